Context: an optimization exercise on an open-source flow, tuned for small area, a short achievable clock period and few clock cycles per item. The choices shown serve that exercise and are no tape-out recipe. Where RTL was checked, it was by simulation tests only, not by an equivalence proof against the original. Runs are listed by start time; runs that overlapped did not see each other's results, and the first one shown may already differ from the original design. The series may have gaps, and a smaller design here may also do less where the tests do not look. No functional check of the RTL was part of run 8.

**flow/run.sh**
```bash
#!/bin/bash
# synth_recipe.tcl (not shown) runs the flow's synth.tcl, then flattens the netlist and writes it again
# the make line also repeats each setting of config.mk as NAME=value (left out here)
make -C /OpenROAD-flow-scripts/flow DESIGN_CONFIG=/design/flow/config.mk WORK_HOME=/design/flow/orfs CLKGATE_MAP_FILE= SYNTH_SCRIPT=/design/flow/synth_recipe.tcl finish
```
**flow/config.mk**
```make
export PLATFORM = sky130hd
export DESIGN_NAME = mul
export DESIGN_NICKNAME = mul
export VERILOG_FILES = /design/flow/design.v
export SDC_FILE = /design/flow/constraint.sdc
export NUM_CORES = 4
export LEC_CHECK = 0
export CAP_MARGIN = 20
export CORE_MARGIN = 2
export CORE_UTILIZATION = 40
export SLEW_MARGIN = 20
```
**flow/constraint.sdc**
```tcl
create_clock -name core_clock -period 13.0 [get_ports {clk}]
set_input_delay 2.6000 -clock core_clock [delete_from_list [all_inputs] [get_ports {clk}]]
set_output_delay 2.6000 -clock core_clock [all_outputs]
set_load 0.01 [all_outputs]
```
**flow/design.v**
```verilog
module mul(
    input                                    clk,
    input                                    rst,
	input                                    clear_pipeline,	
	input                                    mul_initial,
	input  [(3)-1:0]                             mul_para,
	input  [(32)-1:0]                         mul_rs0,
	input  [(32)-1:0]                         mul_rs1,
	output                                   mul_ready,
	output                                   mul_finished,
	output [(32)-1:0]                         mul_data,	
	input                                    mul_ack
);
    function [($clog2(32+1))-1:0] highest_pos(input [(32)-1:0] d);
	integer i;
	begin
	    highest_pos = 0;
	    for (i=0;i<32;i=i+1)
		    if ( d[i] )
	            highest_pos = i;
	end
	endfunction
	function [($clog2(32+1))-1:0] sumbits(input [(32)-1:0] d);
	integer i;
	begin
	    sumbits = 0;
		for (i=0;i<32;i=i+1)
		    sumbits = sumbits + d[i];
	end
	endfunction
	reg                           calc_flag;
	reg  [(3)-1:0]                    calc_para;
	reg                           calc_sign_xor,calc_sign_rs0;
	reg  [(32)-1:0]                calc_a,calc_b,calc_x,calc_y;
	reg  [($clog2(32+1))-1:0]      calc_a_pos,calc_b_pos;
	wire                          calc_over;
	wire [(32)-1:0]                calc_a_in,calc_b_in,calc_x_in,calc_y_in;	
	reg                           write_flag;
	reg  [(32)-1:0]                write_data;
    wire                          write_over;
	wire [(32)-1:0]              rs0_word = mul_rs0;
	wire [(32)-1:0]              rs1_word = mul_rs1;
	wire                        rs0_sign = mul_para[2] ? (~mul_para[0] & rs0_word[31]) : ( (mul_para[1:0]!=2'b11) & rs0_word[31] );
	wire                        rs1_sign = mul_para[2] ? (~mul_para[0] & rs1_word[31]) : ( ~mul_para[1] & rs1_word[31] );	
	wire [(32)-1:0]              rs0_data = rs0_sign ? ( ~rs0_word + 1'b1 ) : rs0_word;
	wire [(32)-1:0]              rs1_data = rs1_sign ? ( ~rs1_word + 1'b1 ) : rs1_word;	
    wire                      mul_direct = mul_para[2] ? ((rs1_word==0)|(rs0_data<rs1_data)) : ((rs0_word==0)|(rs1_word==0));	
    wire                     mul_is_busy = calc_flag|(write_flag & ~write_over);
	assign                     mul_ready = ~mul_is_busy;
	wire                      calc_start = mul_initial & ~mul_direct & ~mul_is_busy & ~clear_pipeline;	
	wire                     write_start = mul_initial &  mul_direct & ~mul_is_busy & ~clear_pipeline;
	always @ ( posedge clk or posedge  rst ) if (   rst   )  calc_flag <= 0;  else
	if ( calc_start )
	    calc_flag <= 1'b1;
	else if ( calc_over|clear_pipeline )
	    calc_flag <= 1'b0;
	else;
	always @ ( posedge clk or posedge  rst ) if (   rst   )  calc_para <= 0;  else
	if ( calc_start|write_start )
	    calc_para <= mul_para[2:0];
	else;
	always @ ( posedge clk or posedge  rst ) if (   rst   )  calc_sign_xor <= 0;  else
	if ( calc_start|write_start )
	    calc_sign_xor <= (mul_para[2]&(rs1_word==0)) ? 0 : (rs0_sign^rs1_sign);
	else;
	always @ ( posedge clk or posedge  rst ) if (   rst   )  calc_sign_rs0 <= 0;  else
	if ( calc_start|write_start )
	    calc_sign_rs0 <= rs0_sign;
    else;
	wire                num_less_compare = sumbits(rs0_data)<sumbits(rs1_data);
	always @ ( posedge clk or posedge  rst ) if (   rst   )  calc_a <= 0;  else
	if ( calc_start|write_start )
	    if ( mul_para[2] )
		    calc_a <= rs0_data;
		else
		    calc_a <= num_less_compare ? rs1_data : rs0_data;
	else if ( calc_flag )
	    calc_a <= calc_a_in;
	else;
	always @ ( posedge clk or posedge  rst ) if (   rst   )  calc_b <= 0;  else
	if ( calc_start|write_start )
	    if ( mul_para[2] )
		    calc_b <= rs1_data;
		else
		    calc_b <= num_less_compare ? rs0_data : rs1_data;
	else if ( calc_flag )
	    calc_b <= calc_b_in;
	else;
	always @ ( posedge clk or posedge  rst ) if (   rst   )  calc_x <= 0;  else
	if ( calc_start|write_start )
	    if ( mul_para[2] )
		    calc_x <= ( rs1_word==0 ) ? 32'hffffffff : 0;
		else
		    calc_x <= 0;
	else if ( calc_flag )
	    calc_x <= calc_x_in;
	else;
	always @ ( posedge clk or posedge  rst ) if (   rst   )  calc_y <= 0;  else
	if ( calc_start|write_start )
	    calc_y <= 0;
	else if ( calc_flag )
	    calc_y <= calc_y_in;
	else;
    wire [(32)-1:0]              pos_a_in = calc_flag ? calc_a_in : rs0_data;
    wire [(5)-1:0]                 pos_a_out = highest_pos(pos_a_in);
    wire [(32)-1:0]              pos_b_in = calc_flag ? calc_b_in : rs1_data;
    wire [(5)-1:0]                 pos_b_out = highest_pos(pos_b_in);
    always @ ( posedge clk or posedge  rst ) if (   rst   )  calc_a_pos <= 0;  else
	if ( calc_start|write_start )
        if ( mul_para[2] )
            calc_a_pos <= pos_a_out;
        else 
            calc_a_pos <= num_less_compare ? pos_b_out : pos_a_out;
	else if ( calc_flag )
	    calc_a_pos <= pos_a_out;
    else;
    always @ ( posedge clk or posedge  rst ) if (   rst   )  calc_b_pos <= 0;  else
	if ( calc_start|write_start )
        if ( mul_para[2] )
            calc_b_pos <= pos_b_out;
        else 
            calc_b_pos <= num_less_compare ? pos_a_out : pos_b_out;
	else if ( calc_flag )
	    calc_b_pos <= pos_b_out;
    else;
	wire [($clog2(32+1))-1:0] calc_ab_gap = calc_a_pos - calc_b_pos;
	wire [($clog2(32))-1:0]  calc_ab_diff = calc_ab_gap;
	wire [(2*32)-1:0]           mul_shift = calc_a<<calc_b_pos;
	wire                        sub_sign = calc_para[2] ? 1'b1 : calc_sign_xor;
	wire [(32)-1:0]           low_add_in0 = calc_para[2] ? calc_a : calc_x;
	wire [(32)-1:0]           low_add_in1 = calc_para[2] ? ( calc_b<<calc_ab_diff ) : mul_shift;
    wire [(32+1)-1:0]         low_add_out = sub_sign ? (low_add_in0 - low_add_in1) : (low_add_in0 + low_add_in1);
	wire                       carry_bit = low_add_out[32];
	wire                    high_add_bit = calc_para[2] ? 1'b0 : carry_bit;
    wire [(32)-1:0]          high_add_in0 = calc_para[2] ? calc_a : calc_y;
    wire [(32)-1:0]          high_add_in1 = calc_para[2] ? ( ( calc_b<<calc_ab_diff )>>1 ) : (mul_shift>>32);
    wire [(32)-1:0]          high_add_out = sub_sign ? (high_add_in0 - high_add_in1 - high_add_bit) : (high_add_in0 + high_add_in1 + high_add_bit);
	assign                     calc_a_in = calc_para[2] ?  ( carry_bit ? high_add_out : low_add_out ) : calc_a;
	assign                     calc_b_in = calc_para[2] ? calc_b : ( calc_b ^ (1'b1<<calc_b_pos) );
	assign                     calc_x_in = calc_para[2] ? ( calc_x|( (1'b1<<calc_ab_diff)>>carry_bit ) ) : low_add_out;
	assign                     calc_y_in = calc_para[2] ? calc_y : high_add_out;
	assign                     calc_over = calc_flag & ( calc_para[2] ? ( calc_a_in<calc_b ) : (calc_b_in==0) );
	always @ ( posedge clk or posedge  rst ) if (   rst   )  write_flag <= 0;  else
	if( write_start|(calc_over & ~clear_pipeline) )
	    write_flag <= 1'b1;
	else if ( write_over|clear_pipeline )
	    write_flag <= 1'b0;
	else;
	always @*
	if ( write_flag )
	    case(calc_para)
	    3'h0          :  write_data = calc_x;
	    3'h1,3'h2,3'h3:  write_data = calc_y;
        3'h4,3'h5     :  write_data = calc_sign_xor ? (~calc_x+1'b1) : calc_x;
        3'h6,3'h7     :  write_data = calc_sign_rs0 ? (~calc_a+1'b1) : calc_a;
        endcase
	else
	    write_data = 0;
	reg  [(1*32)-1:0] mulbuf_data;
	reg  [($clog2(1+1))-1:0]       mulbuf_length;
	wire [(1*32)-1:0] primary_data   = mulbuf_data|(write_data<<(mulbuf_length*32));
	wire [($clog2(1+1))-1:0]       primary_length = (mulbuf_length==1) ? 1 : (mulbuf_length + write_flag);
    assign write_over = write_flag & (mulbuf_length<1);
    assign mul_finished   = primary_length!=0;
    assign mul_data       = primary_data;
    always @ ( posedge clk or posedge  rst ) if (   rst   )  mulbuf_data <= 0;  else
    if ( clear_pipeline )	
	    mulbuf_data <= 0;
	else
	    mulbuf_data <= primary_data>>(mul_ack*32);
	always @ ( posedge clk or posedge  rst ) if (   rst   )  mulbuf_length <= 0;  else
	if ( clear_pipeline )
	    mulbuf_length <= 0;
	else
	    mulbuf_length <= primary_length - mul_ack;
endmodule
```
==> flow_metrics.env, run 1 <==
export IMPL_layout_commonest_cell="nand2_1"
export IMPL_async_flop_share=1.00
export IMPL_ys_top_cells_by_area="dfrtp_1 15%, ha_1 8.6%, mux4_2 5.6%"
export IMPL_ys_types=103
export IMPL_fin_setup_tns_ns=0
export IMPL_pin_count=106
export IMPL_rsz0062_at_grt="no"
export IMPL_num_vias=34016
export IMPL_worst_ep_required_time_ns=13.41
export IMPL_crit_path_top_delay_cell="xnor2_1"
export IMPL_core_area_um2=75900
export IMPL_routedWlPerCell_um=29.9
export IMPL_netlist_instances=4065
export IMPL_final_cell_mix="436 x nand2_1, 307 x o21ai_0, 294 x nor2_1"
export IMPL_grt_pass1_wl_mm=220
export IMPL_cts_sinks=178
export IMPL_synth_edf_count=0
export IMPL_place_port_buffers=105
export IMPL_drt_iter0_markers=4957
export IMPL_ys_ff_latch=178
export IMPL_synth_compound_area_frac=0.279
export IMPL_tritoncts="done"
export IMPL_synth_fa_ha_area_frac=0.121
export IMPL_relSlewSlack=0.259
export IMPL_synth_top_area_frac=0.145
export IMPL_fin_crit_sh=0.951
export IMPL_initial_utilization=0.404
export IMPL_numCtsBuffers=17
export IMPL_synth_cell_area_um2=30600
export IMPL_grt_total_usage=0.382
export IMPL_cts_root_buf="clkbuf_16"
export IMPL_synthMuxAreaShare=0.107
export IMPL_drtPass1Iterations=9
export IMPL_syn_area_per_cell_um2=7.54
export IMPL_cts_buffer_depth=2
export IMPL_worst_setup_path_type="reg2reg"
export IMPL_antenna_found_initial=6
export IMPL_cp_end_kind="register"
export IMPL_synth_main_ff_cell="dfrtp_1"
export IMPL_cp_max_fo=8
export IMPL_wl_mm=153
export IMPL_yosysTopAreaCell="dfrtp_1"
export IMPL_hold_path_class="reg2reg"
export IMPL_ant_nets=0
export IMPL_drive_above_1_share=0.101
export IMPL_multiInputGateArea_um2=24200
export IMPL_vias_per_cell=6.66
export IMPL_arrival_ns=12.77
export IMPL_cts_hold_buf=0
export IMPL_clk_pin_slew_ns=0.08
export IMPL_finalHoldViolations=0
export IMPL_fin_skew_ns=0.0145
export IMPL_grt_start_max_net_pins=141
export IMPL_gp_congestion=1.10
export IMPL_n_fill_cell=7785
export IMPL_cp_slowest_stage_delay_ns=0.68
export IMPL_dpl_hpwl_mm=119
export IMPL_critPathLaunch="calc_a_pos[3]$_DFFE_PP0P_"
export IMPL_worstReg2RegStart="calc_a_pos[3]$_DFFE_PP0P_"
export IMPL_ys_warn_count=1
export IMPL_synth_xor_xnor_area_share=0.0778
export IMPL_die_area_um2=78900
export IMPL_hold_path_startpoint="calc_y[27]$_DFFE_PP0P_"
export IMPL_period_minus_slack_ns=12.36
export IMPL_dpl_worst_slack_ns=0.593
export IMPL_outcome="complete, no violations"
export IMPL_synth_top_family_by_area="compound AO/OA/AOI/OAI gates"
export IMPL_clk_latency_ns=0.54
export IMPL_layout_setup_ws_ns=0.636
export IMPL_finalMaxSlewViolations=0
export IMPL_remaining_drc_errors=0
export IMPL_area_delta_synth_final_pct=10.1
export IMPL_ff_latch_area_um2=4470
export IMPL_htree_levels=4
export IMPL_layout_nets=4396
export IMPL_cpMostUsedCell="o21ai_0"
export IMPL_synth_nets=4402
export IMPL_fp_dieH_um=281
export IMPL_worstMarginPinSlew_ns=1.10
export IMPL_crit_path_start_kind="register"
export IMPL_synthSimpleGateAreaFrac=0.202
export IMPL_die_x_um=281
export IMPL_overflow=0
export IMPL_seq_area_frac_synth=0.145
export IMPL_grt_pass1_vias=31799
export IMPL_drv_cap=0
export IMPL_setup_viol=0
export IMPL_fmax_mhz=80.9
export IMPL_row_count=101
[cells by family (layout without fill, tap and decap cells)]
logic type / Yosys count / count (layout)
simple gates: 1306 / 1306
compound gates: 1302 / 1302
buf+inv: 524 / 531
xor+xnor: 267 / 267
fa+ha+maj: 265 / 265
mux: 223 / 223
flops: 178 / 178
other cells: 0 / 3
[metrics by stage]
| step | hold slack (ns) | area, µm² | instances | utilization |
|---|---|---|---|---|
| detailed placement | 0.464 | 33100 | 5068 | 0.436 |
| global route | 0.508 | 33700 | 5102 | 0.444 |
| finish | 0.481 | 33800 | 5105 | 0.444 |
| floorplan | 0.442 | 30600 | 4065 | - |
| global placement | 0.453 | 33100 | 5068 | 0.435 |
| CTS | 0.481 | 33700 | 5100 | 0.444 |
[Yosys cell counts, drive strengths merged, types with 23 or more instances]
library cell / n
a211oi: 49
a21o: 85
a21oi: 288
a221oi: 29
a31oi: 59
and2: 26
and3: 32
buf: 80
clkbuf: 197
dfrtp: 178
fa: 54
ha: 211
inv: 246
mux2: 69
mux2i: 78
mux4: 76
nand2: 437
nand2b: 59
nand3: 105
nand4: 39
nor2: 299
nor2b: 78
nor3: 104
nor4: 23
o211ai: 78
o21a: 42
o21ai: 327
o22ai: 36
o31ai: 67
o41ai: 23
or3: 36
xnor2: 171
xor2: 96
[per-layer routing]
| metal | GRT usage | part of all wire |
|---|---|---|
| met4 | 0.287 | 0.091 |
| met1 | 0.471 | 0.37 |
| met5 | 0 | 0.000085 |
| met3 | 0.0996 | 0.12 |
| met2 | 0.570 | 0.42 |
[repair_timing]
action	4_1_cts	5_1_grt
resized for setup	0	8
buffers inserted	0	2
setup endpoints to repair	0	2
[final timing paths]
kind                            depth (start not counted)                      end  slack, ns
worst max-delay path                                   48   write_flag$_DFFE_PP0P_       0.64
worst min-delay path                                    2   calc_y[27]$_DFFE_PP0P_       0.48
worst max register to register                         48   write_flag$_DFFE_PP0P_       0.64
worst min register to register                          2   calc_y[27]$_DFFE_PP0P_       0.48
max in group asynchronous                               3    calc_y[3]$_DFFE_PP0P_       8.91
min in group asynchronous                               2  mulbuf_length$_DFF_PP0_       2.64
[worst max-delay path, delay by kind of cell (launching register included)]
family	cells	cell delay (ns)
AO/OA/AOI/OAI	23	5.10
XOR/XNOR	2	0.78
flip-flops	1	0.51
adder cells (fa/ha/maj)	6	2.18
buffers and inverters	1	0.16
AND/OR/NAND/NOR	15	3.16
multiplexers	1	0.30
[flip-flops by register name, summed over array words and instances, names as in the netlist]
name and count:
calc_a 32, calc_b 32, calc_x 32, calc_y 32, mulbuf_data 32, calc_a_pos 5, calc_b_pos 5, calc_para 3
calc_flag 1, calc_sign_rs0 1, calc_sign_xor 1, mulbuf_length 1, write_flag 1
[final cells by class]
class / count / share of cell area
Tap cell: 1030 / 0.0382
Multi-Input combinational cell: 3363 / 0.718
Sequential cell: 178 / 0.132
Clock inverter: 15 / 0.00552
Inverter: 247 / 0.0277
Antenna cell: 3 / 0.000222
Timing Repair Buffer: 252 / 0.0653
Clock buffer: 17 / 0.0126
Power of run 1 is left out: the tool's default activity adds up to more than one toggle a clock period on the data nets, which glitch-free logic cannot reach.
==> run 2: changes to the inputs <==
==> flow/design.v (replaced) <==
module mul(
    input             clk,
    input             rst,
    input             clear_pipeline,
    input             mul_initial,
    input      [2:0]  mul_para,
    input      [31:0] mul_rs0,
    input      [31:0] mul_rs1,
    output            mul_ready,
    output            mul_finished,
    output     [31:0] mul_data,
    input             mul_ack
);
    function [5:0] lzc(input [31:0] d);
        integer i;
        begin
            lzc = 6'd32;
            for (i = 0; i < 32; i = i + 1)
                if (d[i])
                    lzc = 6'd31 - i;
        end
    endfunction
    localparam S_IDLE = 2'd0, S_PREP = 2'd1, S_ITER = 2'd2, S_WB = 2'd3;
    reg  [1:0]  state;
    reg         fin;
    reg  [2:0]  op;
    reg  [31:0] A, X, Y;
    reg  [4:0]  cnt;
    reg         neg;
    assign mul_ready    = (state == S_IDLE) | (state == S_WB);
    assign mul_finished = fin;
    assign mul_data     = Y;
    wire accept = mul_initial & mul_ready & ~clear_pipeline;
    wire y_free = ~fin | mul_ack;
    wire is_div = op[2];
    wire sA = is_div ? (~op[0] & A[31]) : ((op[1:0] != 2'b11) & A[31]);
    wire sB = is_div ? (~op[0] & X[31]) : (~op[1] & X[31]);
    wire [31:0] mA = sA ? (~A + 32'd1) : A;
    wire [31:0] mB = sB ? (~X + 32'd1) : X;
    wire [5:0]  lzA = lzc(mA);
    wire [5:0]  lzB = lzc(mB);
    wire        swap   = lzA > lzB;
    wire [31:0] mcand  = swap ? mB : mA;
    wire [31:0] mplr   = swap ? mA : mB;
    wire [5:0]  lzm    = swap ? lzA : lzB;
    wire        m_zero = lzm[5];
    wire        d_zero = (X == 32'd0);
    wire [6:0]  sdiff  = {1'b0, lzB} - {1'b0, lzA};
    wire        d_less = sdiff[6];
    wire [31:0] sh_in  = is_div ? mB : mplr;
    wire [4:0]  sh_amt = is_div ? sdiff[4:0] : {lzm[4:2], 2'b00};
    wire [31:0] sh_out = sh_in << sh_amt;
    wire        direct = is_div ? (d_zero | d_less) : m_zero;
    wire [31:0] direct_res = ~is_div ? 32'd0 :
                             op[1]   ? A :
                             d_zero  ? 32'hffffffff : 32'd0;
    wire [3:0]  dig = X[31:28];
    wire [35:0] pp  = ({36{dig[0]}} & {4'd0, A})
                    + ({36{dig[1]}} & {3'd0, A, 1'b0})
                    + ({36{dig[2]}} & {2'd0, A, 2'b0})
                    + ({36{dig[3]}} & {1'd0, A, 3'b0});
    wire [36:0] m_lo = {1'b0, Y, 4'b0} + {1'b0, pp};
    wire [27:0] m_hi = X[27:0] + {27'd0, m_lo[36]};
    wire [32:0] d_diff = {1'b0, Y} - {1'b0, A};
    wire        d_ge   = ~d_diff[32];
    wire        sel_x  = is_div ? ~op[1] : (op[1:0] != 2'b00);
    wire [31:0] wb_v   = sel_x ? X : Y;
    wire        wb_cin = neg & ((~is_div & sel_x) ? (Y == 32'd0) : 1'b1);
    wire [31:0] wb_res = (wb_v ^ {32{neg}}) + {31'd0, wb_cin};
    always @(posedge clk or posedge rst)
        if (rst) begin
            state <= S_IDLE;
            fin   <= 1'b0;
        end else if (clear_pipeline) begin
            state <= S_IDLE;
            fin   <= 1'b0;
        end else begin
            case (state)
            S_IDLE: begin
                if (mul_ack) fin <= 1'b0;
                if (accept) state <= S_PREP;
            end
            S_PREP:
                if (y_free) begin
                    fin   <= direct;
                    state <= direct ? S_IDLE : S_ITER;
                end
            S_ITER:
                if (cnt == 5'd0) state <= S_WB;
            S_WB: begin
                fin   <= 1'b1;
                state <= accept ? S_PREP : S_IDLE;
            end
            endcase
        end
    always @(posedge clk) begin
        if (mul_ready) begin
            op <= mul_para;
            A  <= mul_rs0;
            X  <= mul_rs1;
        end
        case (state)
        S_PREP:
            if (y_free) begin
                neg <= is_div ? (op[1] ? sA : (sA ^ sB)) : (sA ^ sB);
                if (direct) begin
                    Y <= direct_res;
                end else if (is_div) begin
                    A   <= sh_out;
                    X   <= 32'd0;
                    Y   <= mA;
                    cnt <= sdiff[4:0];
                end else begin
                    A   <= mcand;
                    X   <= sh_out;
                    Y   <= 32'd0;
                    cnt <= {2'b00, 3'd7 - lzm[4:2]};
                end
            end
        S_ITER: begin
            cnt <= cnt - 5'd1;
            if (is_div) begin
                A <= A >> 1;
                X <= {X[30:0], d_ge};
                if (d_ge) Y <= d_diff[31:0];
            end else begin
                X <= {m_hi, m_lo[35:32]};
                Y <= m_lo[31:0];
            end
        end
        S_WB:
            Y <= wb_res;
        default: ;
        endcase
    end
endmodule
==> flow_metrics.env, run 2 <==
export IMPL_layout_nets=3269
export IMPL_finalHoldViolations=0
export IMPL_drtPass1Iterations=6
export IMPL_wl_met3_mm=11.1
export IMPL_netlist_instances=3040
export IMPL_arrival_ns=10.39
export IMPL_cts_root_buf="clkbuf_16"
export IMPL_cts_sinks=108
export IMPL_synth_fa_ha_area_frac=0.132
export IMPL_num_vias=25301
export IMPL_synthMuxAreaShare=0.0651
export IMPL_finalMaxSlewViolations=0
export IMPL_row_count=84
export IMPL_setup_viol=0
export IMPL_gp_congestion=1.09
export IMPL_worstMarginPinSlew_ns=1.20
export IMPL_cts_buffer_depth=2
export IMPL_cp_max_fo=40
export IMPL_synth_xor_xnor_area_share=0.0885
export IMPL_grt_start_max_net_pins=67
export IMPL_numCtsBuffers=9
export IMPL_hold_path_class="reg2reg"
export IMPL_rsz0062_at_grt="no"
export IMPL_remaining_drc_errors=0
export IMPL_crit_path_top_delay_cell="o31ai_1"
export IMPL_overflow=0
export IMPL_routedWlPerCell_um=30.1
export IMPL_seq_area_frac_synth=0.120
export IMPL_vias_per_cell=6.83
export IMPL_cts_hold_buf=0
export IMPL_top_layer_used="met4"
export IMPL_ys_warn_count=1
export IMPL_cp_end_kind="register"
export IMPL_synth_cell_area_um2=21500
export IMPL_grt_total_usage=0.388
export IMPL_async_flop_share=0.0278
export IMPL_place_port_buffers=105
export IMPL_htree_levels=3
export IMPL_area_delta_synth_final_pct=9.31
export IMPL_cts_resized=0
export IMPL_layout_commonest_cell="nand2_1"
export IMPL_dpl_hpwl_mm=85.2
export IMPL_relSlewSlack=0.195
export IMPL_tritoncts="done"
export IMPL_synth_nets=3300
export IMPL_wl_mm=112
export IMPL_yosysTopAreaCell="ha_1"
export IMPL_met1_length_mm=44.1
export IMPL_top_regs="A x32, X x32, Y x32"
export IMPL_fp_dieH_um=236
export IMPL_die_x_um=236
export IMPL_syn_area_per_cell_um2=7.07
export IMPL_synth_top_family_by_area="compound AO/OA/AOI/OAI gates"
export IMPL_synth_compound_area_frac=0.294
export IMPL_ys_types=99
export IMPL_fmax_mhz=99.0
export IMPL_fin_crit_sh=0.777
export IMPL_initial_utilization=0.406
export IMPL_worst_ep_required_time_ns=13.29
export IMPL_cpMostUsedCell="nand2_1"
export IMPL_post_cts_buffers=0
export IMPL_drive_above_1_share=0.0614
export IMPL_die_area_um2=55600
export IMPL_worst_setup_path_type="reg2reg"
export IMPL_wl_met2_mm=48.6
export IMPL_drt_iter0_markers=3522
export IMPL_clk_latency_ns=0.44
export IMPL_ys_top_cells_by_area="ha_1 7.2%, xnor2_1 6.8%, a21oi_1 6.2%"
export IMPL_yosys_top_cells_count="352 x nand2_1, 298 x nor2_1, 265 x a21oi_1"
export IMPL_drv_cap=0
export IMPL_clk_pin_slew_ns=0.10
export IMPL_grt_pass1_vias=23841
export IMPL_ys_ff_latch=108
export IMPL_final_cell_mix="351 x nand2_1, 292 x nor2_1, 265 x a21oi_1"
export IMPL_antenna_found_initial=3
export IMPL_fin_setup_tns_ns=0
export IMPL_core_area_um2=52900
export IMPL_cp_slowest_stage_delay_ns=0.53
export IMPL_synth_most_common_cell="nand2_1"
export IMPL_synth_top_area_frac=0.0722
export IMPL_ant_nets=0
export IMPL_synth_main_ff_cell="dfxtp_1"
export IMPL_synth_edf_count=41
export IMPL_grt_pass1_wl_mm=161
export IMPL_period_minus_slack_ns=10.10
export IMPL_fin_skew_ns=0.0234
export IMPL_synthSimpleGateAreaFrac=0.231
export IMPL_crit_path_start_kind="register"
export IMPL_ff2ff_setup_slack_ns=2.90
export IMPL_pin_count=106
export IMPL_outcome="complete, no violations"
run 2: kinds of logic after synthesis:
family | count (synthesis)
compound gates | 967
xor+xnor | 217
fa+ha+maj | 188
buf+inv | 371
flops | 108
mux | 137
simple gates | 1052
run 2: path summary, 6_finish.rpt:
kind | startpoint | endpoint | cells past startpoint
worst max-delay path | X[30]$_DFF_P_ | X[30]$_DFF_P_ | 40
worst min-delay path | state[1]$_DFFE_PP0P_ | state[1]$_DFFE_PP0P_ | 2
worst max register to register | X[30]$_DFF_P_ | X[30]$_DFF_P_ | 40
worst min register to register | state[1]$_DFFE_PP0P_ | state[1]$_DFFE_PP0P_ | 2
max in group asynchronous | rst | state[1]$_DFFE_PP0P_ | 2
min in group asynchronous | rst | state[0]$_DFFE_PP0P_ | 2
run 2: area by class of cell:
| class | instances | area, µm² |
|---|---|---|
| Inverter | 143 | 537 |
| Multi-Input combinational cell | 2561 | 17500 |
| Timing Repair Buffer | 186 | 1670 |
| Sequential cell | 108 | 2590 |
| Clock inverter | 7 | 86.3 |
| Tap cell | 688 | 861 |
| Antenna cell | 4 | 10.0 |
| Clock buffer | 9 | 225 |
| Fill cell | 5479 | 29400 |
run 2: worst max-delay path, delay by kind of cell, from the launching register on:
kind / cells / cell delay, ns
AO/OA/AOI/OAI: 16 / 4.07
XOR/XNOR: 2 / 0.27
adder cells (fa/ha/maj): 7 / 2.49
buffers and inverters: 2 / 0.51
flip-flops: 1 / 0.32
AND/OR/NAND/NOR: 13 / 2.23
run 2: routing by layer:
layer  vias up  track usage
met4         0        0.250
met5         -            0
li1      10969            -
met1     12161        0.497
met3       403       0.0695
met2      1768        0.600
run 2: stage by stage:
stage	hold WS, ns	worst slack, ns	instance area [µm²]	instances	util
4_1_cts	0.623	3.21	23500	3702	0.444
3_5_place_dp	0.597	3.26	23200	3686	0.438
2_1_floorplan	0.542	5.06	21500	3040	-
6_report	0.627	2.90	23500	3706	0.444
5_1_grt	0.658	2.25	23500	3702	0.444
3_3_place_gp	0.585	3.30	23100	3686	0.438
Testbench counts for the RTL of run 2, summed over its fixed seeds: cycles 79,704, items 12,000.
Power of run 2 is left out for the same reason.
==> run 3: changes to the inputs <==
--- a/flow/design.v
+++ b/flow/design.v
@@ -29,3 +29,4 @@
     reg         neg;
-    assign mul_ready    = (state == S_IDLE) | (state == S_WB);
+    wire   last         = (cnt == 5'd0);
+    assign mul_ready    = (state == S_IDLE) | (state == S_WB) | ((state == S_ITER) & last & ~neg);
     assign mul_finished = fin;
@@ -62,3 +63,4 @@
     wire [36:0] m_lo = {1'b0, Y, 4'b0} + {1'b0, pp};
-    wire [27:0] m_hi = X[27:0] + {27'd0, m_lo[36]};
+    wire [27:0] x_inc = X[27:0] + 28'd1;
+    wire [27:0] m_hi = m_lo[36] ? x_inc : X[27:0];
     wire [32:0] d_diff = {1'b0, Y} - {1'b0, A};
@@ -88,3 +90,10 @@
             S_ITER:
-                if (cnt == 5'd0) state <= S_WB;
+                if (last) begin
+                    if (neg) begin
+                        state <= S_WB;
+                    end else begin
+                        fin   <= 1'b1;
+                        state <= accept ? S_PREP : S_IDLE;
+                    end
+                end
             S_WB: begin
@@ -96,7 +105,2 @@
     always @(posedge clk) begin
-        if (mul_ready) begin
-            op <= mul_para;
-            A  <= mul_rs0;
-            X  <= mul_rs1;
-        end
         case (state)
@@ -124,6 +128,12 @@
                 X <= {X[30:0], d_ge};
-                if (d_ge) Y <= d_diff[31:0];
+                if (last & ~neg & ~op[1])
+                    Y <= {X[30:0], d_ge};
+                else if (d_ge)
+                    Y <= d_diff[31:0];
             end else begin
                 X <= {m_hi, m_lo[35:32]};
-                Y <= m_lo[31:0];
+                if (last & ~neg & sel_x)
+                    Y <= {m_hi, m_lo[35:32]};
+                else
+                    Y <= m_lo[31:0];
             end
@@ -134,2 +144,7 @@
         endcase
+        if (mul_ready) begin
+            op <= mul_para;
+            A  <= mul_rs0;
+            X  <= mul_rs1;
+        end
     end
==> flow_metrics.env, run 3 <==
export IMPL_outcome="complete, no violations"
export IMPL_overflow=0
export IMPL_synth_top_area_frac=0.142
export IMPL_routedWlPerCell_um=34.2
export IMPL_fp_dieH_um=240
export IMPL_layout_nets=3293
export IMPL_synth_nets=3328
export IMPL_cts_root_buf="clkbuf_16"
export IMPL_ys_types=102
export IMPL_grt_start_max_net_pins=58
export IMPL_die_area_um2=57400
export IMPL_finalHoldViolations=0
export IMPL_cp_slowest_stage_delay_ns=0.74
export IMPL_vias_per_cell=7.03
export IMPL_ys_top_cells_by_area="edfxtp_1 14%, ha_1 6.9%, xnor2_1 6.5%"
export IMPL_final_cell_mix="353 x nand2_1, 299 x nor2_1, 234 x a21oi_1"
export IMPL_async_flop_share=0.0278
export IMPL_place_port_buffers=105
export IMPL_cp_max_fo=30
export IMPL_drtPass1Iterations=7
export IMPL_ant_nets=0
export IMPL_period_minus_slack_ns=9.43
export IMPL_yosys_top_cells_count="355 x nand2_1, 305 x nor2_1, 235 x a21oi_1"
export IMPL_grt_total_usage=0.444
export IMPL_fmax_mhz=106
export IMPL_synth_main_ff_cell="edfxtp_1"
export IMPL_arrival_ns=9.58
export IMPL_layout_commonest_cell="nand2_1"
export IMPL_ys_warn_count=1
export IMPL_synth_most_common_cell="nand2_1"
export IMPL_clk_pin_slew_ns=0.11
export IMPL_drive_above_1_share=0.0612
export IMPL_n_fill_cell=5653
export IMPL_fin_skew_ns=0.0285
export IMPL_yosysTopAreaCell="edfxtp_1"
export IMPL_numCtsBuffers=9
export IMPL_syn_area_per_cell_um2=7.24
export IMPL_cts_buffer_depth=2
export IMPL_fin_setup_tns_ns=0
export IMPL_htree_levels=3
export IMPL_worst_ep_required_time_ns=13.15
export IMPL_wl_mm=130
export IMPL_area_delta_synth_final_pct=9.28
export IMPL_cts_hold_buf=0
export IMPL_rsz0062_at_grt="no"
export IMPL_seq_area_frac_synth=0.145
export IMPL_num_vias=26646
export IMPL_worst_setup_path_type="reg2reg"
export IMPL_top_regs="A x32, X x32, Y x32"
export IMPL_relSlewSlack=0.144
export IMPL_fin_crit_sh=0.725
export IMPL_ys_ff_latch=108
export IMPL_initial_utilization=0.404
export IMPL_netlist_instances=3070
export IMPL_worstMarginPinSlew_ns=1.28
export IMPL_cts_sinks=108
export IMPL_hold_path_class="reg2reg"
export IMPL_core_area_um2=55000
export IMPL_setup_viol=0
export IMPL_die_x_um=240
export IMPL_finish_utilization=0.442
export IMPL_clk_latency_ns=0.43
export IMPL_crit_path_start_kind="register"
export IMPL_pin_count=106
export IMPL_grt_pass1_wl_mm=182
export IMPL_synth_edf_count=105
export IMPL_antenna_found_initial=7
export IMPL_drt_iter0_markers=4800
export IMPL_cts_resized=0
export IMPL_tritoncts="done"
export IMPL_synth_cell_area_um2=22200
export IMPL_finalMaxSlewViolations=0
export IMPL_dpl_hpwl_mm=99.9
export IMPL_remaining_drc_errors=0
export IMPL_grt_pass1_vias=24852
export IMPL_post_cts_buffers=0
export IMPL_cp_end_kind="register"
export IMPL_row_count=86
export IMPL_gp_congestion=1.16
export IMPL_crit_path_top_delay_cell="edfxtp_1"
export IMPL_drv_cap=0
run 3: cell types whose count changed after synthesis, sizes merged, moves of 14 or more:
cell    delta
o21ai     -22
mux2i     -44
edfxtp    +64
nand3     +24
o211ai    +23
a21oi     -30
and3      +17
a21o      +19
a22oi     -17
dfxtp     -64
a211oi    -14
run 3: metrics by stage:
step | setup WS [ns] | std cells | hold WS [ns] | area, µm²
after floorplan | 4.85 | 3070 | 0.575 | 22200
after detailed placement | 3.92 | 3772 | 0.578 | 23900
final | 3.57 | 3793 | 0.607 | 24300
after CTS | 3.86 | 3788 | 0.603 | 24200
after global routing | 3.10 | 3788 | 0.652 | 24300
after global placement | 4.00 | 3772 | 0.583 | 23900
run 3: logic make-up (layout without fill, tap and decap cells):
family,after synthesis,in the layout,synth area share
flops,108,108,0.145
mux,95,95,0.0443
compound gates,954,954,0.286
fa+ha+maj,186,186,0.126
xor+xnor,229,229,0.0903
other cells,0,5,0
simple gates,1121,1121,0.242
buf+inv,377,347,0.0659
run 3: per-layer routing:
layer,global-route usage,up-vias,wire length (µm)
met1,0.540,12599,46700
met5,0.00173,-,68
li1,-,11167,-
met3,0.127,611,16800
met4,0.365,8,13200
met2,0.649,2261,53100
run 3: worst paths after layout:
path	from	depth (start not counted)	to	slack [ns]
max in group asynchronous	rst	2	state[1]$_DFFE_PP0P_	10.53
setup / recovery	X[28]$_DFFE_PP_	29	Y[27]$_DFFE_PP_	3.57
hold reg to reg	fin$_DFFE_PP0P_	2	fin$_DFFE_PP0P_	0.61
hold / removal	fin$_DFFE_PP0P_	2	fin$_DFFE_PP0P_	0.61
min in group asynchronous	rst	2	state[0]$_DFFE_PP0P_	2.33
setup reg to reg	X[28]$_DFFE_PP_	29	Y[27]$_DFFE_PP_	3.57
run 3: cell type report:
type                       instances  area, µm²  share of cell area
antenna                            5       12.5            0.000515
clock buffer                       9        225             0.00928
clock inverter                     7       80.1             0.00330
inverter                         153        577              0.0238
multi-input combinational       2585      17600               0.726
sequential                       108       3230               0.133
tap                              748        936              0.0385
timing repair buffer             178       1600              0.0659
run 3: worst max-delay path, delay by kind of cell (launching register included):
kind	cells	cell delay, ns
AOI/OAI and AO/OA	12	3.58
adders and majority gates	5	2.11
and+or+nand+nor	7	1.55
buffers and inverters	3	0.80
DFF	1	0.74
xor gates and xnor gates	2	0.33
Testbench counts for the RTL of run 3, summed over its fixed seeds: cycles 73,847, items 12,000.
Power of run 3 is left out for the same reason.
==> run 4: changes to the inputs <==
==> flow/design.v (replaced) <==
module mul(
    input             clk,
    input             rst,
    input             clear_pipeline,
    input             mul_initial,
    input      [2:0]  mul_para,
    input      [31:0] mul_rs0,
    input      [31:0] mul_rs1,
    output            mul_ready,
    output            mul_finished,
    output     [31:0] mul_data,
    input             mul_ack
);
    function [5:0] lzc(input [31:0] x);
        reg [15:0] v0; reg [15:0] c0;
        reg [7:0]  v1; reg [15:0] c1;
        reg [3:0]  v2; reg [11:0] c2;
        reg [1:0]  v3; reg [7:0]  c3;
        reg        v4; reg [4:0]  c4;
        integer i;
        begin
            for (i = 0; i < 16; i = i + 1) begin
                v0[i] = x[2*i+1] | x[2*i];
                c0[i] = ~x[2*i+1];
            end
            for (i = 0; i < 8; i = i + 1) begin
                v1[i] = v0[2*i+1] | v0[2*i];
                c1[2*i +: 2] = v0[2*i+1] ? {1'b0, c0[2*i+1]} : {1'b1, c0[2*i]};
            end
            for (i = 0; i < 4; i = i + 1) begin
                v2[i] = v1[2*i+1] | v1[2*i];
                c2[3*i +: 3] = v1[2*i+1] ? {1'b0, c1[2*(2*i+1) +: 2]} : {1'b1, c1[2*(2*i) +: 2]};
            end
            for (i = 0; i < 2; i = i + 1) begin
                v3[i] = v2[2*i+1] | v2[2*i];
                c3[4*i +: 4] = v2[2*i+1] ? {1'b0, c2[3*(2*i+1) +: 3]} : {1'b1, c2[3*(2*i) +: 3]};
            end
            v4 = v3[1] | v3[0];
            c4 = v3[1] ? {1'b0, c3[7:4]} : {1'b1, c3[3:0]};
            lzc = v4 ? {1'b0, c4} : 6'd32;
        end
    endfunction
    localparam S_IDLE = 2'd0, S_ITER = 2'd1, S_WB = 2'd2;
    reg  [1:0]  state;
    reg         fin;
    reg  [2:0]  op;
    reg         neg;
    reg  [32:0] A;
    reg  [31:0] X, Y, OUT;
    reg  [3:0]  cnt;
    reg         first;       
    wire last     = (cnt == 4'd0);
    wire is_div   = op[2];
    wire out_free = ~fin | mul_ack;
    assign mul_ready    = (state == S_IDLE) |
                          (~fin & ((state == S_WB) | ((state == S_ITER) & last & ~neg)));
    assign mul_finished = fin;
    assign mul_data     = OUT;
    wire accept = mul_initial & mul_ready & ~clear_pipeline;
    wire        i_div = mul_para[2];
    wire        sA = i_div ? (~mul_para[0] & mul_rs0[31]) : ((mul_para[1:0] != 2'b11) & mul_rs0[31]);
    wire        sB = i_div ? (~mul_para[0] & mul_rs1[31]) : (~mul_para[1] & mul_rs1[31]);
    wire [32:0] eA = {sA, mul_rs0};
    wire [32:0] eB = {sB, mul_rs1};
    wire [32:0] nA = 33'd0 - eA;
    wire [32:0] nB = 33'd0 - eB;
    wire [31:0] mA = sA ? nA[31:0] : mul_rs0;
    wire [31:0] mB = sB ? nB[31:0] : mul_rs1;
    wire        pA = &(mul_rs0[31:1] | ~mul_rs0[30:0]);
    wire        pB = &(mul_rs1[31:1] | ~mul_rs1[30:0]);
    wire [5:0]  lzA = sA ? lzc(~mul_rs0) - {5'd0, pA} : lzc(mul_rs0);
    wire [5:0]  lzB = sB ? lzc(~mul_rs1) - {5'd0, pB} : lzc(mul_rs1);
    wire        swap   = lzA > lzB;
    wire        m_neg  = sA ^ sB;
    wire [32:0] mcand  = swap ? (sA ? nB : eB) : (sB ? nA : eA);
    wire [31:0] mplr   = swap ? mA : mB;
    wire [5:0]  lzm    = swap ? lzA : lzB;
    wire        m_zero = lzm[5];
    wire        d_zero = (mul_rs1 == 32'd0);
    wire [6:0]  sdiff  = {1'b0, lzB} - {1'b0, lzA};
    wire        d_less = sdiff[6];
    wire [31:0] sh_in  = i_div ? mB : mplr;
    wire [4:0]  sh_amt = i_div ? (sdiff[4:0] | 5'd1) : {lzm[4:3], 3'b000};
    wire        fill   = ~i_div & m_neg;
    wire [32:0] sh_out = ({1'b0, sh_in} << sh_amt) | ({33{fill}} & ~({33{1'b1}} << sh_amt));
    wire        i_direct = i_div ? (d_zero | d_less) : m_zero;
    wire [31:0] direct_res = ~i_div      ? 32'd0 :
                             mul_para[1] ? mul_rs0 :
                             d_zero      ? 32'hffffffff : 32'd0;
    wire        i_neg = i_div & (mul_para[1] ? sA : (sA ^ sB));
    wire [8:0]  bq = {X[31:24], X[23] & ~last};
    localparam [63:0] SEXT = 64'h0 - (64'd85 << 34);
    reg  [63:0] pp_sum;
    integer k;
    always @* begin
        pp_sum = {X[23:0], Y, 8'b0} + SEXT + ({63'd0, first} << 40);
        for (k = 0; k < 4; k = k + 1) begin : booth
            reg one, two, ng;
            reg [34:0] row;
            one = bq[2*k+1] ^ bq[2*k];
            two = (bq[2*k+2] & ~bq[2*k+1] & ~bq[2*k]) | (~bq[2*k+2] & bq[2*k+1] & bq[2*k]);
            ng  = bq[2*k+2];
            row = ({35{one}} & {A[32], A[32], A}) | ({35{two}} & {A[32], A, 1'b0});
            row = row ^ {35{ng}};
            pp_sum = pp_sum + ({28'd0, ~row[34], row[33:0]} << (2*k)) + ({63'd0, ng} << (2*k));
        end
    end
    wire [63:0] m_sum = pp_sum;
    wire [31:0] m_hi  = m_sum[63:32];
    wire [33:0] d_diff1 = {2'b0, Y} - {1'b0, A};
    wire        d_ge1   = ~d_diff1[33];
    wire [31:0] d_y1    = d_ge1 ? d_diff1[31:0] : Y;
    wire [32:0] d_diff2 = {1'b0, d_y1} - {1'b0, A[32:1]};
    wire        d_ge2   = ~d_diff2[32];
    wire [31:0] d_y2    = d_ge2 ? d_diff2[31:0] : d_y1;
    wire [31:0] d_q     = {X[29:0], d_ge1, d_ge2};
    wire        sel_x   = is_div ? ~op[1] : (op[1:0] != 2'b00);
    wire [31:0] it_x    = is_div ? d_q  : m_hi;
    wire [31:0] it_y    = is_div ? d_y2 : m_sum[31:0];
    wire [31:0] it_res  = sel_x ? it_x : it_y;
    wire [31:0] wb_v   = sel_x ? X : Y;
    wire        wb_cin = neg & ((~is_div & sel_x) ? (Y == 32'd0) : 1'b1);
    wire [31:0] wb_res = (wb_v ^ {32{neg}}) + {31'd0, wb_cin};
    wire it_done = (state == S_ITER) & last;
    wire wr_it   = it_done & ~neg & out_free;           
    wire wr_wb   = (state == S_WB) & out_free;          
    wire out_wr  = wr_it | wr_wb;
    wire wr_dir  = accept & i_direct & out_free & ~out_wr;
    always @(posedge clk or posedge rst)
        if (rst) begin
            state <= S_IDLE;
            fin   <= 1'b0;
        end else if (clear_pipeline) begin
            state <= S_IDLE;
            fin   <= 1'b0;
        end else begin
            if (out_wr | wr_dir)
                fin <= 1'b1;
            else if (mul_ack)
                fin <= 1'b0;
            if (accept)
                state <= ~i_direct ? S_ITER : wr_dir ? S_IDLE : S_WB;
            else if (it_done)
                state <= wr_it ? S_IDLE : S_WB;
            else if (wr_wb)
                state <= S_IDLE;
        end
    always @(posedge clk) begin
        if (state == S_ITER) begin
            cnt   <= cnt - 4'd1;
            first <= 1'b0;
            A   <= is_div ? (A >> 2) : A;
            X   <= it_x;
            Y   <= it_y;
        end
        if (out_wr)
            OUT <= wr_it ? it_res : wb_res;
        if (accept) begin
            op  <= mul_para;
            neg <= i_neg & ~i_direct;
            A   <= i_div ? sh_out : mcand;
            X   <= i_direct ? direct_res : i_div ? 32'd0 : sh_out[31:0];
            Y   <= i_direct ? direct_res : i_div ? mA : (lzm[2:0] == 3'd0) ? mcand[31:0] : 32'd0;
            first <= ~i_div & m_neg & (lzm[2:0] != 3'd0);
            cnt <= i_div ? sdiff[4:1] : {2'b00, 2'd3 - lzm[4:3]};
            if (wr_dir)
                OUT <= direct_res;
        end
    end
endmodule
--- a/flow/config.mk
+++ b/flow/config.mk
@@ -7,5 +7,8 @@
 export LEC_CHECK = 0
+export ABC_AREA = 1
 export CAP_MARGIN = 20
 export CORE_MARGIN = 2
-export CORE_UTILIZATION = 40
+export CORE_UTILIZATION = 45
+export SETUP_SLACK_MARGIN = 5
 export SLEW_MARGIN = 20
+export TNS_END_PERCENT = 100
==> flow_metrics.env, run 4 <==
export IMPL_arrival_ns=8.17
export IMPL_crit_path_start_kind="input port"
export IMPL_grt_pass1_vias=35146
export IMPL_rsz0062_at_grt="yes"
export IMPL_synth_cell_area_um2=32000
export IMPL_core_area_um2=70300
export IMPL_cts_buffer_depth=2
export IMPL_worstReg2RegStart="cnt[0]$_DFFE_PP_"
export IMPL_layout_commonest_cell="nand2_1"
export IMPL_whs_path_depth=2
export IMPL_drtPass1Iterations=8
export IMPL_drive_above_1_share=0.0702
export IMPL_setup_viol=0
export IMPL_tritoncts="done"
export IMPL_worstRegToRegCells=37
export IMPL_gp_congestion=1.08
export IMPL_yosysTopAreaCell="nand2_1"
export IMPL_grt_pass1_wl_mm=239
export IMPL_synth_main_ff_cell="edfxtp_1"
export IMPL_top_layer_used="met5"
export IMPL_cp_max_fo=36
export IMPL_pin_count=106
export IMPL_final_cell_mix="1100 x nand2_1, 603 x inv_1, 451 x o21ai_0"
export IMPL_overflow=0
export IMPL_whs_endpoint="OUT[10]$_DFF_P_"
export IMPL_wl_met2_mm=73.0
export IMPL_multiInputGateArea_um2=24500
export IMPL_clk_pin_slew_ns=0.07
export IMPL_synth_nets=5510
export IMPL_relSlewSlack=0.116
export IMPL_wl_mm=167
export IMPL_numCtsBuffers=17
export IMPL_cts_root_buf="clkbuf_16"
export IMPL_layoutNonFillerInstCount=6015
export IMPL_yosys_top_cells_count="1103 x nand2_1, 609 x inv_1, 459 x o21ai_0"
export IMPL_drv_cap=0
export IMPL_seq_area_frac_synth=0.122
export IMPL_r2r_end="OUT[28]$_DFF_P_"
export IMPL_cp_end_kind="register"
export IMPL_cts_sinks=141
export IMPL_worst_ep_required_time_ns=13.20
export IMPL_ys_types=78
export IMPL_worstMarginPinSlew_ns=1.31
export IMPL_netlist_instances=5105
export IMPL_fmax_mhz=125
export IMPL_ant_nets=0
export IMPL_dpl_worst_slack_ns=3.71
export IMPL_grt_start_max_net_pins=73
export IMPL_ys_top_cells_by_area="nand2_1 13%, edfxtp_1 9.9%, ha_1 9.1%"
export IMPL_vias_per_cell=6.20
export IMPL_initial_utilization=0.456
export IMPL_met1_length_mm=62.0
export IMPL_worst_setup_path_type="in2reg"
export IMPL_outcome="complete, no violations"
export IMPL_dp_cells=5952
export IMPL_antenna_found_initial=3
export IMPL_period_minus_slack_ns=7.97
export IMPL_syn_area_per_cell_um2=6.27
export IMPL_largest_reg_flops=33
export IMPL_synth_edf_count=106
export IMPL_ff_latch_area_um2=3900
export IMPL_async_flop_share=0.0213
export IMPL_fin_skew_ns=0.0231
export IMPL_place_port_buffers=105
export IMPL_die_area_um2=73300
export IMPL_grt_total_usage=0.440
export IMPL_area_delta_synth_final_pct=7.47
export IMPL_synth_most_common_cell="nand2_1"
export IMPL_ys_warn_count=1
export IMPL_htree_levels=4
export IMPL_synth_top_area_frac=0.129
export IMPL_drt_iter0_markers=4836
export IMPL_fin_setup_tns_ns=0
export IMPL_hold_path_startpoint="OUT[10]$_DFF_P_"
export IMPL_die_x_um=271
export IMPL_regMostFlops="A"
export IMPL_fin_crit_sh=0.613
export IMPL_cts_hold_buf=0
export IMPL_finalHoldViolations=0
export IMPL_dpl_hpwl_mm=135
export IMPL_clk_latency_ns=0.47
export IMPL_layout_setup_ws_ns=5.03
export IMPL_hold_path_class="reg2reg"
export IMPL_num_vias=37323
export IMPL_remaining_drc_errors=0
export IMPL_n_fill_cell=7522
export IMPL_ys_ff_latch=141
export IMPL_ff2ff_setup_slack_ns=5.12
export IMPL_wl_met3_mm=15.9
export IMPL_finalMaxSlewViolations=0
export IMPL_routedWlPerCell_um=27.7
export IMPL_fp_dieH_um=271
export IMPL_layout_nets=5465
export IMPL_row_count=97
==> run 4: critical path: stages <==
cell             delay [ns]
clkdlybuf4s50_1        0.70
nand2_1                0.15
inv_1                  0.08
nand3_1                0.17
o221ai_1               0.33
a21oi_1                0.15
a21oi_1                0.17
ha_1                   0.23
nand3_2                0.12
o21ai_0                0.42
nand2_1                0.23
ha_1                   0.43
and3_1                 0.26
nand2_4                0.17
nand2_8                0.29
nand3_2                0.18
nand2_2                0.27
nor2_4                 0.07
buf_12                 0.15
buf_4                  0.14
nor2_4                 0.26
nand3_1                0.12
nand2_1                0.15
inv_1                  0.08
nand3_1                0.12
nand3_1                0.09
==> run 4: worst max path at each step <==
stage / from / to / depth (start not counted)
after floorplan: mul_rs1[22] / X[14]$_DFFE_PP_ / 30
after global placement: mul_rs0[3] / X[9]$_DFFE_PP_ / 25
after CTS: mul_rs0[30] / Y[0]$_DFFE_PP_ / 28
after detailed placement: mul_rs0[3] / X[10]$_DFFE_PP_ / 26
after global routing: A[2]$_DFFE_PP_ / OUT[10]$_DFF_P_ / 27
final: mul_rs0[6] / X[31]$_DFFE_PP_ / 26
==> run 4: logic make-up after synthesis <==
kind of cell / after synthesis / share of synthesized area
buf+inv: 930 / 0.119
compound gates: 1243 / 0.223
mux: 1 / 0.000313
fa+ha+maj: 333 / 0.153
simple gates: 2160 / 0.302
flops: 141 / 0.122
xor+xnor: 297 / 0.0812
==> run 4: metrics by stage <==
step	instance area, µm²	hold WS (ns)	util
after floorplan	32000	0.541	-
after global placement	33400	0.523	0.475
after detailed placement	33400	0.528	0.475
after global routing	34400	0.583	0.490
after CTS	34100	0.544	0.485
final	34400	0.545	0.490
==> run 4: layout make-up <==
cell class / count / area share
multi-input combinational: 4039 / 0.712
sequential: 141 / 0.113
inverter: 693 / 0.0767
timing repair buffer: 163 / 0.0454
tap: 940 / 0.0342
clock buffer: 21 / 0.0141
clock inverter: 11 / 0.00269
timing repair inverter: 5 / 0.00102
antenna: 2 / 0.000145
==> run 4: what timing repair did <==
action	4_1_cts	5_1_grt
setup buffers	1	16
pin swaps	3	3
endpoints found under the hold margin	0	0
setup endpoints to repair	115	128
gates resized for setup	18	47
gates cloned	5	5
==> run 4: metal layers <==
layer,global-route usage,up-vias
met5,0,-
met4,0.346,2
met3,0.0756,523
met2,0.698,2233
met1,0.529,17526
li1,-,17039
Testbench counts for the RTL of run 4, summed over its fixed seeds: cycles 36,821, items 12,000.
Power of run 4 is left out for the same reason.
==> run 5: changes to the inputs <==
--- a/flow/design.v
+++ b/flow/design.v
@@ -48,3 +48,4 @@
     reg  [32:0] A;
-    reg  [31:0] X, Y, OUT;
+    reg  [31:0] X, Y, OUT, OUT2;
+    reg         v2;          
     reg  [3:0]  cnt;
@@ -53,5 +54,4 @@
     wire is_div   = op[2];
-    wire out_free = ~fin | mul_ack;
     assign mul_ready    = (state == S_IDLE) |
-                          (~fin & ((state == S_WB) | ((state == S_ITER) & last & ~neg)));
+                          (~v2 & ((state == S_WB) | ((state == S_ITER) & last & ~neg)));
     assign mul_finished = fin;
@@ -121,9 +121,11 @@
     wire [31:0] wb_v   = sel_x ? X : Y;
-    wire        wb_cin = neg & ((~is_div & sel_x) ? (Y == 32'd0) : 1'b1);
-    wire [31:0] wb_res = (wb_v ^ {32{neg}}) + {31'd0, wb_cin};
-    wire it_done = (state == S_ITER) & last;
-    wire wr_it   = it_done & ~neg & out_free;           
-    wire wr_wb   = (state == S_WB) & out_free;          
-    wire out_wr  = wr_it | wr_wb;
-    wire wr_dir  = accept & i_direct & out_free & ~out_wr;
+    wire [31:0] wb_res = (wb_v ^ {32{neg}}) + {31'd0, neg};
+    wire       occ0    = ~fin | (~v2 & mul_ack);
+    wire       occ2    = v2 & ~mul_ack;
+    wire       occ1    = ~occ0 & ~occ2;
+    wire       it_done = (state == S_ITER) & last;
+    wire       res1    = (it_done & ~neg) | (state == S_WB);         
+    wire [31:0] res1_v = (state == S_WB) ? wb_res : it_res;
+    wire       push1   = res1 & ~occ2;
+    wire       push2   = accept & i_direct & ~occ2 & ~(occ1 & push1);  
     always @(posedge clk or posedge rst)
@@ -132,2 +134,3 @@
             fin   <= 1'b0;
+            v2    <= 1'b0;
         end else if (clear_pipeline) begin
@@ -135,14 +138,23 @@
             fin   <= 1'b0;
+            v2    <= 1'b0;
         end else begin
-            if (out_wr | wr_dir)
-                fin <= 1'b1;
-            else if (mul_ack)
-                fin <= 1'b0;
+            fin <= ~occ0 | push1 | push2;
+            v2  <= occ2 | (occ1 & (push1 | push2)) | (push1 & push2);
             if (accept)
-                state <= ~i_direct ? S_ITER : wr_dir ? S_IDLE : S_WB;
+                state <= ~i_direct ? S_ITER : push2 ? S_IDLE : S_WB;
             else if (it_done)
-                state <= wr_it ? S_IDLE : S_WB;
-            else if (wr_wb)
+                state <= push1 ? S_IDLE : S_WB;
+            else if (push1)
                 state <= S_IDLE;
         end
+    always @(posedge clk) begin
+        if (occ0)
+            OUT <= push1 ? res1_v : direct_res;
+        else if (mul_ack)
+            OUT <= OUT2;
+        if (occ1)
+            OUT2 <= push1 ? res1_v : direct_res;
+        else if (occ0)
+            OUT2 <= direct_res;
+    end
     always @(posedge clk) begin
@@ -155,4 +167,2 @@
         end
-        if (out_wr)
-            OUT <= wr_it ? it_res : wb_res;
         if (accept) begin
@@ -165,4 +175,2 @@
             cnt <= i_div ? sdiff[4:1] : {2'b00, 2'd3 - lzm[4:3]};
-            if (wr_dir)
-                OUT <= direct_res;
         end
==> flow_metrics.env, run 5 <==
export IMPL_worstMarginPinSlew_ns=1.28
export IMPL_finalHoldViolations=0
export IMPL_crit_path_start_kind="input port"
export IMPL_crit_path_top_delay_cell="clkinvlp_2"
export IMPL_synth_top_area_frac=0.153
export IMPL_hold_path_startpoint="OUT2[12]$_DFFE_PP_"
export IMPL_drv_cap=0
export IMPL_remaining_drc_errors=0
export IMPL_place_port_buffers=105
export IMPL_period_minus_slack_ns=7.86
export IMPL_yosys_top_cells_count="1167 x nand2_1, 598 x inv_1, 478 x nor2_1"
export IMPL_largest_reg_flops=33
export IMPL_die_area_um2=76400
export IMPL_gp_congestion=1.09
export IMPL_synth_nets=5652
export IMPL_rsz0062_at_grt="no"
export IMPL_relSlewSlack=0.136
export IMPL_row_count=99
export IMPL_finish_utilization=0.490
export IMPL_routedWlPerCell_um=26.9
export IMPL_final_cell_mix="1163 x nand2_1, 593 x inv_1, 471 x nor2_1"
export IMPL_layout_commonest_cell="nand2_1"
export IMPL_worstReg2RegStart="cnt[0]$_DFFE_PP_"
export IMPL_hold_path_class="reg2reg"
export IMPL_clk_pin_slew_ns=0.09
export IMPL_synth_edf_count=170
export IMPL_core_area_um2=73200
export IMPL_clk_latency_ns=0.47
export IMPL_yosysTopAreaCell="edfxtp_1"
export IMPL_fp_dieH_um=276
export IMPL_cts_buffer_depth=2
export IMPL_synth_most_common_cell="nand2_1"
export IMPL_area_delta_synth_final_pct=7.51
export IMPL_fin_crit_sh=0.604
export IMPL_fin_skew_ns=0.0226
export IMPL_whs_endpoint="OUT[12]$_DFFE_PP_"
export IMPL_regMostFlops="A"
export IMPL_cp_end_kind="register"
export IMPL_die_x_um=276
export IMPL_worstRegToRegCells=33
export IMPL_num_vias=37928
export IMPL_fmax_mhz=127
export IMPL_ant_nets=0
export IMPL_finalMaxSlewViolations=0
export IMPL_tritoncts="done"
export IMPL_netlist_instances=5247
export IMPL_ys_ff_latch=174
export IMPL_numCtsBuffers=17
export IMPL_whs_path_depth=2
export IMPL_grt_pass1_vias=35496
export IMPL_ys_top_cells_by_area="edfxtp_1 15%, nand2_1 13%, ha_1 8.8%"
export IMPL_grt_pass1_wl_mm=239
export IMPL_ys_types=75
export IMPL_arrival_ns=8.19
export IMPL_seq_area_frac_synth=0.156
export IMPL_cts_sinks=174
export IMPL_drtPass1Iterations=8
export IMPL_overflow=0
export IMPL_initial_utilization=0.456
export IMPL_dpl_hpwl_mm=135
export IMPL_ff2ff_setup_slack_ns=5.26
export IMPL_synth_main_ff_cell="edfxtp_1"
export IMPL_antenna_found_initial=9
export IMPL_dp_cells=6131
export IMPL_syn_area_per_cell_um2=6.36
export IMPL_cp_slowest_stage_delay_ns=0.69
export IMPL_worst_setup_path_type="in2reg"
export IMPL_cts_root_buf="clkbuf_16"
export IMPL_outcome="complete, no violations"
export IMPL_grt_total_usage=0.422
export IMPL_drt_iter0_markers=4750
export IMPL_holdWs_ns=0.525
export IMPL_ys_warn_count=1
export IMPL_setup_viol=0
export IMPL_r2r_end="OUT2[22]$_DFFE_PP_"
export IMPL_cp_max_fo=25
export IMPL_layoutNonFillerInstCount=6179
export IMPL_async_flop_share=0.0230
export IMPL_drive_above_1_share=0.0690
export IMPL_pin_count=106
export IMPL_synth_cell_area_um2=33400
export IMPL_crit_chain="clkdlybuf4s50_1, inv_1, o21ai_0, a2111oi_1, o2111ai_1, nor2_1, ha_1, ha_1, xnor2_1, a22oi_1, ha_1, nor2_1, nor2_1, nand2_2, clkinvlp_2, nand2_1, nand2_1, nand2_1, nand2_1, nand2_1, nand3_1, a21oi_1"
export IMPL_vias_per_cell=6.14
export IMPL_layout_nets=5610
export IMPL_htree_levels=4
export IMPL_grt_start_max_net_pins=92
export IMPL_fin_setup_tns_ns=0
export IMPL_wl_mm=166
export IMPL_worst_ep_required_time_ns=13.33
export IMPL_cpMostUsedCell="nand2_1"
-- run 5: changes by cell type after synthesis, sizes merged, moves of 49 or more --
cell and delta:
a21oi +57, edfxtp +64, nand2 +61, nand3 +51, nand4 -49, nor2 +56
-- run 5: cell families (layout without fill, tap and decap cells) --
family / after synthesis / after routing / share of synthesized area
AOI/OAI and AO/OA: 1255 / 1255 / 0.214
buffers and inverters: 921 / 889 / 0.111
and+or+nand+nor: 2282 / 2284 / 0.299
DFF: 174 / 174 / 0.156
muxes: 1 / 1 / 0.000300
adders and majority gates: 333 / 333 / 0.147
xor gates and xnor gates: 281 / 281 / 0.0738
other: 0 / 3 / 0
-- run 5: worst max-delay path by stage --
| stage | startpoint | slack, ns | to | cells past startpoint |
|---|---|---|---|---|
| finish | mul_rs0[8] | 5.14 | X[31]$_DFFE_PP_ | 22 |
| global route | cnt[0]$_DFFE_PP_ | 5.02 | OUT2[22]$_DFFE_PP_ | 33 |
| CTS | mul_rs0[10] | 4.90 | Y[22]$_DFFE_PP_ | 27 |
| detailed placement | mul_rs0[10] | 3.96 | Y[22]$_DFFE_PP_ | 27 |
| global placement | mul_rs1[13] | 4.16 | Y[22]$_DFFE_PP_ | 28 |
| floorplan | mul_rs1[6] | 6.46 | A[21]$_DFFE_PP_ | 30 |
-- run 5: routing by layer --
| layer | up-vias | track usage | wire length (µm) |
|---|---|---|---|
| met2 | 2144 | 0.655 | 71300 |
| met3 | 486 | 0.0744 | 15500 |
| met1 | 17804 | 0.525 | 64100 |
| met4 | 12 | 0.316 | 15200 |
| li1 | 17482 | - | - |
| met5 | - | 0 | 65 |
-- run 5: timing repair --
| action | 4_1_cts | 5_1_grt |
|---|---|---|
| hold buffers | 0 | 0 |
| pin swaps | 0 | 4 |
| hold endpoints to repair | 0 | 0 |
| cloned | 1 | 2 |
| setup endpoints to repair | 111 | 132 |
| resized for setup | 10 | 36 |
| buffers inserted | 0 | 10 |
-- run 5: area by class of cell --
class | count | area [µm²]
clock inverters | 14 | 170
repair inverters | 1 | 5.00
inverters | 686 | 2600
multi-input cells | 4154 | 24600
clock buffers | 17 | 425
fillers | 7857 | 37300
repair buffers | 171 | 1620
flip-flops and latches | 174 | 5200
diodes | 3 | 7.51
well taps | 959 | 1200
-- run 5: stage by stage --
| step | cell area, µm² | worst slack, ns |
|---|---|---|
| finish | 35900 | 5.14 |
| global route | 35900 | 5.02 |
| CTS | 35600 | 4.90 |
| detailed placement | 35000 | 3.96 |
| global placement | 35000 | 4.16 |
| floorplan | 33400 | 6.46 |
-- run 5: critical path, delay by kind of cell --
family	cells	cell delay, ns
compound gates	5	1.45
buf+inv	3	1.50
simple gates	10	1.75
xor+xnor	1	0.08
fa+ha+maj	3	0.78
Testbench counts for the RTL of run 5, summed over its fixed seeds: cycles 33,427, items 12,000.
Power of run 5 is left out for the same reason.
==> run 6: changes to the inputs <==
==> flow/flow/run.sh (new file) <==
#!/bin/bash
set -euo pipefail
export BUFFER_PORTS_ARGS="-buffer_cell sky130_fd_sc_hd__buf_4"
bash standard.sh synth > synth.log 2>&1
bash standard.sh > layout.log 2>&1
==> flow/standard.sh (new file) <==
#!/bin/bash
# synth_recipe.tcl (not shown) runs the flow's synth.tcl, then flattens the netlist and writes it again
# the make line also repeats each setting of config.mk as NAME=value (left out here)
make -C /OpenROAD-flow-scripts/flow DESIGN_CONFIG=/design/flow/config.mk WORK_HOME=/design/flow/orfs CLKGATE_MAP_FILE= SYNTH_SCRIPT=/design/flow/synth_recipe.tcl "${@:-finish}"
removed: flow/run.sh
==> flow_metrics.env, run 6 <==
export IMPL_outcome="complete, no violations"
export IMPL_htree_levels=4
export IMPL_cp_slowest_stage_delay_ns=0.56
export IMPL_ys_top_cells_by_area="edfxtp_1 15%, nand2_1 13%, ha_1 8.8%"
export IMPL_ys_ff_latch=174
export IMPL_finalHoldViolations=0
export IMPL_regMostFlops="A"
export IMPL_synth_main_ff_cell="edfxtp_1"
export IMPL_fin_crit_sh=0.601
export IMPL_ys_types=75
export IMPL_n_fill_cell=7912
export IMPL_yosysTopAreaCell="edfxtp_1"
export IMPL_cp_end_kind="register"
export IMPL_yosys_top_cells_count="1167 x nand2_1, 598 x inv_1, 478 x nor2_1"
export IMPL_final_cell_mix="1161 x nand2_1, 593 x inv_1, 474 x nor2_1"
export IMPL_hold_path_startpoint="OUT2[7]$_DFFE_PP_"
export IMPL_layout_nets=5598
export IMPL_tritoncts="done"
export IMPL_core_area_um2=73200
export IMPL_wl_mm=169
export IMPL_finalMaxSlewViolations=0
export IMPL_clk_latency_ns=0.49
export IMPL_synth_edf_count=170
export IMPL_gp_congestion=1.13
export IMPL_multiInputGateArea_um2=24600
export IMPL_r2r_end="OUT2[21]$_DFFE_PP_"
export IMPL_num_vias=38400
export IMPL_drv_cap=0
export IMPL_fin_setup_tns_ns=0
export IMPL_routedWlPerCell_um=27.4
export IMPL_fmax_mhz=128
export IMPL_drtPass1Iterations=8
export IMPL_area_delta_synth_final_pct=6.43
export IMPL_async_flop_share=0.0230
export IMPL_overflow=0
export IMPL_die_x_um=276
export IMPL_dpl_hpwl_mm=137
export IMPL_layout_commonest_cell="nand2_1"
export IMPL_whs_path_depth=2
export IMPL_rsz0062_at_grt="yes"
export IMPL_whs_endpoint="OUT[7]$_DFFE_PP_"
export IMPL_ant_nets=0
export IMPL_place_port_buffers=105
export IMPL_netlist_instances=5247
export IMPL_row_count=99
export IMPL_ys_warn_count=1
export IMPL_worstRegToRegCells=30
export IMPL_worst_setup_path_type="reg2reg"
export IMPL_crit_path_top_delay_cell="fa_1"
export IMPL_seq_area_frac_synth=0.156
export IMPL_cpMostUsedCell="nand2_1"
export IMPL_hold_path_class="reg2reg"
export IMPL_ff2ff_setup_slack_ns=5.19
export IMPL_synth_top_area_frac=0.153
export IMPL_grt_pass1_wl_mm=243
export IMPL_numCtsBuffers=17
export IMPL_remaining_drc_errors=0
export IMPL_syn_area_per_cell_um2=6.36
export IMPL_worstMarginPinSlew_ns=1.37
export IMPL_vias_per_cell=6.22
export IMPL_cp_max_fo=32
export IMPL_drt_iter0_markers=4948
export IMPL_pin_count=106
export IMPL_cts_root_buf="clkbuf_16"
export IMPL_synth_cell_area_um2=33400
export IMPL_grt_start_max_net_pins=92
export IMPL_setup_viol=0
export IMPL_grt_total_usage=0.430
export IMPL_worst_ep_required_time_ns=13.24
export IMPL_arrival_ns=8.05
export IMPL_synth_nets=5652
export IMPL_cts_buffer_depth=2
export IMPL_drive_above_1_share=0.0880
export IMPL_clk_pin_slew_ns=0.10
export IMPL_ff_latch_area_um2=5200
export IMPL_crit_path_start_kind="register"
export IMPL_relSlewSlack=0.0707
export IMPL_grt_pass1_vias=36323
export IMPL_antenna_found_initial=7
export IMPL_cts_sinks=174
export IMPL_initial_utilization=0.456
export IMPL_period_minus_slack_ns=7.81
export IMPL_synth_most_common_cell="nand2_1"
export IMPL_die_area_um2=76400
export IMPL_worstReg2RegStart="cnt[0]$_DFFE_PP_"
export IMPL_fin_skew_ns=0.0312
export IMPL_fp_dieH_um=276
export IMPL_largest_reg_flops=33
## run 6: changes by cell type in the layout (fill, tap and decap cells not counted), sizes merged
cell	before	now
dlymetal6s2s	6	0
buf	66	160
clkinvlp	5	4
bufinv	1	0
clkdlybuf4s50	99	0
diode	3	6
nand2	1208	1207
inv	666	669
## run 6: worst max-delay path: cells and delay by family, from the launching register on
kind / cells / cell delay (ns)
fa+ha+maj: 5 / 2.16
compound gates: 7 / 2.21
simple gates: 10 / 1.69
buf+inv: 6 / 0.68
xor+xnor: 2 / 0.43
flops: 1 / 0.39
## run 6: per-layer routing
metal	vias up	part of all wire	GRT usage
met5	-	0.00037	0.00375
met4	6	0.089	0.330
met3	530	0.092	0.0769
met2	2282	0.44	0.673
met1	18114	0.38	0.524
li1	17468	-	-
## run 6: stage by stage
step	cell area (µm²)	hold WS [ns]	util	worst slack [ns]	cells
floorplan	33400	0.495	-	6.46	5247
global placement	34700	0.503	0.474	4.04	6125
detailed placement	34700	0.502	0.474	4.17	6125
CTS	35300	0.526	0.483	5.00	6157
global route	35500	0.550	0.485	4.97	6165
finish	35500	0.525	0.485	5.19	6171
## run 6: worst max path at each step
stage | from | to | depth (start not counted)
3_3_place_gp | mul_rs0[10] | Y[24]$_DFFE_PP_ | 27
5_1_grt | cnt[0]$_DFFE_PP_ | OUT2[18]$_DFFE_PP_ | 32
2_1_floorplan | mul_rs1[6] | A[21]$_DFFE_PP_ | 30
3_5_place_dp | mul_rs0[10] | Y[24]$_DFFE_PP_ | 27
4_1_cts | mul_rs1[6] | Y[24]$_DFFE_PP_ | 26
6_report | cnt[0]$_DFFE_PP_ | OUT2[21]$_DFFE_PP_ | 30
## run 6: layout make-up
class,count,area share
multi-input combinational,4153,0.693
sequential,174,0.147
inverter,686,0.0732
timing repair buffer,160,0.0345
tap,959,0.0338
clock buffer,17,0.0120
clock inverter,15,0.00599
antenna,6,0.000423
timing repair inverter,1,0.000141
## run 6: timing repair
item,4_1_cts,5_1_grt
endpoints found under the setup margin,23,155
hold endpoints to repair,0,0
pin swaps,0,5
hold buffers,0,0
cloned,0,2
resized for setup,3,35
buffers inserted,0,4
## run 6: cells by family after synthesis
logic type,share of synthesized area
AO/OA/AOI/OAI,0.214
XOR/XNOR,0.0738
adder cells (fa/ha/maj),0.147
buffers and inverters,0.111
flip-flops,0.156
multiplexers,0.000300
AND/OR/NAND/NOR,0.299
Power of run 6 is left out for the same reason.
==> run 7: changes to the inputs <==
==> flow/flow/run.sh (replaced) <==
#!/bin/bash
# The standard layout (standard.sh with the settings of config.mk), except
# that the buffers it puts on every input and output port are
# sky130_fd_sc_hd__buf_4 cells rather than the delay cells buffer_ports picks
# by default, and that the timing repair aims at a setup margin of 6.5 ns.
# Each step's full output goes to its own log here.
set -euo pipefail
export BUFFER_PORTS_ARGS="-buffer_cell sky130_fd_sc_hd__buf_4"
sed "s/SETUP_SLACK_MARGIN=[0-9.]*/SETUP_SLACK_MARGIN=6.5/" standard.sh > standard_margin.sh
grep -q "SETUP_SLACK_MARGIN=6.5 " standard_margin.sh
bash standard.sh synth > synth.log 2>&1
bash standard_margin.sh > layout.log 2>&1
==> flow_metrics.env, run 7 <==
export IMPL_ys_types=75
export IMPL_grt_pass1_vias=36755
export IMPL_yosys_top_cells_count="1167 x nand2_1, 598 x inv_1, 478 x nor2_1"
export IMPL_row_count=99
export IMPL_fin_crit_sh=0.504
export IMPL_drv_cap=0
export IMPL_ys_warn_count=1
export IMPL_yosysTopAreaCell="edfxtp_1"
export IMPL_whs_endpoint="OUT[29]$_DFFE_PP_"
export IMPL_synth_cell_area_um2=33400
export IMPL_tritoncts="done"
export IMPL_num_vias=39602
export IMPL_hold_path_class="reg2reg"
export IMPL_initial_utilization=0.456
export IMPL_regMostFlops="A"
export IMPL_pin_count=106
export IMPL_gp_congestion=1.13
export IMPL_cts_buffer_depth=2
export IMPL_setup_viol=0
export IMPL_worst_ep_required_time_ns=13.22
export IMPL_fin_setup_tns_ns=0
export IMPL_grt_start_max_net_pins=76
export IMPL_worstRegToRegCells=30
export IMPL_antenna_found_initial=10
export IMPL_htree_levels=4
export IMPL_vias_per_cell=6.25
export IMPL_core_area_um2=73200
export IMPL_routedWlPerCell_um=27.8
export IMPL_synth_most_common_cell="nand2_1"
export IMPL_finish_utilization=0.549
export IMPL_clk_latency_ns=0.49
export IMPL_relSlewSlack=0.262
export IMPL_grt_total_usage=0.442
export IMPL_fp_dieH_um=276
export IMPL_synth_edf_count=170
export IMPL_drive_above_1_share=0.215
export IMPL_hold_path_startpoint="OUT2[29]$_DFFE_PP_"
export IMPL_crit_path_top_delay_cell="fa_1"
export IMPL_layout_commonest_cell="nand2_1"
export IMPL_cts_hold_buf=0
export IMPL_crit_path_start_kind="register"
export IMPL_fin_skew_ns=0.0217
export IMPL_holdWs_ns=0.527
export IMPL_synth_top_area_frac=0.153
export IMPL_ys_top_cells_by_area="edfxtp_1 15%, nand2_1 13%, ha_1 8.8%"
export IMPL_worstMarginPinSlew_ns=1.11
export IMPL_outcome="complete, no violations"
export IMPL_synth_main_ff_cell="edfxtp_1"
export IMPL_grt_pass1_wl_mm=250
export IMPL_dpl_hpwl_mm=137
export IMPL_arrival_ns=6.77
export IMPL_layout_nets=5768
export IMPL_syn_area_per_cell_um2=6.36
export IMPL_die_area_um2=76400
export IMPL_cts_sinks=174
export IMPL_overflow=0
export IMPL_worstReg2RegStart="cnt[3]$_DFFE_PP_"
export IMPL_final_cell_mix="1058 x nand2_1, 551 x inv_1, 411 x nor2_1"
export IMPL_rsz0062_at_grt="yes"
export IMPL_netlist_instances=5247
export IMPL_numCtsBuffers=17
export IMPL_drtPass1Iterations=6
export IMPL_drt_iter0_markers=5382
export IMPL_ant_nets=0
export IMPL_whs_path_depth=2
export IMPL_wl_mm=176
export IMPL_worst_setup_path_type="reg2reg"
export IMPL_r2r_end="OUT2[18]$_DFFE_PP_"
export IMPL_async_flop_share=0.0230
export IMPL_die_x_um=276
export IMPL_area_delta_synth_final_pct=20.5
export IMPL_seq_area_frac_synth=0.156
export IMPL_clk_pin_slew_ns=0.09
export IMPL_finalMaxSlewViolations=0
export IMPL_cp_max_fo=8
export IMPL_cts_root_buf="clkbuf_16"
export IMPL_cp_end_kind="register"
export IMPL_finalHoldViolations=0
export IMPL_cpMostUsedCell="inv_1"
export IMPL_ff2ff_setup_slack_ns=6.45
export IMPL_cp_slowest_stage_delay_ns=0.53
export IMPL_place_port_buffers=105
export IMPL_period_minus_slack_ns=6.55
export IMPL_synth_nets=5652
export IMPL_largest_reg_flops=33
export IMPL_ys_ff_latch=174
export IMPL_fmax_mhz=153
export IMPL_remaining_drc_errors=0
export IMPL_n_fill_cell=7543
==> run 7: cell count changes in the layout (fill, tap and decap cells not counted), sizes merged, moves of 4 or more <==
cell	change
inv	-4
buf	+154
clkinvlp	+11
clkbuf	+6
clkinv	-4
nand2	+4
==> run 7: metal layers <==
layer	share of wire	vias up	global-route usage
met4	0.090	12	0.318
met2	0.44	2524	0.688
met1	0.38	18640	0.542
met5	0.00083	-	0.00813
li1	-	17802	-
met3	0.098	624	0.0916
==> run 7: critical path, delay by kind of cell, from the launching register on <==
family / cells / cell delay [ns]
fa+ha+maj: 4 / 1.78
simple gates: 9 / 1.70
compound gates: 10 / 1.68
buf+inv: 6 / 0.54
flops: 1 / 0.43
xor+xnor: 1 / 0.11
==> run 7: worst max path at each step <==
stage	start	end	slack, ns	cells after the start
finish	cnt[3]$_DFFE_PP_	OUT2[18]$_DFFE_PP_	6.45	30
detailed placement	mul_rs0[10]	Y[22]$_DFFE_PP_	4.37	27
global route	cnt[0]$_DFFE_PP_	OUT2[18]$_DFFE_PP_	6.33	31
CTS	cnt[0]$_DFFE_PP_	OUT2[4]$_DFFE_PP_	6.44	34
floorplan	mul_rs1[6]	A[28]$_DFFE_PP_	6.55	22
global placement	mul_rs0[10]	Y[9]$_DFFE_PP_	4.26	27
==> run 7: final cells by class <==
class,count,area [µm²],area share
timing repair buffer,321,2910,0.0725
tap,959,1200,0.0298
clock inverter,15,201,0.00501
inverter,686,2710,0.0674
sequential,174,5200,0.129
clock buffer,17,425,0.0106
timing repair inverter,4,27.5,0.000685
multi-input combinational,4159,27500,0.684
antenna,4,10.0,0.000249
==> run 7: per-stage QoR <==
| stage | instances | setup WS, ns | cell area, µm² |
|---|---|---|---|
| 2_1_floorplan | 5247 | 6.55 | 33400 |
| 3_3_place_gp | 6128 | 4.26 | 34700 |
| 3_5_place_dp | 6129 | 4.37 | 34700 |
| 4_1_cts | 6240 | 6.44 | 37500 |
| 5_1_grt | 6336 | 6.33 | 40200 |
| 6_report | 6339 | 6.45 | 40200 |
==> run 7: timing repair <==
action | CTS | global route
setup buffers | 67 | 86
endpoints found under the setup margin | 167 | 163
gates cloned | 12 | 7
gates resized for setup | 380 | 487
pin swaps | 64 | 157
==> run 7: cells by family (layout without fill, tap and decap cells) <==
family,Yosys count,count (layout),synth area share
and+or+nand+nor,2282,2289,0.299
AOI/OAI and AO/OA,1255,1255,0.214
buffers and inverters,921,1043,0.111
adders and majority gates,333,333,0.147
xor gates and xnor gates,281,281,0.0738
DFF,174,174,0.156
muxes,1,1,0.000300
other,0,4,0
Power of run 7 is left out for the same reason.
==> run 8: changes to the inputs <==
--- a/flow/design.v
+++ b/flow/design.v
@@ -42,2 +42,12 @@
     endfunction
+    function [11:0] booth_enc(input [8:0] b);
+        integer k;
+        begin
+            for (k = 0; k < 4; k = k + 1) begin
+                booth_enc[8+k] = b[2*k+1] ^ b[2*k];
+                booth_enc[4+k] = (b[2*k+2] & ~b[2*k+1] & ~b[2*k]) | (~b[2*k+2] & b[2*k+1] & b[2*k]);
+                booth_enc[k]   = b[2*k+2];
+            end
+        end
+    endfunction
     localparam S_IDLE = 2'd0, S_ITER = 2'd1, S_WB = 2'd2;
@@ -52,2 +62,3 @@
     reg         first;       
+    reg  [11:0] bsel;        
     wire last     = (cnt == 4'd0);
@@ -78,2 +89,5 @@
     wire        m_zero = lzm[5];
+    wire [8:0]  top_bq = (lzm[4:3] == 2'd0) ? {mplr[31:23]} :
+                         (lzm[4:3] == 2'd1) ? {mplr[23:15]} :
+                         (lzm[4:3] == 2'd2) ? {mplr[15:7]}  : {mplr[7:0], 1'b0};
     wire        d_zero = (mul_rs1 == 32'd0);
@@ -90,3 +104,3 @@
     wire        i_neg = i_div & (mul_para[1] ? sA : (sA ^ sB));
-    wire [8:0]  bq = {X[31:24], X[23] & ~last};
+    wire [11:0] next_bsel = booth_enc({X[23:16], X[15] & (cnt != 4'd1)});
     localparam [63:0] SEXT = 64'h0 - (64'd85 << 34);
@@ -99,5 +113,5 @@
             reg [34:0] row;
-            one = bq[2*k+1] ^ bq[2*k];
-            two = (bq[2*k+2] & ~bq[2*k+1] & ~bq[2*k]) | (~bq[2*k+2] & bq[2*k+1] & bq[2*k]);
-            ng  = bq[2*k+2];
+            one = bsel[8+k];
+            two = bsel[4+k];
+            ng  = bsel[k];
             row = ({35{one}} & {A[32], A[32], A}) | ({35{two}} & {A[32], A, 1'b0});
@@ -163,2 +177,3 @@
             first <= 1'b0;
+            bsel  <= next_bsel;
             A   <= is_div ? (A >> 2) : A;
@@ -174,2 +189,3 @@
             first <= ~i_div & m_neg & (lzm[2:0] != 3'd0);
+            bsel  <= booth_enc(top_bq);
             cnt <= i_div ? sdiff[4:1] : {2'b00, 2'd3 - lzm[4:3]};
==> flow/flow/run.sh (replaced) <==
#!/bin/bash
# The standard layout (standard.sh with the settings of config.mk), except
# that the buffers it puts on every input and output port are
# sky130_fd_sc_hd__buf_4 cells rather than the delay cells buffer_ports picks
# by default, and that the timing repair aims at a setup margin of 6 ns.
# Each step's full output goes to its own log here.
set -euo pipefail
export BUFFER_PORTS_ARGS="-buffer_cell sky130_fd_sc_hd__buf_4"
sed "s/SETUP_SLACK_MARGIN=[0-9.]*/SETUP_SLACK_MARGIN=6/" standard.sh > standard_margin.sh
grep -q "SETUP_SLACK_MARGIN=6 " standard_margin.sh
bash standard.sh synth > synth.log 2>&1
bash standard_margin.sh > layout.log 2>&1
==> flow_metrics.env, run 8 <==
export IMPL_critPathLaunch="Y[0]$_DFFE_PP_"
export IMPL_finalMaxSlewViolations=0
export IMPL_arrival_ns=7.15
export IMPL_ys_types=70
export IMPL_worstReg2RegStart="Y[0]$_DFFE_PP_"
export IMPL_rsz0062_at_grt="yes"
export IMPL_row_count=101
export IMPL_finalHoldViolations=0
export IMPL_syn_area_per_cell_um2=6.34
export IMPL_crit_path_start_kind="register"
export IMPL_worstSetupPathDepth=30
export IMPL_dpl_hpwl_mm=141
export IMPL_dp_cells=6291
export IMPL_multiInputGateArea_um2=26000
export IMPL_crit_path_top_delay_cell="edfxtp_1"
export IMPL_drt_iter0_markers=4996
export IMPL_fmax_mhz=145
export IMPL_async_flop_share=0.0215
export IMPL_drtPass1Iterations=6
export IMPL_layoutNonFillerInstCount=6392
export IMPL_antenna_found_initial=4
export IMPL_cp_end_kind="register"
export IMPL_synth_most_common_cell="nand2_1"
export IMPL_vias_per_cell=6.21
export IMPL_die_x_um=280
export IMPL_netlist_instances=5410
export IMPL_synth_edf_count=182
export IMPL_fp_dieH_um=280
export IMPL_hold_path_class="reg2reg"
export IMPL_grt_total_usage=0.433
export IMPL_clk_latency_ns=0.50
export IMPL_cts_root_buf="clkbuf_16"
export IMPL_largest_reg_flops=33
export IMPL_relSlewSlack=0.262
export IMPL_cpLargestDelayFamily="simple AND/OR/NAND/NOR gates"
export IMPL_fin_setup_tns_ns=0
export IMPL_layout_nets=5812
export IMPL_finish_utilization=0.499
export IMPL_ff_latch_area_um2=5570
export IMPL_remaining_drc_errors=0
export IMPL_fin_skew_ns=0.0278
export IMPL_ys_ff_latch=186
export IMPL_num_vias=39716
export IMPL_drive_above_1_share=0.113
export IMPL_gp_congestion=1.09
export IMPL_diodes=0
export IMPL_yosysTopAreaCell="edfxtp_1"
export IMPL_core_area_um2=75700
export IMPL_outcome="complete, no violations"
export IMPL_wl_mm=174
export IMPL_synth_cell_area_um2=34300
export IMPL_synth_top_area_frac=0.159
export IMPL_drv_cap=0
export IMPL_holdWs_ns=0.520
export IMPL_cp_slowest_stage_delay_ns=0.55
export IMPL_cp_max_fo=32
export IMPL_synth_nets=5821
export IMPL_cpMostUsedCell="nand2_1"
export IMPL_ys_warn_count=1
export IMPL_whs_path_depth=2
export IMPL_cts_sinks=186
export IMPL_worst_ep_required_time_ns=13.26
export IMPL_n_fill_cell=8137
export IMPL_routedWlPerCell_um=27.2
export IMPL_worst_setup_path_type="reg2reg"
export IMPL_period_minus_slack_ns=6.89
export IMPL_clk_pin_slew_ns=0.10
export IMPL_numCtsBuffers=17
export IMPL_synth_main_ff_cell="edfxtp_1"
export IMPL_critPathBufInv=3
export IMPL_grt_pass1_wl_mm=248
export IMPL_pin_count=106
export IMPL_seq_area_frac_synth=0.162
export IMPL_initial_utilization=0.453
export IMPL_ys_top_cells_by_area="edfxtp_1 16%, nand2_1 15%, ha_1 8.8%"
export IMPL_worstMarginPinSlew_ns=1.10
export IMPL_tritoncts="done"
export IMPL_final_cell_mix="1308 x nand2_1, 580 x inv_1, 428 x nor2_1"
export IMPL_layout_commonest_cell="nand2_1"
export IMPL_regMostFlops="A"
export IMPL_ant_nets=0
export IMPL_grt_pass1_vias=36772
export IMPL_fin_crit_sh=0.530
export IMPL_cts_buffer_depth=2
export IMPL_overflow=0
export IMPL_place_port_buffers=105
export IMPL_die_area_um2=78400
export IMPL_setup_viol=0
export IMPL_htree_levels=4
export IMPL_yosys_top_cells_count="1340 x nand2_1, 587 x inv_1, 459 x nor2_1"
export IMPL_hold_path_startpoint="OUT2[30]$_DFFE_PP_"
export IMPL_grt_start_max_net_pins=76
export IMPL_area_delta_synth_final_pct=10.3
export IMPL_worstRegToRegCells=30
## run 8: what timing repair did
item                                    in CTS  in global routing
pin swaps                                    7                 31
setup buffers                                9                 43
hold buffers                                 0                  0
endpoints found under the setup margin     175                173
resized for setup                          124                154
cloned                                       7                 10
## run 8: metal layers
metal  part of all wire  track usage  vias up  wire length (µm)
met2               0.43        0.665     2313             74800
li1                   -            -    18118                 -
met4              0.094        0.340        4             16400
met1               0.39        0.547    18764             68000
met5            0.00013            0        -                23
met3              0.086       0.0618      517             15000
## run 8: metrics by stage
| step | setup slack [ns] | area (µm²) |
|---|---|---|
| 2_1_floorplan | 6.21 | 34300 |
| 3_3_place_gp | 4.26 | 35600 |
| 3_5_place_dp | 4.30 | 35600 |
| 4_1_cts | 6.00 | 36700 |
| 5_1_grt | 5.96 | 37800 |
| 6_report | 6.11 | 37800 |
## run 8: path summary, 6_finish.rpt
path,end,slack [ns]
max reg2reg,OUT[1]$_DFFE_PP_,6.11
min reg2reg,OUT[30]$_DFFE_PP_,0.52
min,OUT[30]$_DFFE_PP_,0.52
max in group asynchronous,state[1]$_DFFE_PP0P_,10.86
min in group asynchronous,fin$_DFF_PP0_,1.99
max,OUT[1]$_DFFE_PP_,6.11
## run 8: final cells by class
class	instances	share of cell area
Clock buffer	17	0.0113
Multi-Input combinational cell	4325	0.689
Tap cell	978	0.0324
Inverter	659	0.0678
Timing Repair Buffer	207	0.0469
Timing Repair inverter	5	0.000993
Clock inverter	15	0.00496
Sequential cell	186	0.147
## run 8: cell families (layout without fill, tap and decap cells)
logic type,count (synthesis),in the layout,share of synthesized area
and+or+nand+nor,2454,2463,0.305
DFF,186,186,0.162
xor gates and xnor gates,298,298,0.0761
adders and majority gates,339,339,0.145
buffers and inverters,908,903,0.105
muxes,2,2,0.000657
AOI/OAI and AO/OA,1223,1223,0.205
## run 8: worst register-to-register path: cells and delay by family, from the launching register on
family          cells  cell delay (ns)
simple gates       15             2.41
compound gates      8             1.88
fa+ha+maj           3             1.07
buf+inv             3             0.61
flops               1             0.55
xor+xnor            1             0.17
Power of run 8 is left out for the same reason.
==> run 9: changes to the inputs <==
--- a/flow/design.v
+++ b/flow/design.v
@@ -42,12 +42,2 @@
     endfunction
-    function [11:0] booth_enc(input [8:0] b);
-        integer k;
-        begin
-            for (k = 0; k < 4; k = k + 1) begin
-                booth_enc[8+k] = b[2*k+1] ^ b[2*k];
-                booth_enc[4+k] = (b[2*k+2] & ~b[2*k+1] & ~b[2*k]) | (~b[2*k+2] & b[2*k+1] & b[2*k]);
-                booth_enc[k]   = b[2*k+2];
-            end
-        end
-    endfunction
     localparam S_IDLE = 2'd0, S_ITER = 2'd1, S_WB = 2'd2;
@@ -62,3 +52,2 @@
     reg         first;       
-    reg  [11:0] bsel;        
     wire last     = (cnt == 4'd0);
@@ -89,5 +78,2 @@
     wire        m_zero = lzm[5];
-    wire [8:0]  top_bq = (lzm[4:3] == 2'd0) ? {mplr[31:23]} :
-                         (lzm[4:3] == 2'd1) ? {mplr[23:15]} :
-                         (lzm[4:3] == 2'd2) ? {mplr[15:7]}  : {mplr[7:0], 1'b0};
     wire        d_zero = (mul_rs1 == 32'd0);
@@ -104,3 +90,3 @@
     wire        i_neg = i_div & (mul_para[1] ? sA : (sA ^ sB));
-    wire [11:0] next_bsel = booth_enc({X[23:16], X[15] & (cnt != 4'd1)});
+    wire [8:0]  bq = {X[31:24], X[23] & ~last};
     localparam [63:0] SEXT = 64'h0 - (64'd85 << 34);
@@ -113,5 +99,5 @@
             reg [34:0] row;
-            one = bsel[8+k];
-            two = bsel[4+k];
-            ng  = bsel[k];
+            one = bq[2*k+1] ^ bq[2*k];
+            two = (bq[2*k+2] & ~bq[2*k+1] & ~bq[2*k]) | (~bq[2*k+2] & bq[2*k+1] & bq[2*k]);
+            ng  = bq[2*k+2];
             row = ({35{one}} & {A[32], A[32], A}) | ({35{two}} & {A[32], A, 1'b0});
@@ -177,3 +163,2 @@
             first <= 1'b0;
-            bsel  <= next_bsel;
             A   <= is_div ? (A >> 2) : A;
@@ -189,3 +174,2 @@
             first <= ~i_div & m_neg & (lzm[2:0] != 3'd0);
-            bsel  <= booth_enc(top_bq);
             cnt <= i_div ? sdiff[4:1] : {2'b00, 2'd3 - lzm[4:3]};
==> flow_metrics.env, run 9 <==
export IMPL_cts_root_buf="clkbuf_16"
export IMPL_synth_cell_area_um2=33400
export IMPL_yosysTopAreaCell="edfxtp_1"
export IMPL_yosys_top_cells_count="1167 x nand2_1, 598 x inv_1, 478 x nor2_1"
export IMPL_setup_viol=0
export IMPL_remaining_drc_errors=0
export IMPL_core_area_um2=73200
export IMPL_cp_end_kind="register"
export IMPL_whs_endpoint="OUT[4]$_DFFE_PP_"
export IMPL_die_area_um2=76400
export IMPL_fin_setup_tns_ns=0
export IMPL_drtPass1Iterations=9
export IMPL_fin_area_um2=36900
export IMPL_die_x_um=276
export IMPL_dp_cells=6125
export IMPL_grt_total_usage=0.434
export IMPL_netlist_instances=5247
export IMPL_place_port_buffers=105
export IMPL_rsz0062_at_grt="yes"
export IMPL_drv_cap=0
export IMPL_hold_path_class="reg2reg"
export IMPL_hold_path_startpoint="OUT2[4]$_DFFE_PP_"
export IMPL_synth_edf_count=170
export IMPL_drt_iter0_markers=5030
export IMPL_final_cell_mix="1140 x nand2_1, 585 x inv_1, 453 x nor2_1"
export IMPL_synth_top_area_frac=0.153
export IMPL_tritoncts="done"
export IMPL_worst_setup_path_type="in2reg"
export IMPL_seq_area_frac_synth=0.156
export IMPL_worstRegToRegCells=29
export IMPL_fmax_mhz=144
export IMPL_finalMaxSlewViolations=0
export IMPL_ant_nets=0
export IMPL_grt_pass1_vias=36581
export IMPL_layout_nets=5658
export IMPL_synth_most_common_cell="nand2_1"
export IMPL_clk_pin_slew_ns=0.10
export IMPL_whs_path_depth=2
export IMPL_cts_buffer_depth=2
export IMPL_period_minus_slack_ns=6.92
export IMPL_wl_mm=172
export IMPL_dpl_hpwl_mm=137
export IMPL_syn_area_per_cell_um2=6.36
export IMPL_initial_utilization=0.456
export IMPL_clk_latency_ns=0.48
export IMPL_layout_setup_ws_ns=6.08
export IMPL_layout_commonest_cell="nand2_1"
export IMPL_fin_skew_ns=0.0256
export IMPL_worstReg2RegStart="A[8]$_DFFE_PP_"
export IMPL_r2r_end="OUT2[7]$_DFFE_PP_"
export IMPL_worstMarginPinSlew_ns=1.26
export IMPL_area_delta_synth_final_pct=10.6
export IMPL_layoutNonFillerInstCount=6229
export IMPL_ys_ff_latch=174
export IMPL_async_flop_share=0.0230
export IMPL_dpl_worst_slack_ns=4.17
export IMPL_largest_reg_flops=33
export IMPL_fp_dieH_um=276
export IMPL_place_area_um2=34700
export IMPL_routedWlPerCell_um=27.6
export IMPL_synth_nets=5652
export IMPL_grt_pass1_wl_mm=246
export IMPL_cts_hold_buf=0
export IMPL_row_count=99
export IMPL_cts_sinks=174
export IMPL_worst_ep_required_time_ns=13.22
export IMPL_grt_start_max_net_pins=78
export IMPL_drive_above_1_share=0.128
export IMPL_pin_count=106
export IMPL_relSlewSlack=0.153
export IMPL_synth_main_ff_cell="edfxtp_1"
export IMPL_gp_congestion=1.13
export IMPL_cp_max_fo=11
export IMPL_overflow=0
export IMPL_ys_top_cells_by_area="edfxtp_1 15%, nand2_1 13%, ha_1 8.8%"
export IMPL_numCtsBuffers=17
export IMPL_vias_per_cell=6.20
export IMPL_outcome="complete, no violations"
export IMPL_fin_crit_sh=0.532
export IMPL_finalHoldViolations=0
export IMPL_ff2ff_setup_slack_ns=6.13
export IMPL_ys_warn_count=1
export IMPL_htree_levels=4
export IMPL_num_vias=38628
export IMPL_crit_path_start_kind="input port"
export IMPL_arrival_ns=7.14
export IMPL_ys_types=75
export IMPL_antenna_found_initial=10
export IMPL_regMostFlops="A"
run 9: cell count changes after synthesis, sizes merged, moves of 28 or more:
cell    change
inv        +28
nand2     -168
nand3      -35
o21ai      +53
a21oi      +29
o211ai     -34
nor2       +30
run 9: logic make-up (layout without fill, tap and decap cells):
group / count (synthesis) / in the layout / synth area share
xor gates and xnor gates: 281 / 281 / 0.0738
muxes: 1 / 1 / 0.000300
AOI/OAI and AO/OA: 1255 / 1255 / 0.214
DFF: 174 / 174 / 0.156
buffers and inverters: 921 / 932 / 0.111
and+or+nand+nor: 2282 / 2290 / 0.299
other: 0 / 4 / 0
adders and majority gates: 333 / 333 / 0.147
run 9: what timing repair did:
item	4_1_cts	5_1_grt
setup endpoints to repair	167	162
cloned	6	8
pin swaps	14	35
setup buffers	17	37
resized for setup	91	192
run 9: worst max path at each step:
stage / slack (ns) / cells past startpoint / from / end
after floorplan: 6.46 / 30 / mul_rs1[6] / A[21]$_DFFE_PP_
after global placement: 4.04 / 27 / mul_rs0[10] / Y[24]$_DFFE_PP_
after detailed placement: 4.17 / 27 / mul_rs0[10] / Y[24]$_DFFE_PP_
after CTS: 6.00 / 24 / mul_rs0[10] / X[17]$_DFFE_PP_
after global routing: 5.95 / 32 / cnt[0]$_DFFE_PP_ / OUT2[5]$_DFFE_PP_
final: 6.08 / 25 / mul_rs0[10] / Y[3]$_DFFE_PP_
run 9: per-layer routing:
metal,global-route usage,vias to the layer above,share of wire
met5,0,-,0.00038
met4,0.335,10,0.093
met3,0.0891,576,0.095
met2,0.677,2280,0.44
met1,0.525,18179,0.37
li1,-,17583,-
run 9: metrics by stage:
stage	hold WS [ns]	util
floorplan	0.495	-
global placement	0.503	0.474
detailed placement	0.502	0.474
CTS	0.526	0.489
global route	0.550	0.504
finish	0.524	0.504
run 9: final cells by class:
type | instances | area, µm²
Tap cell | 959 | 1200
Fill cell | 7826 | 36300
Timing Repair Buffer | 210 | 1710
Clock inverter | 15 | 213
Multi-Input combinational cell | 4160 | 25500
Antenna cell | 4 | 10.0
Sequential cell | 174 | 5200
Timing Repair inverter | 4 | 26.3
Inverter | 686 | 2630
Clock buffer | 17 | 425
run 9: worst max-delay path, cell delays in order:
cell	delay [ns]
buf_4	0.14
inv_1	0.10
nand2_1	0.10
o21ai_2	0.10
a2111oi_4	0.36
o2111ai_2	0.22
nor2_2	0.16
ha_1	0.19
ha_2	0.21
nand3_1	0.08
nand2_1	0.06
nand2_1	0.06
a21oi_2	0.18
inv_1	0.10
ha_4	0.28
inv_1	0.06
o21bai_1	0.08
a21oi_2	0.14
buf_6	0.17
buf_4	0.16
nand2_4	0.13
o311ai_1	0.95
o22ai_1	0.25
nand2_1	0.15
a21oi_1	0.08
Testbench counts for the RTL of run 9, summed over its fixed seeds: cycles 33,427, items 12,000.
Power of run 9 is left out for the same reason.
==> run 10: changes to the inputs <==
--- a/flow/config.mk
+++ b/flow/config.mk
@@ -10,3 +10,3 @@
 export CORE_MARGIN = 2
-export CORE_UTILIZATION = 45
+export CORE_UTILIZATION = 55
 export SETUP_SLACK_MARGIN = 5
==> flow_metrics.env, run 10 <==
export IMPL_outcome="complete, no violations"
export IMPL_regMostFlops="A"
export IMPL_worstMarginPinSlew_ns=1.23
export IMPL_worst_ep_required_time_ns=13.23
export IMPL_grt_pass1_wl_mm=228
export IMPL_cts_root_buf="clkbuf_16"
export IMPL_relSlewSlack=0.170
export IMPL_place_port_buffers=105
export IMPL_syn_area_per_cell_um2=6.36
export IMPL_crit_path_top_delay_cell="fa_1"
export IMPL_seq_area_frac_synth=0.156
export IMPL_grt_use_met3=0.147
export IMPL_grt_total_usage=0.491
export IMPL_setup_viol=0
export IMPL_fin_setup_tns_ns=0
export IMPL_synth_nets=5652
export IMPL_remaining_drc_errors=0
export IMPL_htree_levels=4
export IMPL_drt_iter0_markers=6125
export IMPL_synth_main_ff_cell="edfxtp_1"
export IMPL_ys_ff_latch=174
export IMPL_ant_nets=0
export IMPL_initial_utilization=0.555
export IMPL_fmax_mhz=144
export IMPL_period_minus_slack_ns=6.96
export IMPL_cp_slowest_stage_delay_ns=0.58
export IMPL_wl_mm=160
export IMPL_finalHoldViolations=0
export IMPL_cpMostUsedCell="nand2_1"
export IMPL_dpl_hpwl_mm=125
export IMPL_num_vias=39298
export IMPL_cts_buffer_depth=2
export IMPL_largest_reg_flops=33
export IMPL_ys_warn_count=1
export IMPL_final_cell_mix="1144 x nand2_1, 585 x inv_1, 461 x nor2_1"
export IMPL_grt_start_max_net_pins=76
export IMPL_grt_busiest_layer="met2"
export IMPL_clk_latency_ns=0.48
export IMPL_die_x_um=250
export IMPL_ys_types=75
export IMPL_synth_cell_area_um2=33400
export IMPL_yosysTopAreaCell="edfxtp_1"
export IMPL_synth_most_common_cell="nand2_1"
export IMPL_gp_congestion=1.11
export IMPL_cts_sinks=174
export IMPL_worst_setup_path_type="reg2reg"
export IMPL_drv_cap=0
export IMPL_area_delta_synth_final_pct=8.85
export IMPL_numCtsBuffers=17
export IMPL_grt_pass1_vias=35805
export IMPL_vias_per_cell=6.50
export IMPL_finalMaxSlewViolations=0
export IMPL_hold_path_class="reg2reg"
export IMPL_layout_commonest_cell="nand2_1"
export IMPL_die_area_um2=62700
export IMPL_grt_util_met2=0.730
export IMPL_yosys_top_cells_count="1167 x nand2_1, 598 x inv_1, 478 x nor2_1"
export IMPL_fp_dieH_um=250
export IMPL_crit_path_start_kind="register"
export IMPL_synth_top_area_frac=0.153
export IMPL_grtUsageMet1=0.579
export IMPL_fin_skew_ns=0.0241
export IMPL_routedWlPerCell_um=26.5
export IMPL_layout_nets=5643
export IMPL_synth_edf_count=170
export IMPL_arrival_ns=7.19
export IMPL_overflow=0
export IMPL_netlist_instances=5247
export IMPL_cp_max_fo=32
export IMPL_core_area_um2=60100
export IMPL_async_flop_share=0.0230
export IMPL_fin_crit_sh=0.536
export IMPL_row_count=90
export IMPL_drtPass1Iterations=12
export IMPL_tritoncts="done"
export IMPL_clk_pin_slew_ns=0.09
export IMPL_ys_top_cells_by_area="edfxtp_1 15%, nand2_1 13%, ha_1 8.8%"
export IMPL_antenna_found_initial=10
export IMPL_pin_count=106
export IMPL_drive_above_1_share=0.117
export IMPL_rsz0062_at_grt="yes"
export IMPL_cp_end_kind="register"
run 10: cell count changes in the layout (fill, tap and decap cells not counted), sizes merged, moves of 6 or more:
| cell | delta |
|---|---|
| buf | -13 |
| clkinvlp | +8 |
| inv | -7 |
| diode | +6 |
run 10: worst paths after layout:
| path | start | endpoint | slack (ns) | cells after the start |
|---|---|---|---|---|
| setup / recovery | cnt[0]$_DFFE_PP_ | OUT[5]$_DFFE_PP_ | 6.04 | 31 |
| hold / removal | OUT2[25]$_DFFE_PP_ | OUT[25]$_DFFE_PP_ | 0.53 | 2 |
| setup reg to reg | cnt[0]$_DFFE_PP_ | OUT[5]$_DFFE_PP_ | 6.04 | 31 |
| hold reg to reg | OUT2[25]$_DFFE_PP_ | OUT[25]$_DFFE_PP_ | 0.53 | 2 |
| max in group asynchronous | rst | state[0]$_DFFE_PP0P_ | 10.81 | 2 |
| min in group asynchronous | rst | fin$_DFF_PP0_ | 2.02 | 2 |
run 10: stage by stage:
| step | std cells | cell area, µm² | utilization | hold WS (ns) | worst slack, ns |
|---|---|---|---|---|---|
| 3_3_place_gp | 5941 | 34400 | 0.572 | 0.505 | 4.78 |
| 3_5_place_dp | 5942 | 34400 | 0.572 | 0.510 | 4.89 |
| 6_report | 6043 | 36300 | 0.604 | 0.533 | 6.04 |
| 5_1_grt | 6033 | 36300 | 0.604 | 0.538 | 5.88 |
| 4_1_cts | 5979 | 35200 | 0.586 | 0.535 | 5.99 |
| 2_1_floorplan | 5247 | 33400 | - | 0.495 | 6.46 |
run 10: logic make-up (layout without fill, tap and decap cells):
kind of cell / Yosys count / after routing / share of synthesized area
xor+xnor: 281 / 281 / 0.0738
other cells: 0 / 10 / 0
simple gates: 2282 / 2289 / 0.299
fa+ha+maj: 333 / 333 / 0.147
flops: 174 / 174 / 0.156
buf+inv: 921 / 918 / 0.111
mux: 1 / 1 / 0.000300
compound gates: 1255 / 1255 / 0.214
run 10: cell type report:
class                   count  area (µm²)
clock inverters            15         166
inverters                 686        2660
diodes                     10        25.0
clock buffers              17         425
well taps                 782         978
repair inverters            4        26.3
fillers                  5926       23800
multi-input cells        4159       25200
repair buffers            196        1630
flip-flops and latches    174        5200
run 10: critical path: cells and delay by family (launching register included):
kind	cells	cell delay, ns
buffers and inverters	5	0.47
DFF	1	0.39
and+or+nand+nor	12	1.66
AOI/OAI and AO/OA	7	1.66
adders and majority gates	5	2.21
xor gates and xnor gates	2	0.29
run 10: what timing repair did:
action / CTS / global route
pin swaps: 5 / 20
hold buffers: 0 / 0
gates cloned: 3 / 11
endpoints found under the setup margin: 159 / 161
gates resized for setup: 58 / 150
setup buffers: 2 / 39
run 10: per-layer routing:
metal / wire (µm) / up-vias
li1: - / 17526
met1: 55900 / 18011
met2: 66700 / 2976
met3: 20500 / 775
met4: 16600 / 10
met5: 82 / -
Power of run 10 is left out for the same reason.
==> run 11: changes to the inputs <==
==> flow/flow/run.sh (replaced) <==
#!/bin/bash
# The standard layout (standard.sh with the settings of config.mk), except
# that the buffers it puts on every input and output port are
# sky130_fd_sc_hd__buf_4 cells rather than the delay cells buffer_ports picks
# by default, and that the timing repair aims at a setup margin of 6.25 ns.
# Each step's full output goes to its own log here.
set -euo pipefail
export BUFFER_PORTS_ARGS="-buffer_cell sky130_fd_sc_hd__buf_4"
sed "s/SETUP_SLACK_MARGIN=[0-9.]*/SETUP_SLACK_MARGIN=6.25/" standard.sh > standard_margin.sh
grep -q "SETUP_SLACK_MARGIN=6.25 " standard_margin.sh
bash standard.sh synth > synth.log 2>&1
bash standard_margin.sh > layout.log 2>&1
--- a/flow/config.mk
+++ b/flow/config.mk
@@ -10,3 +10,3 @@
 export CORE_MARGIN = 2
-export CORE_UTILIZATION = 55
+export CORE_UTILIZATION = 45
 export SETUP_SLACK_MARGIN = 5
==> flow_metrics.env, run 11 <==
export IMPL_period_minus_slack_ns=6.71
export IMPL_wl_met2_mm=75.1
export IMPL_overflow=0
export IMPL_yosys_top_cells_count="1167 x nand2_1, 598 x inv_1, 478 x nor2_1"
export IMPL_seq_area_frac_synth=0.156
export IMPL_antenna_found_initial=10
export IMPL_netlist_instances=5247
export IMPL_cts_hold_buf=0
export IMPL_crit_path_start_kind="input port"
export IMPL_top_layer_used="met5"
export IMPL_routedWlPerCell_um=27.6
export IMPL_cp_end_kind="register"
export IMPL_finalMaxSlewViolations=0
export IMPL_cts_buffer_depth=2
export IMPL_row_count=99
export IMPL_synth_edf_count=170
export IMPL_cts_root_buf="clkbuf_16"
export IMPL_arrival_ns=6.92
export IMPL_largest_reg_flops=33
export IMPL_layout_nets=5711
export IMPL_ys_top_cells_by_area="edfxtp_1 15%, nand2_1 13%, ha_1 8.8%"
export IMPL_die_x_um=276
export IMPL_drv_cap=0
export IMPL_yosysTopAreaCell="edfxtp_1"
export IMPL_die_area_um2=76400
export IMPL_wl_met3_mm=17.5
export IMPL_wl_mm=174
export IMPL_cp_max_fo=12
export IMPL_clk_pin_slew_ns=0.10
export IMPL_regMostFlops="A"
export IMPL_met1_length_mm=64.0
export IMPL_dpl_hpwl_mm=137
export IMPL_core_area_um2=73200
export IMPL_grt_start_max_net_pins=78
export IMPL_htree_levels=4
export IMPL_fmax_mhz=149
export IMPL_drive_above_1_share=0.164
export IMPL_grt_total_usage=0.438
export IMPL_setup_viol=0
export IMPL_fin_skew_ns=0.0313
export IMPL_synth_top_area_frac=0.153
export IMPL_fin_crit_sh=0.516
export IMPL_synth_most_common_cell="nand2_1"
export IMPL_final_cell_mix="1100 x nand2_1, 577 x inv_1, 443 x nor2_1"
export IMPL_synth_main_ff_cell="edfxtp_1"
export IMPL_initial_utilization=0.456
export IMPL_ys_ff_latch=174
export IMPL_drtPass1Iterations=8
export IMPL_num_vias=39067
export IMPL_tritoncts="done"
export IMPL_vias_per_cell=6.22
export IMPL_syn_area_per_cell_um2=6.36
export IMPL_grt_pass1_vias=36929
export IMPL_finalHoldViolations=0
export IMPL_worst_ep_required_time_ns=13.21
export IMPL_worstMarginPinSlew_ns=1.27
export IMPL_numCtsBuffers=17
export IMPL_synth_cell_area_um2=33400
export IMPL_synth_nets=5652
export IMPL_fin_setup_tns_ns=0
export IMPL_remaining_drc_errors=0
export IMPL_async_flop_share=0.0230
export IMPL_worst_setup_path_type="in2reg"
export IMPL_outcome="complete, no violations"
export IMPL_cp_slowest_stage_delay_ns=0.93
export IMPL_area_delta_synth_final_pct=14.9
export IMPL_gp_congestion=1.13
export IMPL_layout_commonest_cell="nand2_1"
export IMPL_cpMostUsedCell="nand2_1"
export IMPL_ys_types=75
export IMPL_pin_count=106
export IMPL_drt_iter0_markers=4851
export IMPL_clk_latency_ns=0.49
export IMPL_ys_warn_count=1
export IMPL_hold_path_class="reg2reg"
export IMPL_grt_pass1_wl_mm=248
export IMPL_ant_nets=0
export IMPL_place_port_buffers=105
export IMPL_relSlewSlack=0.142
export IMPL_crit_path_top_delay_cell="o311ai_1"
export IMPL_rsz0062_at_grt="yes"
export IMPL_cts_sinks=174
export IMPL_fp_dieH_um=276
run 11: final timing paths:
path / from / to / slack [ns] / cells past startpoint
max: mul_rs1[4] / Y[3]$_DFFE_PP_ / 6.29 / 26
min: OUT2[4]$_DFFE_PP_ / OUT[4]$_DFFE_PP_ / 0.52 / 2
max reg2reg: cnt[0]$_DFFE_PP_ / OUT[23]$_DFFE_PP_ / 6.41 / 32
min reg2reg: OUT2[4]$_DFFE_PP_ / OUT[4]$_DFFE_PP_ / 0.52 / 2
max in group asynchronous: rst / state[1]$_DFFE_PP0P_ / 10.86 / 2
min in group asynchronous: rst / fin$_DFF_PP0_ / 1.99 / 2
run 11: cell families after synthesis:
group	synth area share
AND/OR/NAND/NOR	0.299
AO/OA/AOI/OAI	0.214
buffers and inverters	0.111
adder cells (fa/ha/maj)	0.147
XOR/XNOR	0.0738
flip-flops	0.156
multiplexers	0.000300
run 11: final cells by class:
class,instances,area (µm²)
clock buffers,17,425
repair buffers,262,2210
inverters,686,2670
repair inverters,3,23.8
well taps,959,1200
multi-input cells,4162,26400
flip-flops and latches,174,5200
clock inverters,15,213
fillers,7634,34900
diodes,6,15.0
run 11: worst max-delay path: cells and delay by family:
kind	cells	cell delay, ns
adder cells (fa/ha/maj)	3	0.64
buffers and inverters	6	0.63
AND/OR/NAND/NOR	9	0.98
AO/OA/AOI/OAI	8	2.05
run 11: timing repair:
| action | CTS | global route |
|---|---|---|
| gates resized for setup | 168 | 351 |
| gates cloned | 12 | 5 |
| buffers inserted | 42 | 61 |
| pin swaps | 29 | 87 |
| endpoints found under the setup margin | 168 | 164 |
run 11: metal layers:
| metal | vias up | GRT usage |
|---|---|---|
| met5 | - | 0 |
| met4 | 10 | 0.357 |
| met3 | 625 | 0.0943 |
| met2 | 2366 | 0.674 |
| met1 | 18370 | 0.527 |
| li1 | 17696 | - |
run 11: metrics by stage:
stage	hold WS [ns]	instance area, µm²	cells	util	worst slack [ns]
after global placement	0.503	34700	6125	0.474	4.04
after detailed placement	0.502	34700	6125	0.474	4.17
final	0.525	38300	6284	0.524	6.29
after floorplan	0.495	33400	5247	-	6.46
after CTS	0.526	36400	6211	0.497	6.22
after global routing	0.550	38300	6278	0.523	6.19
Power of run 11 is left out for the same reason.
==> run 12: changes to the inputs <==
==> flow/flow/run.sh (replaced) <==
#!/bin/bash
# The standard layout (standard.sh with the settings of config.mk), except
# that the buffers it puts on every input and output port are
# sky130_fd_sc_hd__buf_4 cells rather than the delay cells buffer_ports picks
# by default, and that the timing repair aims at a setup margin of 6 ns.
# Each step's full output goes to its own log here.
set -euo pipefail
export BUFFER_PORTS_ARGS="-buffer_cell sky130_fd_sc_hd__buf_4"
sed "s/SETUP_SLACK_MARGIN=[0-9.]*/SETUP_SLACK_MARGIN=6/" standard.sh > standard_margin.sh
grep -q "SETUP_SLACK_MARGIN=6 " standard_margin.sh
bash standard.sh synth > synth.log 2>&1
bash standard_margin.sh > layout.log 2>&1
--- a/flow/config.mk
+++ b/flow/config.mk
@@ -11,2 +11,3 @@
 export CORE_UTILIZATION = 45
+export PLACE_DENSITY = 0.72
 export SETUP_SLACK_MARGIN = 5
==> flow_metrics.env, run 12 <==
export IMPL_crit_chain="buf_4, nor2_4, a21oi_1, a2111oi_4, o2111ai_2, nor2_2, ha_2, ha_2, nand3_1, nand2_1, nand2_1, a21oi_4, inv_1, ha_4, inv_1, o21bai_1, a21oi_2, buf_4, buf_8, a21boi_4, bufbuf_16, o311ai_1, nor2_1, o21a_1"
export IMPL_wl_mm=165
export IMPL_synth_most_common_cell="nand2_1"
export IMPL_setup_viol=0
export IMPL_yosysTopAreaCell="edfxtp_1"
export IMPL_clk_pin_slew_ns=0.09
export IMPL_crit_path_start_kind="input port"
export IMPL_grt_total_usage=0.412
export IMPL_fmax_mhz=143
export IMPL_syn_area_per_cell_um2=6.36
export IMPL_grt_start_max_net_pins=78
export IMPL_holdWs_ns=0.535
export IMPL_fin_skew_ns=0.0223
export IMPL_die_x_um=276
export IMPL_cts_sinks=174
export IMPL_area_delta_synth_final_pct=10.1
export IMPL_vias_per_cell=6.28
export IMPL_cp_end_kind="register"
export IMPL_crit_path_top_delay_cell="o311ai_1"
export IMPL_grt_pass1_vias=35700
export IMPL_arrival_ns=7.22
export IMPL_row_count=99
export IMPL_remaining_drc_errors=0
export IMPL_critPathBufInv=6
export IMPL_layout_nets=5651
export IMPL_layout_commonest_cell="nand2_1"
export IMPL_clk_latency_ns=0.47
export IMPL_worstMarginPinSlew_ns=1.29
export IMPL_largest_reg_flops=33
export IMPL_async_flop_share=0.0230
export IMPL_ff2ff_setup_slack_ns=6.13
export IMPL_hold_path_class="reg2reg"
export IMPL_ys_top_cells_by_area="edfxtp_1 15%, nand2_1 13%, ha_1 8.8%"
export IMPL_num_vias=39103
export IMPL_fp_dieH_um=276
export IMPL_pin_count=106
export IMPL_initial_utilization=0.456
export IMPL_seq_area_frac_synth=0.156
export IMPL_rsz0062_at_grt="yes"
export IMPL_synth_main_ff_cell="edfxtp_1"
export IMPL_drv_cap=0
export IMPL_synth_cell_area_um2=33400
export IMPL_core_area_um2=73200
export IMPL_netlist_instances=5247
export IMPL_overflow=0
export IMPL_whs_path_depth=2
export IMPL_relSlewSlack=0.133
export IMPL_worstReg2RegStart="cnt[0]$_DFFE_PP_"
export IMPL_layout_setup_ws_ns=6.00
export IMPL_ys_ff_latch=174
export IMPL_worstSetupPathDepth=24
export IMPL_cpLargestDelayFamily="compound AO/OA/AOI/OAI gates"
export IMPL_antenna_found_initial=14
export IMPL_cp_slowest_stage_delay_ns=0.90
export IMPL_gp_congestion=1.12
export IMPL_synth_nets=5652
export IMPL_drt_iter0_markers=6103
export IMPL_die_area_um2=76400
export IMPL_htree_levels=4
export IMPL_drive_above_1_share=0.117
export IMPL_dpl_worst_slack_ns=4.75
export IMPL_drtPass1Iterations=10
export IMPL_finalHoldViolations=0
export IMPL_dpl_hpwl_mm=129
export IMPL_synth_top_area_frac=0.153
export IMPL_fin_crit_sh=0.539
export IMPL_ys_types=75
export IMPL_r2r_end="X[21]$_DFFE_PP_"
export IMPL_ant_nets=0
export IMPL_finalMaxSlewViolations=0
export IMPL_ys_warn_count=1
export IMPL_whs_endpoint="OUT[1]$_DFFE_PP_"
export IMPL_worstRegToRegCells=30
export IMPL_cp_max_fo=16
export IMPL_hold_path_startpoint="OUT2[1]$_DFFE_PP_"
export IMPL_outcome="complete, no violations"
export IMPL_numCtsBuffers=17
export IMPL_synth_edf_count=170
export IMPL_cts_buffer_depth=2
export IMPL_place_port_buffers=105
export IMPL_routedWlPerCell_um=26.4
export IMPL_fin_setup_tns_ns=0
export IMPL_final_cell_mix="1150 x nand2_1, 589 x inv_1, 463 x nor2_1"
export IMPL_worst_ep_required_time_ns=13.22
export IMPL_tritoncts="done"
export IMPL_yosys_top_cells_count="1167 x nand2_1, 598 x inv_1, 478 x nor2_1"
export IMPL_cts_root_buf="clkbuf_16"
export IMPL_grt_pass1_wl_mm=235
export IMPL_worst_setup_path_type="in2reg"
export IMPL_period_minus_slack_ns=7.00
export IMPL_regMostFlops="A"
==> run 12: changes by cell type in the layout (fill, tap and decap cells not counted), sizes merged <==
cell,previous run,this run
diode,6,8
bufinv,0,1
nand2,1214,1210
clkinvlp,12,13
inv,669,665
buf,256,204
clkbuf,22,20
==> run 12: layer usage <==
layer | global-route usage | wire (µm) | share of wire
met4 | 0.313 | 15700 | 0.095
met1 | 0.501 | 59800 | 0.36
met2 | 0.628 | 69500 | 0.42
met3 | 0.103 | 19500 | 0.12
met5 | 0.00500 | 117 | 0.00071
==> run 12: tightest hold or removal path, cell delays in order (launching register included) <==
cell	delay [ns]
edfxtp_1	0.32
nand2_1	0.05
nand2_1	0.07
==> run 12: worst max-delay path by stage <==
stage	slack (ns)	start	to
floorplan	6.46	mul_rs1[6]	A[21]$_DFFE_PP_
global placement	4.72	mul_rs0[10]	Y[25]$_DFFE_PP_
detailed placement	4.75	mul_rs0[10]	Y[29]$_DFFE_PP_
CTS	5.89	cnt[0]$_DFFE_PP_	OUT[5]$_DFFE_PP_
global route	5.90	Y[0]$_DFFE_PP_	OUT[8]$_DFFE_PP_
finish	6.00	mul_rs0[25]	Y[13]$_DFFE_PP_
==> run 12: cell type report <==
class	instances	area, µm²
Tap cell	959	1200
Clock buffer	17	425
Fill cell	7624	36500
Timing Repair inverter	1	7.51
Antenna cell	8	20.0
Multi-Input combinational cell	4158	25200
Inverter	686	2660
Sequential cell	174	5200
Timing Repair Buffer	208	1850
Clock inverter	15	205
==> run 12: cells by family (layout without fill, tap and decap cells) <==
| logic type | Yosys count | after routing | synth area share |
|---|---|---|---|
| compound gates | 1255 | 1255 | 0.214 |
| mux | 1 | 1 | 0.000300 |
| fa+ha+maj | 333 | 333 | 0.147 |
| xor+xnor | 281 | 281 | 0.0738 |
| buf+inv | 921 | 927 | 0.111 |
| other cells | 0 | 8 | 0 |
| flops | 174 | 174 | 0.156 |
| simple gates | 2282 | 2288 | 0.299 |
==> run 12: metrics by stage <==
stage	instance area (µm²)	std cells	utilization
5_1_grt	36700	6219	0.502
3_5_place_dp	34700	6122	0.473
2_1_floorplan	33400	5247	-
6_report	36800	6226	0.502
3_3_place_gp	34700	6122	0.473
4_1_cts	35600	6168	0.486
==> run 12: what timing repair did <==
action	CTS	global route
gates cloned	4	5
gates resized for setup	56	159
setup endpoints to repair	157	163
pin swaps	10	32
hold buffers	0	0
buffers inserted	10	42
Power of run 12 is left out for the same reason.

re-timing with driven ports:
How much do the figures lean on ideal ports? The routed layouts below were timed once more, with nothing changed but the port constraints. Step 1 (the two cells are an assumption about what drives the block):
set clk [get_ports {clk}]
set_driving_cell -lib_cell sky130_fd_sc_hd__clkbuf_16 $clk
set_driving_cell -lib_cell sky130_fd_sc_hd__buf_2 [delete_from_list [all_inputs] $clk]
Step 2 adds t to the input delays and takes it off the output delays; t is the mean of the earliest and latest rising clock arrival at the registers after step 1. Input paths then give back, and output paths get back, about the clock's delay inside the block. a / b / c = no drivers / after step 1 / after step 2; a / b = the first two.
| run | t, ns | slack for setup (ns) | pins driven straight from the clock port |
|---|---|---|---|
| run 1 | 0.604 | 0.636 / 0.636 / 0.634 | 1 |
| run 2 | 0.484 | 2.901 / 2.901 / 2.901 | 1 |
| run 3 | 0.482 | 3.573 / 3.573 / 3.573 | 1 |
| run 4 | 0.515 | 5.031 / 5.061 / 4.546 | 1 |
| run 5 | 0.526 | 5.145 / 5.182 / 4.656 | 1 |
| run 6 | 0.542 | 5.189 / 5.189 / 4.712 | 1 |
| run 7 | 0.554 | 6.452 / 6.452 / 5.958 | 1 |
| run 8 | 0.548 | 6.107 / 6.107 / 5.643 | 1 |
| run 9 | 0.544 | 6.079 / 6.084 / 5.540 | 1 |
| run 10 | 0.524 | 6.036 / 6.036 / 5.572 | 1 |
| run 11 | 0.548 | 6.291 / 6.340 / 5.792 | 1 |
| run 12 | 0.525 | 5.996 / 6.036 / 5.511 | 1 |
After both steps setup and hold are still met in every run listed. The setup slack of run 9, which loses most, moves by +0.005 ns with the drivers and by -0.539 ns with both steps.
